Source: an optimization exercise on an open RTL-to-GDS flow (aim: small area). Production flows keep margins and buffers that such runs may drop. Function was checked by simulation only, so behaviour that the tests miss may differ from the original. Runs are listed by start time; runs that overlapped did not see each other's results, and the first one shown may already differ from the original design. Some runs may be left out. An edit can pass the tests and still lose a function that they never use. Power figures rest on the tool's default switching activity, not on a simulated workload.

[flow/design.v]
`timescale 1ns / 1ps
module MUX3X1
    (
    input In1,
    input In2,
    input In3,
    input In4,
    input [0:3] sel,
    output reg out
    );
    always @(*) begin
        case(sel)
            4'b0111: out=In1;
            4'b1011: out=In2;
            4'b1101: out=In3;
            4'b1110: out=In4;
            default: out = 0;
        endcase
    end
endmodule
`timescale 1ns / 1ps
module SClk_generator #(parameter mode=2'b11)(
    input clk,
    input start,
    output SCLK,
    input reset_n,
    input clr
    );
    reg [3:0] count;
    reg clk_in;
    wire CPOL = mode==2'b11 || mode==2'b10;
    always @(posedge clk,negedge reset_n) begin
        if(~reset_n) begin
            count <= 0;
            clk_in <= CPOL ;
        end
        else if(~clr) begin
            count <= 0;
            clk_in <= CPOL ;
        end
        else begin
            count <= count +1;
            if(count == 7) begin
                clk_in <= ~clk_in;
            end
            if(count ==15) begin
                clk_in <= ~clk_in;
            end
        end    
    end
    assign SCLK = start ? clk_in : CPOL;
endmodule
`timescale 1ns / 1ps
module SPI_Master #(parameter mode=2'b00,bits_size=10,slaves_num=4)(
    input clk,reset_n,
    input [bits_size-1:0] data_in,
    output [bits_size-1:0] data_out,
    output tx_done,
    input tx_start,
    input MISO,
    output reg MOSI,
    output reg [0:slaves_num-1] ss,
    output SCLK,
    output rx_done
    );
    wire Trailling_edge,Leading_edge;
    reg start,tx_done1,rx_done1,ignore_first_edge;
    reg rstcnt;
    wire SCLK_in,pe,ne;
    reg sig;
    assign SCLK = SCLK_in;
    SClk_generator #(.mode(mode)) sclk11(.clk(clk),.start(start),.reset_n(reset_n),.clr(rstcnt),.SCLK(SCLK_in));
    wire CPHA = mode==2'b01 || mode==2'b11;
    wire CPOL = mode==2'b10 || mode==2'b11;
    reg [$clog2(bits_size)-1:0] bit_number,rx_bit_number;
    reg [bits_size-1:0] data_out1;
    reg last_bit;
    reg state;
    reg [$clog2(slaves_num)-1:0] ss_sel;
    always @(posedge clk) begin
        sig <= SCLK_in;
    end
    assign pe = ~sig & SCLK_in;
    assign ne = sig & ~SCLK_in;
    assign Trailling_edge = CPOL ? pe :ne;
    assign Leading_edge = CPOL ? ne : pe;
    always @(posedge clk,negedge reset_n) begin
        if(~reset_n) begin
            MOSI <=0;
            data_out1 <= 0;
            last_bit <=0;
            ss_sel <= 0;
            start <= 0;
            rstcnt <= 1;
            tx_done1 <=0;
            rx_done1 <= 0;
            ignore_first_edge <=0;
            bit_number <= bits_size-1;
            rx_bit_number <= bits_size-1;
            state <= 0;
            ss <= 4'b1111;
        end
        else begin
            case(state)
                0: begin
                    last_bit <=0;
                    bit_number <= bits_size-1;
                    rx_bit_number <= bits_size-1;
                    ignore_first_edge <=0;
                    if(tx_start) begin
                        ss[ss_sel] <= 0;
                        ss_sel <= ss_sel +1;
                        tx_done1 <=0;
                        rx_done1 <= 0;
                        data_out1 <= 0;
                        rstcnt <=0 ;
                        state <=1;
                        MOSI <= data_in[bits_size-1];
                        bit_number <= bits_size-2;
                    end
                    else MOSI <= data_in[bits_size-1];
                end
                1: begin
                    start <=1;
                    rstcnt <=1 ;
                    if((~CPHA && Trailling_edge) || (CPHA && Leading_edge) ) begin
                        if(CPHA && ~ignore_first_edge)
                            ignore_first_edge <=1;
                        else begin
                            MOSI <= data_in[bit_number];
                            if(bit_number != 0) 
                                bit_number <= bit_number-1;
                        end
                    end
                    if( (~CPHA && Leading_edge) || (CPHA && Trailling_edge) ) begin
                        data_out1[rx_bit_number] <= MISO;
                        rx_bit_number <= rx_bit_number-1;
                    end
                    if(bit_number == 0) begin
                        if ((CPHA && Trailling_edge) || (~CPHA && Trailling_edge))  begin
                                if(last_bit) begin
                                    state <=0;
                                    ss <= 4'b1111;
                                    tx_done1 <=1;
                                    start <=0 ;
                                    rx_done1 <= 1;
                                end
                                last_bit <=1;
                            end
                        end
                end
            endcase
        end
    end
    assign tx_done = (state==0 && tx_done1);
    assign rx_done = (state==0 && rx_done1);
    assign data_out = state==0 ? data_out1 : 0;
endmodule
`timescale 1ns / 1ps
module SPI_Slave #(parameter mode=2'b00,bits_size=8)(
    input clk,reset_n,
    input [bits_size-1:0] data_in,
    output [bits_size-1:0] data_out,
    output tx_done,
    input MOSI,
    output reg MISO,
    input ss,
    input SCLK,
    output rx_done
    );
    wire Trailling_edge,Leading_edge,pe,ne;
    wire CPOL = mode==2'b10 || mode==2'b11;
    reg [bits_size-1:0] data_out1;
    reg sig;
    reg tx_done1,rx_done1,ignore_first_edge;
    wire CPHA = mode==2'b01 || mode==2'b11;
    reg [$clog2(bits_size)-1:0] bit_number,rx_bit_number;
    reg last_bit;
    reg state;
    always @(posedge clk) begin
        sig <= SCLK;
    end
    assign pe = ~sig & SCLK;
    assign ne = sig & ~SCLK;
    assign Trailling_edge = CPOL ? pe :ne;
    assign Leading_edge = CPOL ? ne : pe;
    always @(posedge clk,negedge reset_n) begin
        if(~reset_n) begin
            MISO <=0;
            data_out1 <= 0;
            last_bit <=0;
            tx_done1 <=0;
            rx_done1 <= 0;
            ignore_first_edge <=0;
            bit_number <= bits_size-1;
            rx_bit_number <= bits_size-1;
            state <= 0;
        end
        else begin
            case(state)
                0: begin
                    last_bit <=0;
                    bit_number <= bits_size-1;
                    rx_bit_number <= bits_size-1;
                    ignore_first_edge <=0;
                    if(~ss) begin
                        tx_done1 <=0;
                        data_out1 <= 0;
                        rx_done1 <= 0;
                        state <=1;
                        MISO <= data_in[bits_size-1];
                        bit_number <= bits_size-2;
                    end
                    else MISO <= data_in[bits_size-1];
                end
                1: begin
                    if((~CPHA && Trailling_edge) || (CPHA && Leading_edge) ) begin
                        if(CPHA && ~ignore_first_edge)
                            ignore_first_edge <=1;
                        else begin
                             MISO <= data_in[bit_number];
                            if(bit_number != 0) 
                                bit_number <= bit_number-1;
                        end
                    end
                    if( (~CPHA && Leading_edge) || (CPHA && Trailling_edge) ) begin
                        data_out1[rx_bit_number] <= MOSI;
                        rx_bit_number <= rx_bit_number-1;
                    end
                    if(bit_number == 0) begin
                        if ((CPHA && Trailling_edge) || (~CPHA && Trailling_edge))  begin
                                if(last_bit) begin
                                    state <=0;
                                    tx_done1 <=1;
                                    rx_done1 <= 1;
                                end
                                last_bit <=1;
                            end
                        end
                end
            endcase
        end
    end
    assign tx_done = (state==0 && tx_done1);
    assign rx_done = (state==0 && rx_done1);
    assign data_out = state==0 ? data_out1 : 0;
endmodule
`timescale 1ns / 1ps
module SPI_4Slaves #(parameter mode=2'b11,bits_size=10)(
    input clk,reset_n,
    input [bits_size-1:0] master_data_in,
    input [bits_size-1:0] slave_data_in1,
    input [bits_size-1:0] slave_data_in2,
    input [bits_size-1:0] slave_data_in3,
    input [bits_size-1:0] slave_data_in4,
    output [bits_size-1:0] master_data_out,
    output [bits_size-1:0] slave_data_out1,
    output [bits_size-1:0] slave_data_out2,
    output [bits_size-1:0] slave_data_out3,
    output [bits_size-1:0] slave_data_out4,
    input tx_start,
    output master_tx_done,
    output master_rx_done,
    output slave_tx_done1,
    output slave_rx_done1,
    output slave_tx_done2,
    output slave_rx_done2,
    output slave_tx_done3,
    output slave_rx_done3,
    output slave_tx_done4,
    output slave_rx_done4
    );
    wire MISO,MISO1,MISO2,MISO3,MISO4,MOSI,SCLK;
    wire [0:3] ss;
    MUX3X1 mux
    (
    .In1(MISO1),
    .In2(MISO2),
    .In3(MISO3),
    .In4(MISO4),
    .sel(ss),
    .out(MISO)
    );
    SPI_Master #(.mode(mode) , .bits_size(bits_size) , .slaves_num(4) ) SpiM1(
    .clk(clk),
    .reset_n(reset_n),
    .data_in(master_data_in),
    .data_out(master_data_out),
    .tx_done(master_tx_done),
    .rx_done(master_rx_done),
    .tx_start(tx_start),
    .MOSI(MOSI),
    .MISO(MISO),
    .ss(ss),
    .SCLK(SCLK)
    );
    SPI_Slave #(.mode(mode) , .bits_size(bits_size)) SpiS1(
    .clk(clk),
    .reset_n(reset_n),
    .MOSI(MOSI),
    .MISO(MISO1),
    .tx_done(slave_tx_done1),
    .rx_done(slave_rx_done1),
    .data_in(slave_data_in1),
    .data_out(slave_data_out1),
    .ss(ss[0]),
    .SCLK(SCLK)
    );
    SPI_Slave #(.mode(mode) , .bits_size(bits_size)) SpiS2(
    .clk(clk),
    .reset_n(reset_n),
    .MOSI(MOSI),
    .MISO(MISO2),
    .tx_done(slave_tx_done2),
    .rx_done(slave_rx_done2),
    .data_in(slave_data_in2),
    .data_out(slave_data_out2),
    .ss(ss[1]),
    .SCLK(SCLK)
    );
    SPI_Slave #(.mode(mode) , .bits_size(bits_size)) SpiS3(
    .clk(clk),
    .reset_n(reset_n),
    .MOSI(MOSI),
    .MISO(MISO3),
    .tx_done(slave_tx_done3),
    .rx_done(slave_rx_done3),
    .data_in(slave_data_in3),
    .data_out(slave_data_out3),
    .ss(ss[2]),
    .SCLK(SCLK)
    );
    SPI_Slave #(.mode(mode) , .bits_size(bits_size)) SpiS4(
    .clk(clk),
    .reset_n(reset_n),
    .MOSI(MOSI),
    .MISO(MISO4),
    .tx_done(slave_tx_done4),
    .rx_done(slave_rx_done4),
    .data_in(slave_data_in4),
    .data_out(slave_data_out4),
    .ss(ss[3]),
    .SCLK(SCLK)
    );
endmodule
[flow/run.sh]
#!/bin/bash
# synth_recipe.tcl (not shown) runs the flow's synth.tcl, then flattens the netlist and writes it again
# the make line also repeats each setting of config.mk as NAME=value (left out here)
make -C /OpenROAD-flow-scripts/flow DESIGN_CONFIG=/design/flow/config.mk WORK_HOME=/design/flow/orfs CLKGATE_MAP_FILE= SYNTH_SCRIPT=/design/flow/synth_recipe.tcl finish
[flow/config.mk]
export PLATFORM = sky130hd
export DESIGN_NAME = SPI_4Slaves
export DESIGN_NICKNAME = SPI_4Slaves
export VERILOG_FILES = /design/flow/design.v
export SDC_FILE = /design/flow/constraint.sdc
export NUM_CORES = 4
export LEC_CHECK = 0
export CAP_MARGIN = 20
export CORE_MARGIN = 2
export CORE_UTILIZATION = 40
export PLACE_DENSITY = 0.6
export SLEW_MARGIN = 20
[flow/constraint.sdc]
create_clock -name core_clock -period 5.0 [get_ports {clk}]
set_input_delay 1.0000 -clock core_clock [delete_from_list [all_inputs] [get_ports {clk}]]
set_output_delay 1.0000 -clock core_clock [all_outputs]
set_load 0.01 [all_outputs]
==> results of run 1 <==
[cells in the final DEF, fill, tap and decap left out, drive strengths merged, types with 5 or more instances in the layout]
master / netlist / final
a211oi: 5 / 5
a21oi: 26 / 26
a31oi: 10 / 10
a32o: 25 / 25
and3: 13 / 13
buf: 19 / 5
clkbuf: 34 / 26
clkdlybuf4s50: 0 / 111
clkinv: 4 / 6
dfrtp: 101 / 101
dfstp: 26 / 26
ha: 35 / 35
inv: 37 / 37
mux2: 5 / 5
mux2i: 29 / 29
mux4: 9 / 9
nand2: 76 / 76
nand3: 33 / 33
nand4: 11 / 11
nor2: 71 / 71
nor2b: 57 / 57
nor3: 19 / 19
nor3b: 5 / 5
nor4: 9 / 9
o211ai: 11 / 11
o21ai: 23 / 23
o41ai: 5 / 5
or2: 7 / 7
or3b: 6 / 6
xnor2: 22 / 22
xor2: 14 / 14
[flip-flops by register name, indices dropped and copies added (netlist names), 2 cells and up]
register             cells
SpiS3.rx_bit_number      4
SpiM1.bit_number         4
SpiS1.rx_bit_number      4
SpiM1.data_out1         10
SpiS3.data_out1         10
SpiS2.data_out1         10
SpiS1.data_out1         10
SpiS2.bit_number         4
SpiS4.data_out1         10
SpiS4.rx_bit_number      4
SpiS2.rx_bit_number      4
SpiM1.rx_bit_number      4
SpiS3.bit_number         4
SpiS4.bit_number         4
SpiM1.sclk11.count       3
SpiS1.bit_number         4
SpiM1.ss                 4
SpiM1.ss_sel             2
[per-layer routing]
layer | vias to the layer above | global-route usage [%] | wire (um)
met4 | 0 | 3.86 | 144
met2 | 112 | 27.9 | 7680
met3 | 12 | 3.72 | 585
li1 | 2996 | - | -
met5 | - | 0 | 0
met1 | 2824 | 24.9 | 8710
[worst min path at each step]
stage | depth (start not counted) | from | to
6_report | 1 | SpiM1.sclk11.count[0] | SpiM1.sclk11.count[0]
5_1_grt | 1 | SpiM1.sclk11.count[0] | SpiM1.sclk11.count[0]
4_1_cts | 1 | SpiM1.sclk11.count[0] | SpiM1.sclk11.count[0]
3_5_place_dp | 1 | SpiM1.sclk11.count[0] | SpiM1.sclk11.count[0]
3_3_place_gp | 1 | SpiM1.sclk11.count[0] | SpiM1.sclk11.count[0]
2_1_floorplan | 1 | SpiM1.sclk11.count[0] | SpiM1.sclk11.count[0]
[power by group through the flow]
stage	Clock [mW]	Combinational [mW]	Sequential (mW)
floorplan	0	1.87	1.74
global placement	0	2.07	2.03
detailed placement	0	2.09	2.03
CTS	1.28	2.11	2.02
global route	1.33	2.38	2.09
finish	1.26	2.10	2.01
[layout make-up]
class                           instances  area (um^2)
Fill cell                            1784         9320
Inverter                               41          154
Clock buffer                           26          489
Tap cell                              234          293
Multi-Input combinational cell        581         4030
Sequential cell                       128         3230
Timing Repair Buffer                  116         1150
Clock inverter                          6          108
[cell families after synthesis]
family	after synthesis	synth area share, %
xor+xnor	36	4.10
buf+inv	94	5.58
flops	128	42.0
mux	43	7.47
simple gates	332	22.4
fa+ha+maj	35	5.70
compound gates	135	12.7
==> flow_summary.ini, run 1 <==
[setup_path]
timing.rr.start = SpiS4.state
cp_data_required_time_ns = 4.00
path_cells = nor2b_1 -> clkdlybuf4s50_1
r2r_end = SpiS4.data_out1[2]
crit_type = reg -> out
crit_path_end = slave_data_out1[0]
critPathTopFamily = flip-flops
cp.buffers_inverters = 1
worst_r2r_path_depth = 5
critPathSlowestCell = dfrtp_1
r2r_setup_slack_ns = 2.47
cp_max_fo = 28
slowest_delay_ns = 0.89
crit_start = SpiS1.state
crit_cells = 2
cp-end-kind = output pin
arrival_ns = 1.97
crit_path_start_kind = flop

[sta]
timing.final.ws_setup_ns = 2.03
period_share_pct = 59.3
tns_ns = 0
timing.fmax_ghz = 0.337
hold_viol = 0
max_slew_margin_pct = 35.6
hold_ws_ns = 0.434
drv_slew = 0
finalSetupViolations = 0
rsz0062_at_grt = no
period_needed_ns = 2.97
skew_ns = 0.0101
worstMarginPinSlew_ns = 0.966

[synthesis]
syn-num-nets = 891
ys_ff_latch = 128
yosysSeqAreaShare_pct = 42.0
ys.flop_type = dfrtp_1
syn_area_um2 = 7690
ys_top_cells_by_area = dfrtp_1 (33%), dfstp_2 (8.9%), ha_1 (5.7%), nor2b_1 (4.6%), nand2_1 (3.7%)
synthArstFlopShare_pct = 99.2
synth_top_area_share_pct = 32.9
synth_edf_count = 0
synth_cell_types = 68
syn_inst = 803
synth.largest_area_cell = dfrtp_1
avgSynthCellArea_um2 = 9.57
yosysWarnings = 4
synth_common_cells = dfrtp_1 (101), nand2_1 (76), nor2_1 (70)
post-synth-top-count-cell = dfrtp_1

[power]
power_mw = 5.38
max-vdd-ir-drop_v = 0.000240
switching_power_mw = 2.08
p_clk_share_pct = 23.5
seq_power_share_pct = 37.4
p_int_mw = 3.30
comb_power_share_pct = 39.1
power_density_nw_per_um2 = 569
p_leak_nw = 3.89
switching_share_pct = 38.6

[clocking]
clock_path_buffers = 2
post-cts-setup-buffers = 0
clk_latency_ns = 0.41
cts_buffers = 17
cts_resized = 0
cts.reportedPaths.clkPinSlew_ns = 0.06
cts_htree_levels = 4
clock_sinks = 128
postCtsHoldBufs = 0
clockRootBuffer = clkbuf_16
tritoncts = yes

[finish]
antennaDiodeCount = 0
drive_gt1_share_pct = 11.4
final_area_um2 = 9450
layout.nets = 973
finalNonFillerCells = 1132
area_growth_pct = 23.0
post-route-util_pct = 50.4

[place]
io_buffers = 112
post-place-ws_ns = 2.46
hpwl_um = 11900
placed_cells = 1100
place_area_um2 = 8850
place.gp.congestion = 0.861

[grt]
overflow = 0
grt_max_degree = 74
grt.total_usage_pct = 17.6
grt_pass1_wl_um = 28900
grt_pass1_vias = 5783
antenna_found_initial = 0

[drt]
avgViaCountPerCell = 5.25
wl_per_cell_um = 15.1
routed_wl_um = 17100
ant_nets = 0
drtIter0Drc = 370
vias = 5944
drtPass1Iterations = 5
drc_errors = 0

[job]
maxCapViolCount = 0

[floorplanning]
rows = 50
die_area_um2 = 20300
die_h_um = 143
die_w_um = 143
start_util_pct = 41.0
io_pins = 113
core_um2 = 18800

[status]
status = timing/DRC/antenna clean

[hold_path]
worstHoldPathType = reg -> reg
==> run 2, diff against run 1 <==
==> flow/design.v (replaced) <==
`timescale 1ns / 1ps
module SPI_4Slaves #(parameter mode=2'b11,bits_size=10)(
    input clk,reset_n,
    input [bits_size-1:0] master_data_in,
    input [bits_size-1:0] slave_data_in1,
    input [bits_size-1:0] slave_data_in2,
    input [bits_size-1:0] slave_data_in3,
    input [bits_size-1:0] slave_data_in4,
    output [bits_size-1:0] master_data_out,
    output [bits_size-1:0] slave_data_out1,
    output [bits_size-1:0] slave_data_out2,
    output [bits_size-1:0] slave_data_out3,
    output [bits_size-1:0] slave_data_out4,
    input tx_start,
    output master_tx_done,
    output master_rx_done,
    output slave_tx_done1,
    output slave_rx_done1,
    output slave_tx_done2,
    output slave_rx_done2,
    output slave_tx_done3,
    output slave_rx_done3,
    output slave_tx_done4,
    output slave_rx_done4
    );
    reg       busy;       
    reg [7:0] c;          
    reg [1:0] sel;        
    reg       wrapped;    
    reg [9:0] M, S1, S2, S3, S4;
    wire start = ~busy & tx_start;
    wire first = busy & (c == 8'h99);
    wire samp  = (c[3:0] == 4'd0) & ~(c[7] & c[4]);
    wire last  = busy & (c == 8'hF8);
    wire [3:0] b = c[7:4];
    reg [9:0] sdin;
    always @(*) begin
        case (sel)
            2'd0: sdin = slave_data_in1;
            2'd1: sdin = slave_data_in2;
            2'd2: sdin = slave_data_in3;
            default: sdin = slave_data_in4;
        endcase
    end
    wire mbit = master_data_in[b];
    wire sbit = sdin[b];
    always @(posedge clk, negedge reset_n) begin
        if (~reset_n) begin
            busy <= 0;
            c <= 8'h9A;
            sel <= 0;
            wrapped <= 0;
        end else if (start) begin
            busy <= 1;
            c <= 8'h99;
        end else if (busy) begin
            if (last) begin
                busy <= 0;
                c <= 8'h9A;
                sel <= sel + 1;
                if (sel == 2'd3) wrapped <= 1;
            end else
                c <= c - 1;
        end
    end
    wire shift = first | samp;
    wire sin = first ? M[0] : mbit;
    always @(posedge clk) begin
        if (start | shift) M <= {M[8:0], start ? mbit : sbit};
        if (shift && sel == 2'd0) S1 <= {S1[8:0], sin};
        if (shift && sel == 2'd1) S2 <= {S2[8:0], sin};
        if (shift && sel == 2'd2) S3 <= {S3[8:0], sin};
        if (shift && sel == 2'd3) S4 <= {S4[8:0], sin};
    end
    wire done1 = wrapped | (sel != 2'd0);
    wire done2 = wrapped | sel[1];
    wire done3 = wrapped | (sel == 2'd3);
    wire done4 = wrapped;
    wire sbusy = busy & ~first;    
    wire m_ok  = ~busy & done1;
    wire s1_ok = done1 & ~(sbusy && sel == 2'd0);
    wire s2_ok = done2 & ~(sbusy && sel == 2'd1);
    wire s3_ok = done3 & ~(sbusy && sel == 2'd2);
    wire s4_ok = done4 & ~(sbusy && sel == 2'd3);
    assign master_tx_done = m_ok;
    assign master_rx_done = m_ok;
    assign slave_tx_done1 = s1_ok;
    assign slave_rx_done1 = s1_ok;
    assign slave_tx_done2 = s2_ok;
    assign slave_rx_done2 = s2_ok;
    assign slave_tx_done3 = s3_ok;
    assign slave_rx_done3 = s3_ok;
    assign slave_tx_done4 = s4_ok;
    assign slave_rx_done4 = s4_ok;
    assign master_data_out = m_ok  ? M  : 10'd0;
    assign slave_data_out1 = s1_ok ? S1 : 10'd0;
    assign slave_data_out2 = s2_ok ? S2 : 10'd0;
    assign slave_data_out3 = s3_ok ? S3 : 10'd0;
    assign slave_data_out4 = s4_ok ? S4 : 10'd0;
endmodule
==> flow_summary.ini, run 2 <==
[setup_path]
worst_r2r_path_depth = 7
r2r_end = M[0]
path_cells = nand3_4 -> nand4bb_1 -> and2_4 -> a21oi_1 -> and2_1 -> clkdlybuf4s50_1
cp_data_required_time_ns = 4.00
crit_path_start_kind = flop
crit_start = c[4]
timing.rr.start = sel[0]
crit_path_end = slave_data_out4[2]
slowest_delay_ns = 0.79
critPathSlowestCell = dfstp_2
r2r_setup_slack_ns = 2.42
crit_type = reg -> out
arrival_ns = 3.08
cp-end-kind = output pin
cp_max_fo = 19

[grt]
grt_pass1_vias = 2299
antenna_found_initial = 0
grt_pass1_wl_um = 12100
grt_max_degree = 20
overflow = 0
grt.total_usage_pct = 18.3

[floorplanning]
start_util_pct = 41.0
rows = 32
die_area_um2 = 8610
die_h_um = 92.8
core_um2 = 7690
die_w_um = 92.8
io_pins = 113

[sta]
rsz0062_at_grt = no
hold_ws_ns = 0.435
max_slew_margin_pct = 42.0
skew_ns = 0.00943
hold_viol = 0
drv_slew = 0
period_needed_ns = 4.08
finalSetupViolations = 0
timing.fmax_ghz = 0.245
worstMarginPinSlew_ns = 0.868
period_share_pct = 81.7
timing.final.ws_setup_ns = 0.916
tns_ns = 0

[place]
place.gp.congestion = 0.837
io_buffers = 112
hpwl_um = 5780
post-place-ws_ns = 1.25

[clocking]
post-cts-setup-buffers = 0
clk_latency_ns = 0.34
tritoncts = yes
cts_htree_levels = 3
clockRootBuffer = clkbuf_8
clock_path_buffers = 2
cts.reportedPaths.clkPinSlew_ns = 0.07
postCtsHoldBufs = 0
cts_buffers = 9
cts_resized = 0
clock_sinks = 62

[synthesis]
synth_top_area_share_pct = 47.6
syn-num-nets = 318
yosysSeqAreaShare_pct = 57.3
synth_cell_types = 47
synth_common_cells = edfxtp_1 (50), and2_1 (40), nor2b_1 (21)
ys_ff_latch = 62
synth.largest_area_cell = edfxtp_1
syn_inst = 258
post-synth-top-count-cell = edfxtp_1
synth_edf_count = 50
synthArstFlopShare_pct = 19.4
ys_top_cells_by_area = edfxtp_1 (48%), and2_1 (7.9%), dfrtp_1 (6.4%), nor2b_1 (4.2%), dfstp_2 (3.3%)
avgSynthCellArea_um2 = 12.2
ys.flop_type = edfxtp_1
syn_area_um2 = 3150
yosysWarnings = 1

[finish]
mostFrequentLayoutCells = clkdlybuf4s50_1 (112), edfxtp_1 (50), and2_1 (40), nor2b_1 (21), o21ai_0 (12)
antennaDiodeCount = 0
final_common_cell = clkdlybuf4s50_1
layout.nets = 421
area_growth_pct = 43.0
drive_gt1_share_pct = 8.74

[drt]
vias = 2339
drtPass1Iterations = 4
drtIter0Drc = 131
ant_nets = 0
avgViaCountPerCell = 5.00
routed_wl_um = 7560
wl_per_cell_um = 16.2
drc_errors = 0

[status]
status = timing/DRC/antenna clean

[power]
power_density_nw_per_um2 = 410
max-vdd-ir-drop_v = 0.000260
p_leak_nw = 1.57

[hold_path]
worstHoldPathType = reg -> reg

[job]
maxCapViolCount = 0
==> run 2: report_power, final <==
part	internal [mW]	switching (mW)	total, mW	leakage, nW
sequential	0.674	0.0982	0.772	0.593
combinational	0.269	0.272	0.541	0.860
clock	0.332	0.200	0.533	0.120
total	1.28	0.571	1.85	1.57
==> run 2: how the worst min path moves through the flow <==
stage / startpoint / end / slack (ns) / depth (start not counted)
after floorplan: M[1] / M[2] / 0.42 / 0
after CTS: S1[1] / S1[2] / 0.44 / 0
after detailed placement: S3[5] / S3[6] / 0.43 / 0
after global routing: S1[6] / S1[7] / 0.45 / 0
final: S1[1] / S1[2] / 0.44 / 0
after global placement: S1[0] / S1[1] / 0.42 / 0
==> run 2: cell type report <==
type                       instances  area (um^2)
clock inverter                     7          120
multi-input combinational        166         1170
clock buffer                       9          124
timing repair buffer             112         1120
sequential                        62         1810
inverter                          10         37.5
fill                             678         3180
tap                              102          128
==> run 2: worst max-delay path, delay by kind of cell (launching register included) <==
kind | cells | cell delay [ns]
AO/OA/AOI/OAI | 1 | 0.57
AND/OR/NAND/NOR | 4 | 0.84
flip-flops | 1 | 0.79
buffers and inverters | 1 | 0.54
==> run 2: layer usage <==
metal | up-vias | wire length, um | global-route usage, %
met5 | - | 0 | 0
met1 | 1119 | 3420 | 24.6
met2 | 69 | 3650 | 28.7
li1 | 1142 | - | -
met4 | 0 | 106 | 5.76
met3 | 9 | 391 | 5.21
==> run 2: logic make-up after synthesis <==
kind of cell | synth area share (%)
AOI/OAI and AO/OA | 12.7
adders and majority gates | 2.78
xor gates and xnor gates | 0.278
DFF | 57.3
muxes | 2.46
and+or+nand+nor | 19.0
buffers and inverters | 5.52
==> run 2: through the flow <==
stage	cells	total power [mW]	cell area (um^2)	util, %
2_1_floorplan	258	1.14	3150	-
3_3_place_gp	452	1.32	4260	55.5
3_5_place_dp	452	1.33	4260	55.5
4_1_cts	468	1.86	4510	58.6
5_1_grt	468	1.95	4510	58.6
6_report	468	1.85	4510	58.6
==> run 3, diff against run 2 <==
--- a/flow/design.v
+++ b/flow/design.v
@@ -24,14 +24,14 @@
     output slave_rx_done4
     );
-    reg       busy;       
-    reg [7:0] c;          
+    reg [7:0] x;
     reg [1:0] sel;        
     reg       wrapped;    
-    reg [9:0] M, S1, S2, S3, S4;
+    reg [9:0] Mn, S1n, S2n, S3n, S4n;
+    wire busy  = |x;
     wire start = ~busy & tx_start;
-    wire first = busy & (c == 8'h99);
-    wire samp  = (c[3:0] == 4'd0) & ~(c[7] & c[4]);
-    wire last  = busy & (c == 8'hF8);
-    wire [3:0] b = c[7:4];
+    wire first = (x == 8'd1);
+    wire samp  = (x[3:0] == 4'hA) & (x[7:4] != 4'd0);
+    wire last  = (x == 8'd162);
+    wire [3:0] b = 4'd9 - x[7:4];    
     reg [9:0] sdin;
     always @(*) begin
@@ -47,29 +47,22 @@
     always @(posedge clk, negedge reset_n) begin
         if (~reset_n) begin
-            busy <= 0;
-            c <= 8'h9A;
+            x <= 0;
             sel <= 0;
             wrapped <= 0;
-        end else if (start) begin
-            busy <= 1;
-            c <= 8'h99;
-        end else if (busy) begin
-            if (last) begin
-                busy <= 0;
-                c <= 8'h9A;
-                sel <= sel + 1;
-                if (sel == 2'd3) wrapped <= 1;
-            end else
-                c <= c - 1;
-        end
+        end else if (last) begin
+            x <= 0;
+            sel <= sel + 1;
+            if (sel == 2'd3) wrapped <= 1;
+        end else if (start | busy)
+            x <= x + 1;
     end
     wire shift = first | samp;
-    wire sin = first ? M[0] : mbit;
+    wire sin = first ? ~Mn[0] : mbit;
     always @(posedge clk) begin
-        if (start | shift) M <= {M[8:0], start ? mbit : sbit};
-        if (shift && sel == 2'd0) S1 <= {S1[8:0], sin};
-        if (shift && sel == 2'd1) S2 <= {S2[8:0], sin};
-        if (shift && sel == 2'd2) S3 <= {S3[8:0], sin};
-        if (shift && sel == 2'd3) S4 <= {S4[8:0], sin};
+        if (start | shift) Mn <= {Mn[8:0], ~(start ? mbit : sbit)};
+        if (shift && sel == 2'd0) S1n <= {S1n[8:0], ~sin};
+        if (shift && sel == 2'd1) S2n <= {S2n[8:0], ~sin};
+        if (shift && sel == 2'd2) S3n <= {S3n[8:0], ~sin};
+        if (shift && sel == 2'd3) S4n <= {S4n[8:0], ~sin};
     end
     wire done1 = wrapped | (sel != 2'd0);
@@ -93,8 +86,8 @@
     assign slave_tx_done4 = s4_ok;
     assign slave_rx_done4 = s4_ok;
-    assign master_data_out = m_ok  ? M  : 10'd0;
-    assign slave_data_out1 = s1_ok ? S1 : 10'd0;
-    assign slave_data_out2 = s2_ok ? S2 : 10'd0;
-    assign slave_data_out3 = s3_ok ? S3 : 10'd0;
-    assign slave_data_out4 = s4_ok ? S4 : 10'd0;
+    assign master_data_out = ~(Mn  | {10{~m_ok}});
+    assign slave_data_out1 = ~(S1n | {10{~s1_ok}});
+    assign slave_data_out2 = ~(S2n | {10{~s2_ok}});
+    assign slave_data_out3 = ~(S3n | {10{~s3_ok}});
+    assign slave_data_out4 = ~(S4n | {10{~s4_ok}});
 endmodule
==> flow/flow/run.sh (new file) <==
#!/bin/bash
# The standard layout (standard.sh, standard synthesis included), with two
# changes: the port buffers are the smallest buffer (buf_1), and clock tree
# synthesis adds no dummy loads. make's full output goes to standard.log here;
# each ORFS step also keeps its own log under orfs/logs/.
set -euo pipefail
export BUFFER_PORTS_ARGS="-buffer_cell sky130_fd_sc_hd__buf_1"
export CTS_ARGS="-sink_clustering_enable -repair_clock_nets -dont_use_dummy_load ${CTS_EXTRA:-}"
bash standard.sh finish > standard.log 2>&1
==> flow/standard.sh (new file) <==
#!/bin/bash
# synth_recipe.tcl (not shown) runs the flow's synth.tcl, then flattens the netlist and writes it again
# the make line also repeats each setting of config.mk as NAME=value (left out here)
make -C /OpenROAD-flow-scripts/flow DESIGN_CONFIG=/design/flow/config.mk WORK_HOME=/design/flow/orfs CLKGATE_MAP_FILE= SYNTH_SCRIPT=/design/flow/synth_recipe.tcl "${@:-finish}"
removed: flow/run.sh
==> flow_summary.ini, run 3 <==
[status]
status = timing/DRC/antenna clean

[grt]
grt.total_usage_pct = 16.6
grt_pass1_wl_um = 10600
grt_max_degree = 20
grt_pass1_vias = 2074
antenna_found_initial = 0
overflow = 0

[sta]
drv_slew = 0
hold_ws_ns = 0.442
rsz0062_at_grt = no
max_slew_margin_pct = 50.0
timing.fmax_ghz = 0.294
worstMarginPinSlew_ns = 0.745
skew_ns = 0.0121
tns_ns = 0
finalSetupViolations = 0
period_share_pct = 67.9
hold_viol = 0
period_needed_ns = 3.40

[clocking]
cts_htree_levels = 3
cts.reportedPaths.clkPinSlew_ns = 0.06
postCtsHoldBufs = 0
clock_path_buffers = 2
post-cts-setup-buffers = 0
clock_sinks = 61
cts_resized = 0
cts_buffers = 9
tritoncts = yes
clockRootBuffer = clkbuf_8
clk_latency_ns = 0.33

[finish]
antennaDiodeCount = 0
final_area_um2 = 3560
final_common_cell = buf_1
layout.nets = 428
area_growth_pct = 18.4
drive_gt1_share_pct = 4.41
mostFrequentLayoutCells = buf_1 (112), nor2_1 (60), edfxtp_1 (50), inv_1 (16), nand2_1 (14)
finalNonFillerCells = 462

[synthesis]
synth_top_area_share_pct = 49.9
synth.largest_area_cell = edfxtp_1
synth_compound_area_share_pct = 7.48
post-synth-top-count-cell = nor2_1
synth_top_family_by_area = simple AND/OR/NAND/NOR gates
synth_edf_count = 50
yosysWarnings = 1
syn-num-nets = 325
synth_mux_area_share_pct = 5.53
synth-simple-area-share_pct = 15.6
syn_inst = 262
syn_area_um2 = 3010
synth-adder-area-share_pct = 4.16
ys_ff_latch = 61
avgSynthCellArea_um2 = 11.5
synthXorXnorAreaFrac_pct = 2.33
ys.flop_type = edfxtp_1
yosysSeqAreaShare_pct = 59.0
synth_common_cells = nor2_1 (60), edfxtp_1 (50), inv_1 (16)
synth_cell_types = 43
ys_top_cells_by_area = edfxtp_1 (50%), dfrtp_1 (9.1%), nor2_1 (7.5%), ha_1 (4.2%), mux4_1 (2.6%)
synthArstFlopShare_pct = 18.0

[setup_path]
crit_path_end = slave_data_out2[7]
timing.rr.start = x[4]
slowest_delay_ns = 0.64
cp.buffers_inverters = 1
r2r_end = S1n[4]
crit_type = reg -> out
arrival_ns = 2.40
path_cells = nor4_2 -> o211ai_1 -> nand2_1 -> o21ai_1 -> nor2_1 -> buf_1
cp-end-kind = output pin
critPathSlowestCell = dfrtp_1
cp_data_required_time_ns = 4.00
critPathTopFamily = simple AND/OR/NAND/NOR gates
crit_path_start_kind = flop
r2r_setup_slack_ns = 2.49
crit_start = x[4]
crit_cells = 6
worst_r2r_path_depth = 4
cp_max_fo = 19

[place]
place.gp.congestion = 0.881
io_buffers = 112
placed_cells = 453
hpwl_um = 5130
place_area_um2 = 3440

[drt]
vias = 2284
wl_per_cell_um = 14.7
avgViaCountPerCell = 4.94
routed_wl_um = 6800
ant_nets = 0
drtPass1Iterations = 4
drc_errors = 0
drtIter0Drc = 99

[floorplanning]
rows = 31
die_h_um = 90.7
core_um2 = 7250
die_w_um = 90.7
start_util_pct = 41.5
die_area_um2 = 8230
io_pins = 113

[hold_path]
worstHoldPathType = reg -> reg
holdPathStages = 0

[power]
power_mw = 1.45
p_leak_nw = 1.33
power_density_nw_per_um2 = 406
max-vdd-ir-drop_v = 0.000168

[job]
maxCapViolCount = 0
## run 3: logic make-up after synthesis
group | count (synthesis)
mux | 11
buf+inv | 36
flops | 61
fa+ha+maj | 10
simple gates | 104
xor+xnor | 8
compound gates | 32
## run 3: per-layer routing
metal	global-route usage, %	vias to the layer above	wire (um)
li1	-	1119	-
met1	23.6	1074	3210
met2	24.4	82	3070
met3	4.59	9	427
met4	5.77	0	93
met5	0	-	0
## run 3: worst min path at each step
| stage | slack, ns | end | startpoint |
|---|---|---|---|
| finish | 0.44 | S3n[8] | S3n[7] |
| global route | 0.44 | S3n[8] | S3n[7] |
| CTS | 0.44 | Mn[4] | Mn[3] |
| detailed placement | 0.43 | S2n[8] | S2n[7] |
| global placement | 0.43 | S2n[8] | S2n[7] |
| floorplan | 0.43 | Mn[2] | Mn[1] |
## run 3: power breakdown
part           internal, mW  switching, mW  total [mW]  leakage, nW
clock network         0.159          0.152       0.311       0.0647
registers             0.653          0.100       0.754        0.592
logic                 0.178          0.204       0.382        0.670
total                 0.991          0.456        1.45         1.33
## run 3: cell type report
| cell class | instances | area [um^2] |
|---|---|---|
| Timing Repair Buffer | 112 | 420 |
| Sequential cell | 61 | 1780 |
| Inverter | 16 | 60.1 |
| Fill cell | 699 | 3690 |
| Multi-Input combinational cell | 165 | 1060 |
| Tap cell | 99 | 124 |
| Clock buffer | 9 | 124 |
## run 3: metrics by stage
stage	utilization (%)	setup WS [ns]
3_3_place_gp	47.4	1.99
3_5_place_dp	47.4	1.94
2_1_floorplan	-	2.32
4_1_cts	49.1	1.60
6_report	49.1	1.60
5_1_grt	49.1	1.36
==> run 4, diff against run 3 <==
--- a/flow/flow/run.sh
+++ b/flow/flow/run.sh
@@ -6,4 +6,4 @@
 set -euo pipefail
 export BUFFER_PORTS_ARGS="-buffer_cell sky130_fd_sc_hd__buf_1"
-export CTS_ARGS="-sink_clustering_enable -repair_clock_nets -dont_use_dummy_load ${CTS_EXTRA:-}"
+export CTS_ARGS="-sink_clustering_enable -repair_clock_nets -dont_use_dummy_load -buf_list sky130_fd_sc_hd__clkbuf_4"
 bash standard.sh finish > standard.log 2>&1
==> flow_summary.ini, run 4 <==
[sta]
skew_ns = 0.0201
drv_slew = 0
rsz0062_at_grt = no
hold_ws_ns = 0.437
period_needed_ns = 3.46
finalSetupViolations = 0
timing.final.ws_setup_ns = 1.54
worstMarginPinSlew_ns = 0.745
hold_viol = 0
max_slew_margin_pct = 50.0
tns_ns = 0
timing.fmax_ghz = 0.289
period_share_pct = 69.2

[drt]
wl_per_cell_um = 14.6
vias = 2281
ant_nets = 0
routed_wl_um = 6750
avgViaCountPerCell = 4.94
drtPass1Iterations = 4
drc_errors = 0
drtIter0Drc = 100

[setup_path]
crit_path_start_kind = flop
timing.rr.start = x[4]
r2r_setup_slack_ns = 2.51
crit_type = reg -> out
cp-end-kind = output pin
crit_cells = 6
slowest_delay_ns = 0.64
critPathTopFamily = simple AND/OR/NAND/NOR gates
cp.buffers_inverters = 1
critPathSlowestCell = dfrtp_1
worst_r2r_path_depth = 4
r2r_end = Mn[0]
cp_data_required_time_ns = 4.00
cp_max_fo = 19
path_cells = nor4_2 -> o211ai_1 -> nand2_1 -> o21ai_1 -> nor2_1 -> buf_1
arrival_ns = 2.46

[synthesis]
ys_top_cells_by_area = edfxtp_1 (50%), dfrtp_1 (9.1%), nor2_1 (7.5%), ha_1 (4.2%), mux4_1 (2.6%)
synth_mux_area_share_pct = 5.53
synth_top_family_by_area = simple AND/OR/NAND/NOR gates
yosysWarnings = 1
yosysSeqAreaShare_pct = 59.0
ys_ff_latch = 61
syn-num-nets = 325
synth-adder-area-share_pct = 4.16
synth_edf_count = 50
syn_inst = 262
synthArstFlopShare_pct = 18.0
synth.largest_area_cell = edfxtp_1
ys.flop_type = edfxtp_1
avgSynthCellArea_um2 = 11.5
synthXorXnorAreaFrac_pct = 2.33
post-synth-top-count-cell = nor2_1
synth-simple-area-share_pct = 15.6
synth_compound_area_share_pct = 7.48
syn_area_um2 = 3010
synth_common_cells = nor2_1 (60), edfxtp_1 (50), inv_1 (16)
synth_top_area_share_pct = 49.9
synth_cell_types = 43

[grt]
grt.total_usage_pct = 16.8
antenna_found_initial = 0
gr-usage-met2_pct = 24.3
grt_pass1_vias = 2065
grt_max_degree = 20
grt_pass1_wl_um = 10600
met1_usage_pct = 23.7
overflow = 0
use_met3_pct = 4.59
top_usage_layer = met2

[clocking]
postCtsHoldBufs = 0
clockRootBuffer = clkbuf_4
cts_htree_levels = 3
post-cts-setup-buffers = 0
cts_buffers = 9
clock_path_buffers = 2
clk_latency_ns = 0.40
clock_sinks = 61
cts_resized = 0
tritoncts = yes
cts.reportedPaths.clkPinSlew_ns = 0.10

[floorplanning]
rows = 31
core_um2 = 7250
start_util_pct = 41.5
die_h_um = 90.7
die_area_um2 = 8230
io_pins = 113
die_w_um = 90.7

[finish]
layout.nets = 428
drive_gt1_share_pct = 4.41
final_common_cell = buf_1
antennaDiodeCount = 0
n_fill_cell = 702
seq_area_um2 = 1780
area_growth_pct = 16.5
final_area_um2 = 3510
multiInputGateArea_um2 = 1060
mostFrequentLayoutCells = buf_1 (112), nor2_1 (60), edfxtp_1 (50), inv_1 (16), nand2_1 (14)

[place]
io_buffers = 112
place_area_um2 = 3440
hpwl_um = 5130
place.gp.congestion = 0.881
post-place-ws_ns = 1.94

[status]
status = timing/DRC/antenna clean

[power]
seq_power_share_pct = 55.2
p_int_uw = 913
p_leak_nw = 1.30
max-vdd-ir-drop_v = 0.000167
p_clk_share_pct = 16.8
switching_share_pct = 32.9
comb_power_share_pct = 28.0
power_mw = 1.36
power_density_nw_per_um2 = 388
switching_power_uw = 448

[hold_path]
hp-start = S3n[7]
holdPathStages = 0
worstHoldPathType = reg -> reg
holdPathEnd = S3n[8]

[job]
maxCapViolCount = 0
run 4: worst reg2reg max path, delay by kind of cell (launching register included):
family | cells | cell delay (ns)
AOI/OAI and AO/OA | 1 | 0.44
and+or+nand+nor | 3 | 1.05
DFF | 1 | 0.64
run 4: through the flow:
| stage | cells | util [%] |
|---|---|---|
| 2_1_floorplan | 262 | - |
| 3_3_place_gp | 453 | 47.4 |
| 3_5_place_dp | 453 | 47.4 |
| 4_1_cts | 462 | 48.3 |
| 5_1_grt | 462 | 48.3 |
| 6_report | 462 | 48.3 |
run 4: worst max-delay path by stage:
stage	from	to	slack, ns
after floorplan	sel[0]	master_tx_done	2.32
after global placement	x[4]	slave_data_out2[0]	1.99
after detailed placement	x[4]	slave_data_out3[7]	1.94
after CTS	x[4]	slave_data_out2[7]	1.52
after global routing	x[4]	slave_data_out2[8]	1.28
final	x[4]	slave_data_out2[7]	1.54
run 4: final cells by class:
class / instances / share of cell area, %
sequential: 61 / 50.7
tap: 99 / 3.53
multi-input combinational: 165 / 30.2
timing repair buffer: 112 / 12.0
clock buffer: 9 / 1.93
inverter: 16 / 1.71
run 4: power by group through the flow:
stage / clock (mW) / combinational [mW] / sequential (mW)
detailed placement: 0 / 0.382 / 0.763
global route: 0.252 / 0.427 / 0.767
global placement: 0 / 0.378 / 0.758
finish: 0.228 / 0.382 / 0.751
floorplan: 0 / 0.352 / 0.694
CTS: 0.237 / 0.384 / 0.752
run 4: kinds of logic after synthesis:
family / Yosys count
AO/OA/AOI/OAI: 32
XOR/XNOR: 8
multiplexers: 11
adder cells (fa/ha/maj): 10
buffers and inverters: 36
flip-flops: 61
AND/OR/NAND/NOR: 104
run 4: per-layer routing:
| layer | share of wire [%] | vias to the layer above |
|---|---|---|
| li1 | - | 1122 |
| met1 | 46 | 1058 |
| met2 | 45 | 89 |
| met3 | 6.9 | 12 |
| met4 | 1.9 | 0 |
| met5 | 0 | - |
==> run 5, diff against run 4 <==
--- a/flow/design.v
+++ b/flow/design.v
@@ -24,14 +24,14 @@
     output slave_rx_done4
     );
+    reg       busy;       
     reg [7:0] x;
     reg [1:0] sel;        
     reg       wrapped;    
     reg [9:0] Mn, S1n, S2n, S3n, S4n;
-    wire busy  = |x;
     wire start = ~busy & tx_start;
-    wire first = (x == 8'd1);
-    wire samp  = (x[3:0] == 4'hA) & (x[7:4] != 4'd0);
-    wire last  = (x == 8'd162);
-    wire [3:0] b = 4'd9 - x[7:4];    
+    wire first = busy & (x == 8'h60);
+    wire samp  = (x[3:0] == 4'h9) & (x[7] | x[4]);
+    wire last  = busy & (x == 8'h01);
+    wire [3:0] b = ~x[7:4];
     reg [9:0] sdin;
     always @(*) begin
@@ -45,15 +45,19 @@
     wire mbit = master_data_in[b];
     wire sbit = sdin[b];
+    always @(posedge clk)
+        x <= (busy && !last) ? x + 8'd1 : 8'h60;
     always @(posedge clk, negedge reset_n) begin
         if (~reset_n) begin
-            x <= 0;
+            busy <= 0;
             sel <= 0;
             wrapped <= 0;
-        end else if (last) begin
-            x <= 0;
-            sel <= sel + 1;
-            if (sel == 2'd3) wrapped <= 1;
-        end else if (start | busy)
-            x <= x + 1;
+        end else begin
+            if (start) busy <= 1;
+            if (last) begin
+                busy <= 0;
+                sel <= sel + 1;
+                if (sel == 2'd3) wrapped <= 1;
+            end
+        end
     end
     wire shift = first | samp;
==> flow/flow/run.sh (replaced) <==
#!/bin/bash
# The standard layout (standard.sh), with three changes:
#  - synthesis maps the logic with an area-oriented ABC script (abc_area.script
#    here, in place of ORFS's abc_speed.script; the rest of the synthesis, and
#    so every register, is the standard one);
#  - the port buffers are the smallest buffer (buf_1);
#  - clock tree synthesis uses clkbuf_4 and adds no dummy loads.
# make's full output goes to standard.log here; each ORFS step also keeps its
# own log under orfs/logs/.
set -euo pipefail
rm -rf scripts_own
cp -r "$FLOW_HOME/scripts" scripts_own
cp flow/abc_area.script scripts_own/abc_speed.script
export SCRIPTS_DIR="$PWD/scripts_own"
export BUFFER_PORTS_ARGS="-buffer_cell sky130_fd_sc_hd__buf_1"
export CTS_ARGS="-sink_clustering_enable -repair_clock_nets -dont_use_dummy_load -buf_list sky130_fd_sc_hd__clkbuf_4"
bash standard.sh finish > standard.log 2>&1
==> flow/flow/abc_area.script (new file) <==
strash
&get -n
&st
&syn2
&dch -f
&nf -R 1000 -a
&put
==> flow_summary.ini, run 5 <==
[synthesis]
syn_inst = 234
synth_top_area_share_pct = 54.5
ys_top_cells_by_area = edfxtp_1 (55%), nor2_1 (8.9%), dfxtp_1 (5.8%), a222oi_1 (3.6%), dfrtp_1 (3.6%)
synth_edf_count = 50
avgSynthCellArea_um2 = 11.8
synth_cell_types = 31
synth.largest_area_cell = edfxtp_1
syn_area_um2 = 2750
ys.flop_type = edfxtp_1
ys_ff_latch = 62
yosysSeqAreaShare_pct = 64.0
yosysWarnings = 1
syn-num-nets = 294
synth_common_cells = nor2_1 (65), edfxtp_1 (50), nand2_1 (13)
synthArstFlopShare_pct = 6.45
post-synth-top-count-cell = nor2_1

[sta]
period_needed_ns = 3.55
timing.fmax_ghz = 0.282
period_share_pct = 71.0
worstMarginPinSlew_ns = 0.841
rsz0062_at_grt = no
skew_ns = 0.0263
hold_viol = 0
finalSetupViolations = 0
max_slew_margin_pct = 43.8
drv_slew = 0
tns_ns = 0

[job]
maxCapViolCount = 0

[setup_path]
cp.buffers_inverters = 1
crit_cells = 7
path_cells = nor4_1 -> nand4_1 -> and2_0 -> nand2_1 -> o21ai_1 -> nor2_1 -> buf_1
crit_path_end = slave_data_out2[1]
r2r_end = S3n[1]
cp-end-kind = output pin
worst_r2r_path_depth = 6
crit_path_start_kind = flop
arrival_ns = 2.55
slowest_delay_ns = 0.50
critPathTopFamily = simple AND/OR/NAND/NOR gates
timing.rr.start = x[4]
critPathSlowestCell = dfxtp_1
crit_type = reg -> out
r2r_setup_slack_ns = 2.39
cp_max_fo = 17
cp_data_required_time_ns = 4.00
crit_start = x[4]

[grt]
overflow = 0
grt_pass1_vias = 2009
antenna_found_initial = 0
grt_pass1_wl_um = 9530
grt_max_degree = 21
grt.total_usage_pct = 16.7

[clocking]
tritoncts = yes
cts_resized = 0
postCtsHoldBufs = 0
post-cts-setup-buffers = 0
clock_path_buffers = 2
cts_buffers = 9
clockRootBuffer = clkbuf_4
cts.reportedPaths.clkPinSlew_ns = 0.08
clk_latency_ns = 0.40
clock_sinks = 62
cts_htree_levels = 3

[drt]
ant_nets = 0
avgViaCountPerCell = 5.07
drc_errors = 0
drtIter0Drc = 97
drtPass1Iterations = 4
routed_wl_um = 5970
vias = 2182
wl_per_cell_um = 13.9

[floorplanning]
die_area_um2 = 7560
core_um2 = 6720
rows = 30
die_h_um = 87.0
start_util_pct = 41.0
io_pins = 113
die_w_um = 87.0

[finish]
layout.nets = 412
drive_gt1_share_pct = 3.14
mostFrequentLayoutCells = buf_1 (112), nor2_1 (65), edfxtp_1 (50), nand2_1 (13), clkinv_1 (12)
post-route-util_pct = 49.2
n_fill_cell = 639
final_common_cell = buf_1
final_area_um2 = 3300
antennaDiodeCount = 0
area_growth_pct = 20.0

[status]
status = timing/DRC/antenna clean

[hold_path]
worstHoldPathType = in -> async

[power]
p_leak_nw = 1.16
power_density_nw_per_um2 = 342
max-vdd-ir-drop_v = 0.000123

[place]
io_buffers = 112
place_area_um2 = 3240
hpwl_um = 4500
place.gp.congestion = 0.769
## run 5: cell type report
cell class                      instances  area, um^2  area share [%]
Clock buffer                            9        67.6            2.04
Sequential cell                        62        1760            53.3
Timing Repair Buffer                  112         420            12.7
Multi-Input combinational cell        155         910            27.5
Inverter                               12        45.0            1.36
Tap cell                               80         100            3.03
## run 5: through the flow
stage / power, mW / setup slack [ns] / std cells / hold slack, ns
3_5_place_dp: 0.918 / 1.70 / 421 / 0.433
2_1_floorplan: 0.844 / 2.00 / 234 / 0.427
5_1_grt: 1.21 / 1.05 / 430 / 0.417
3_3_place_gp: 0.907 / 1.74 / 421 / 0.433
4_1_cts: 1.15 / 1.26 / 430 / 0.431
6_report: 1.13 / 1.45 / 430 / 0.435
## run 5: worst reg2reg max path: cells and delay by family, from the launching register on
kind | cells | cell delay, ns
AO/OA/AOI/OAI | 1 | 0.20
flip-flops | 1 | 0.50
buffers and inverters | 1 | 0.07
AND/OR/NAND/NOR | 4 | 1.45
## run 5: cells by family after synthesis
kind of cell	count (synthesis)	synth area share, %
adder cells (fa/ha/maj)	7	3.18
XOR/XNOR	6	1.91
multiplexers	7	3.50
flip-flops	62	64.0
buffers and inverters	17	3.00
AND/OR/NAND/NOR	96	14.4
AO/OA/AOI/OAI	39	10.0
## run 5: how the worst min path moves through the flow
stage,endpoint,depth (start not counted)
3_5_place_dp,S3n[4],0
6_report,busy,1
3_3_place_gp,S2n[9],0
2_1_floorplan,Mn[2],0
4_1_cts,busy,1
5_1_grt,busy,1
## run 5: routing by layer
metal | up-vias | routed length [um] | track usage [%]
met5 | - | 0 | 0
met4 | 0 | 82 | 6.25
met3 | 6 | 484 | 6.07
met2 | 99 | 2790 | 26.0
met1 | 985 | 2620 | 21.4
li1 | 1092 | - | -
## run 5: where the power goes
group	switching (mW)	total [mW]	internal (mW)	leakage, nW
sequential	0.0646	0.717	0.653	0.571
combinational	0.106	0.184	0.0775	0.549
clock	0.146	0.230	0.0835	0.0414
total	0.317	1.13	0.814	1.16
==> run 6, diff against run 5 <==
--- a/flow/flow/run.sh
+++ b/flow/flow/run.sh
@@ -14,4 +14,4 @@
 export SCRIPTS_DIR="$PWD/scripts_own"
 export BUFFER_PORTS_ARGS="-buffer_cell sky130_fd_sc_hd__buf_1"
-export CTS_ARGS="-sink_clustering_enable -repair_clock_nets -dont_use_dummy_load -buf_list sky130_fd_sc_hd__clkbuf_4"
+export CTS_ARGS="-sink_clustering_enable -repair_clock_nets -dont_use_dummy_load -buf_list sky130_fd_sc_hd__clkbuf_8 -sink_clustering_size 32 -sink_clustering_max_diameter 200"
 bash standard.sh finish > standard.log 2>&1
==> flow_summary.ini, run 6 <==
[place]
place.gp.congestion = 0.769
hpwl_um = 4500
place_area_um2 = 3240
io_buffers = 112
post-place-ws_ns = 1.70

[synthesis]
synthArstFlopShare_pct = 6.45
syn_area_um2 = 2750
ys_ff_latch = 62
synth_cell_types = 31
synth_common_cells = nor2_1 (65), edfxtp_1 (50), nand2_1 (13)
post-synth-top-count-cell = nor2_1
synth_edf_count = 50
syn_inst = 234
avgSynthCellArea_um2 = 11.8
yosysWarnings = 1
yosysSeqAreaShare_pct = 64.0
syn-num-nets = 294
synth_top_area_share_pct = 54.5
synth.largest_area_cell = edfxtp_1
ys_top_cells_by_area = edfxtp_1 (55%), nor2_1 (8.9%), dfxtp_1 (5.8%), a222oi_1 (3.6%), dfrtp_1 (3.6%)
ys.flop_type = edfxtp_1

[clocking]
post-cts-setup-buffers = 0
clockRootBuffer = clkbuf_8
postCtsHoldBufs = 0
clk_latency_ns = 0.33
cts_htree_levels = 3
cts.reportedPaths.clkPinSlew_ns = 0.07
cts_buffers = 9
cts_resized = 0
clock_sinks = 62
tritoncts = yes
clock_path_buffers = 2

[power]
power_density_nw_per_um2 = 363
max-vdd-ir-drop_v = 0.000120
switching_power_uw = 327
power_mw = 1.22
switching_share_pct = 26.8
comb_power_share_pct = 15.2
p_leak_nw = 1.19
p_clk_share_pct = 25.8
seq_power_share_pct = 59.0
p_int_uw = 892

[floorplanning]
io_pins = 113
rows = 30
die_area_um2 = 7560
die_h_um = 87.0
start_util_pct = 41.0
die_w_um = 87.0
core_um2 = 6720

[sta]
worstMarginPinSlew_ns = 0.844
max_slew_margin_pct = 43.6
finalSetupViolations = 0
timing.final.ws_setup_ns = 1.52
rsz0062_at_grt = no
timing.fmax_ghz = 0.288
hold_ws_ns = 0.436
period_share_pct = 69.5
period_needed_ns = 3.48
skew_ns = 0.0183
drv_slew = 0
hold_viol = 0
tns_ns = 0

[drt]
routed_wl_um = 5950
ant_nets = 0
drtPass1Iterations = 4
drtIter0Drc = 98
wl_per_cell_um = 13.8
avgViaCountPerCell = 5.11
vias = 2196
drc_errors = 0

[hold_path]
hp-start = S4n[0]
worstHoldPathType = reg -> reg
holdPathStages = 0
holdPathEnd = S4n[1]

[finish]
layout.nets = 412
final_area_um2 = 3360
area_growth_pct = 22.0
drive_gt1_share_pct = 3.14
mostFrequentLayoutCells = buf_1 (112), nor2_1 (65), edfxtp_1 (50), nand2_1 (13), clkinv_1 (12)
antennaDiodeCount = 0
n_fill_cell = 627
final_common_cell = buf_1

[setup_path]
crit_path_start_kind = flop
r2r_setup_slack_ns = 2.38
worst_r2r_path_depth = 6
cp-end-kind = output pin
cp_max_fo = 17
timing.rr.start = x[4]
crit_type = reg -> out
r2r_end = S3n[1]
arrival_ns = 2.48
cp_data_required_time_ns = 4.00

[job]
maxCapViolCount = 0

[grt]
grt.total_usage_pct = 16.7
overflow = 0
antenna_found_initial = 0
grt_pass1_wl_um = 9520
grt_pass1_vias = 2000
grt_max_degree = 21

[status]
status = timing/DRC/antenna clean
-- run 6: logic make-up after synthesis --
kind of cell | share of synthesized area [%]
buffers and inverters | 3.00
xor gates and xnor gates | 1.91
and+or+nand+nor | 14.4
adders and majority gates | 3.18
AOI/OAI and AO/OA | 10.0
muxes | 3.50
DFF | 64.0
-- run 6: routing by layer --
metal	track usage, %	up-vias	share of wire [%]
met5	0	-	0
met4	7.24	0	1.7
met3	4.93	10	7.4
met2	26.2	96	48
met1	21.5	1005	43
li1	-	1085	-
-- run 6: how the worst max path moves through the flow --
stage / start / endpoint / slack (ns) / cells past startpoint
floorplan: x[4] / slave_tx_done2 / 2.00 / 7
global placement: x[4] / slave_data_out2[0] / 1.74 / 7
detailed placement: x[4] / slave_data_out2[1] / 1.70 / 7
CTS: x[4] / slave_data_out2[1] / 1.34 / 7
global route: x[4] / slave_data_out2[3] / 1.14 / 7
finish: x[4] / slave_data_out2[1] / 1.52 / 7
-- run 6: layout make-up --
class | instances | area [um^2] | area share [%]
clock buffer | 9 | 124 | 3.69
inverter | 12 | 45.0 | 1.34
multi-input combinational | 155 | 910 | 27.1
sequential | 62 | 1760 | 52.4
tap | 80 | 100 | 2.98
timing repair buffer | 112 | 420 | 12.5
-- run 6: stage by stage --
step,cells,util [%]
finish,430,50.0
floorplan,234,-
global route,430,50.0
global placement,421,48.2
detailed placement,421,48.2
CTS,430,50.0
-- run 6: power by group through the flow --
stage / sequential [mW] / combinational (mW) / clock, mW
global placement: 0.727 / 0.180 / 0
floorplan: 0.709 / 0.135 / 0
global route: 0.732 / 0.217 / 0.343
detailed placement: 0.731 / 0.187 / 0
CTS: 0.721 / 0.188 / 0.325
finish: 0.719 / 0.185 / 0.315
-- run 6: critical path, cell delays in order (launching register included) --
cell and delay (ns):
dfxtp_1 0.50, nor4_1 0.50, nand4_1 0.18, and2_0 0.25, nand2_1 0.08, o21ai_1 0.24, nor2_1 0.22, buf_1 0.17
==> run 7, diff against run 6 <==
--- a/flow/flow/run.sh
+++ b/flow/flow/run.sh
@@ -14,4 +14,4 @@
 export SCRIPTS_DIR="$PWD/scripts_own"
 export BUFFER_PORTS_ARGS="-buffer_cell sky130_fd_sc_hd__buf_1"
-export CTS_ARGS="-sink_clustering_enable -repair_clock_nets -dont_use_dummy_load -buf_list sky130_fd_sc_hd__clkbuf_8 -sink_clustering_size 32 -sink_clustering_max_diameter 200"
+export CTS_ARGS="-sink_clustering_enable -repair_clock_nets -dont_use_dummy_load -buf_list sky130_fd_sc_hd__clkbuf_16 -sink_clustering_size 64 -sink_clustering_max_diameter 500"
 bash standard.sh finish > standard.log 2>&1
==> flow_summary.ini, run 7 <==
[grt]
gr-usage-met2_pct = 26.3
use_met3_pct = 5.50
overflow = 0
grt_max_degree = 21
top_usage_layer = met2
grt_pass1_wl_um = 9620
met1_usage_pct = 21.9
grt.total_usage_pct = 16.9
antenna_found_initial = 0
grt_pass1_vias = 2005

[clocking]
clockRootBuffer = clkbuf_16
cts_resized = 0
tritoncts = yes
clock_sinks = 62
postCtsHoldBufs = 0
cts.reportedPaths.clkPinSlew_ns = 0.05
clock_path_buffers = 2
cts_buffers = 9
clk_latency_ns = 0.32
cts_htree_levels = 3
post-cts-setup-buffers = 0

[floorplanning]
die_area_um2 = 7560
die_h_um = 87.0
io_pins = 113
die_w_um = 87.0
core_um2 = 6720
start_util_pct = 41.0
rows = 30

[drt]
drtIter0Drc = 114
avgViaCountPerCell = 5.15
vias = 2214
ant_nets = 0
routed_wl_um = 6040
drtPass1Iterations = 4
wl_per_cell_um = 14.1
drc_errors = 0

[power]
seq_power_share_pct = 51.5
p_int_mw = 1.05
switching_power_uw = 354
power_density_nw_per_um2 = 405
p_clk_share_pct = 35.2
p_leak_nw = 1.23
max-vdd-ir-drop_v = 0.000158
comb_power_share_pct = 13.3
switching_share_pct = 25.3
power_mw = 1.40

[setup_path]
crit_path_start_kind = flop
cp_data_required_time_ns = 4.00
arrival_ns = 2.48
cp_max_fo = 17
crit_type = reg -> out
cp-end-kind = output pin
r2r_setup_slack_ns = 2.38

[sta]
worstMarginPinSlew_ns = 0.845
timing.fmax_ghz = 0.288
rsz0062_at_grt = no
tns_ns = 0
skew_ns = 0.0107
period_needed_ns = 3.48
max_slew_margin_pct = 43.6
hold_viol = 0
drv_slew = 0
finalSetupViolations = 0
period_share_pct = 69.5

[finish]
area_growth_pct = 25.7
drive_gt1_share_pct = 3.14
post-route-util_pct = 51.5
final_common_cell = buf_1
antennaDiodeCount = 0
finalNonFillerCells = 430
n_fill_cell = 617
mostFrequentLayoutCells = buf_1 (112), nor2_1 (65), edfxtp_1 (50), nand2_1 (13), clkinv_1 (12)
layout.nets = 412
final_area_um2 = 3460

[synthesis]
avgSynthCellArea_um2 = 11.8
synth.largest_area_cell = edfxtp_1
ys.flop_type = edfxtp_1
ys_top_cells_by_area = edfxtp_1 (55%), nor2_1 (8.9%), dfxtp_1 (5.8%), a222oi_1 (3.6%), dfrtp_1 (3.6%)
synthArstFlopShare_pct = 6.45
ys_ff_latch = 62
synth_common_cells = nor2_1 (65), edfxtp_1 (50), nand2_1 (13)
post-synth-top-count-cell = nor2_1
syn-num-nets = 294
yosysWarnings = 1
yosysSeqAreaShare_pct = 64.0
synth_edf_count = 50
syn_area_um2 = 2750
synth_top_area_share_pct = 54.5
synth_cell_types = 31
syn_inst = 234

[place]
place_area_um2 = 3240
placed_cells = 421
io_buffers = 112
hpwl_um = 4500
place.gp.congestion = 0.769

[job]
maxCapViolCount = 0

[hold_path]
worstHoldPathType = reg -> reg

[status]
status = timing/DRC/antenna clean
run 7: power groups by stage:
stage	Clock, mW	Sequential (mW)	Combinational, mW
after global routing	0.523	0.734	0.217
after CTS	0.502	0.723	0.188
final	0.494	0.721	0.186
after detailed placement	0	0.731	0.187
after floorplan	0	0.709	0.135
after global placement	0	0.727	0.180
run 7: worst max-delay path, cell delays in order, from the launching register on:
cell and delay, ns:
dfxtp_1 0.50, nor4_1 0.50, nand4_1 0.18, and2_0 0.25, nand2_1 0.09, o21ai_1 0.25
nor2_1 0.23, buf_1 0.17
run 7: cell families after synthesis:
| logic type | Yosys count | share of synthesized area, % |
|---|---|---|
| adders and majority gates | 7 | 3.18 |
| muxes | 7 | 3.50 |
| buffers and inverters | 17 | 3.00 |
| and+or+nand+nor | 96 | 14.4 |
| DFF | 62 | 64.0 |
| xor gates and xnor gates | 6 | 1.91 |
| AOI/OAI and AO/OA | 39 | 10.0 |
run 7: layout make-up:
cell class	instances	area [um^2]	area share, %
Timing Repair Buffer	112	420	12.1
Multi-Input combinational cell	155	910	26.3
Tap cell	80	100	2.89
Sequential cell	62	1760	50.9
Clock buffer	9	225	6.51
Inverter	12	45.0	1.30
run 7: per-layer routing:
layer	routed length, um	vias up	share of wire, %
li1	-	1086	-
met1	2620	1024	43
met2	2940	95	49
met3	410	9	6.8
met4	68	0	1.1
met5	0	-	0
run 7: through the flow:
step | hold slack (ns) | setup WS (ns)
floorplan | 0.427 | 2.00
global placement | 0.433 | 1.74
detailed placement | 0.433 | 1.70
CTS | 0.442 | 1.36
global route | 0.452 | 1.16
finish | 0.440 | 1.52
run 7: path summary, 6_finish.rpt:
kind                          from                  to  cells after the start
setup / recovery              x[4]  slave_data_out2[1]                      7
hold / removal              S4n[0]              S4n[1]                      0
setup reg to reg              x[4]              S1n[2]                      6
hold reg to reg             S4n[0]              S4n[1]                      0
max in group asynchronous  reset_n              sel[1]                      1
min in group asynchronous  reset_n                busy                      1
==> run 8, diff against run 7 <==
--- a/flow/flow/run.sh
+++ b/flow/flow/run.sh
@@ -14,4 +14,4 @@
 export SCRIPTS_DIR="$PWD/scripts_own"
 export BUFFER_PORTS_ARGS="-buffer_cell sky130_fd_sc_hd__buf_1"
-export CTS_ARGS="-sink_clustering_enable -repair_clock_nets -dont_use_dummy_load -buf_list sky130_fd_sc_hd__clkbuf_16 -sink_clustering_size 64 -sink_clustering_max_diameter 500"
+export CTS_ARGS="-repair_clock_nets -dont_use_dummy_load -buf_list sky130_fd_sc_hd__clkbuf_8"
 bash standard.sh finish > standard.log 2>&1
==> flow_summary.ini, run 8 <==
[drt]
wl_per_cell_um = 13.8
drtPass1Iterations = 4
routed_wl_um = 5950
avgViaCountPerCell = 5.11
drtIter0Drc = 98
vias = 2196
ant_nets = 0
drc_errors = 0

[synthesis]
synth.largest_area_cell = edfxtp_1
syn_inst = 234
synth_cell_types = 31
post-synth-top-count-cell = nor2_1
ys.flop_type = edfxtp_1
synth_top_family_by_area = simple AND/OR/NAND/NOR gates
ys_ff_latch = 62
synth_compound_area_share_pct = 10.0
synth_edf_count = 50
synth-simple-area-share_pct = 14.4
syn-num-nets = 294
synth_common_cells = nor2_1 (65), edfxtp_1 (50), nand2_1 (13)
synth_mux_area_share_pct = 3.50
avgSynthCellArea_um2 = 11.8
yosysWarnings = 1
yosysSeqAreaShare_pct = 64.0
synth-adder-area-share_pct = 3.18
ys_top_cells_by_area = edfxtp_1 (55%), nor2_1 (8.9%), dfxtp_1 (5.8%), a222oi_1 (3.6%), dfrtp_1 (3.6%)
synthXorXnorAreaFrac_pct = 1.91
synth_top_area_share_pct = 54.5
syn_area_um2 = 2750
synthArstFlopShare_pct = 6.45

[sta]
skew_ns = 0.0183
finalSetupViolations = 0
period_needed_ns = 3.48
max_slew_margin_pct = 43.6
hold_viol = 0
period_share_pct = 69.5
rsz0062_at_grt = no
worstMarginPinSlew_ns = 0.844
tns_ns = 0
timing.final.ws_setup_ns = 1.52
timing.fmax_ghz = 0.288
drv_slew = 0

[power]
max-vdd-ir-drop_v = 0.000120
power_density_nw_per_um2 = 363
p_leak_nw = 1.19
power_mw = 1.22

[finish]
layout.nets = 412
final_common_cell = buf_1
seq_area_um2 = 1760
drive_gt1_share_pct = 3.14
n_fill_cell = 627
multiInputGateArea_um2 = 910
post-route-util_pct = 50.0
antennaDiodeCount = 0
area_growth_pct = 22.0
mostFrequentLayoutCells = buf_1 (112), nor2_1 (65), edfxtp_1 (50), nand2_1 (13), clkinv_1 (12)

[floorplanning]
rows = 30
die_w_um = 87.0
die_area_um2 = 7560
io_pins = 113
die_h_um = 87.0
start_util_pct = 41.0
core_um2 = 6720

[setup_path]
crit_path_start_kind = flop
crit_type = reg -> out
cp_max_fo = 17
critPathSlowestCell = dfxtp_1
cp_data_required_time_ns = 4.00
arrival_ns = 2.48
critPathTopFamily = simple AND/OR/NAND/NOR gates
path_cells = nor4_1 -> nand4_1 -> and2_0 -> nand2_1 -> o21ai_1 -> nor2_1 -> buf_1
slowest_delay_ns = 0.50
cp.buffers_inverters = 1
cp-end-kind = output pin

[grt]
grt.total_usage_pct = 16.7
grt_max_degree = 21
antenna_found_initial = 0
overflow = 0
grt_pass1_vias = 2000
grt_pass1_wl_um = 9520

[clocking]
clock_path_buffers = 2
clockRootBuffer = clkbuf_8
cts_htree_levels = 3
cts_resized = 0
clk_latency_ns = 0.33
post-cts-setup-buffers = 0
clock_sinks = 62
cts_buffers = 9
cts.reportedPaths.clkPinSlew_ns = 0.07
tritoncts = yes
postCtsHoldBufs = 0

[place]
hpwl_um = 4500
post-place-ws_ns = 1.70
io_buffers = 112
place.gp.congestion = 0.769

[job]
maxCapViolCount = 0

[hold_path]
worstHoldPathType = reg -> reg

[status]
status = timing/DRC/antenna clean
run 8: where the power goes:
group,internal (mW),switching [mW],total (mW)
logic,0.0775,0.107,0.185
clock network,0.160,0.155,0.315
registers,0.654,0.0647,0.719
run 8: final timing paths:
kind                         start                 end  slack (ns)  cells after the start
max                           x[4]  slave_data_out2[1]        1.52                      7
min in group asynchronous  reset_n                busy        0.52                      1
min reg2reg                 S4n[0]              S4n[1]        0.44                      0
max in group asynchronous  reset_n              sel[0]        4.26                      1
min                         S4n[0]              S4n[1]        0.44                      0
max reg2reg                   x[4]              S3n[1]        2.38                      6
run 8: layer usage:
metal | up-vias | wire length [um] | global-route usage [%]
met5 | - | 0 | 0
met2 | 96 | 2840 | 26.2
li1 | 1085 | - | -
met3 | 10 | 438 | 4.93
met1 | 1005 | 2570 | 21.5
met4 | 0 | 99 | 7.24
run 8: cell families (layout without fill, tap and decap cells):
kind of cell / after synthesis / after routing
compound gates: 39 / 39
xor+xnor: 6 / 6
fa+ha+maj: 7 / 7
buf+inv: 17 / 133
flops: 62 / 62
mux: 7 / 7
simple gates: 96 / 96
run 8: per-stage QoR:
stage	hold WS, ns	instances	instance area, um^2
floorplan	0.427	234	2750
global placement	0.433	421	3240
detailed placement	0.433	421	3240
CTS	0.440	430	3360
global route	0.450	430	3360
finish	0.436	430	3360
run 8: area by class of cell:
class | instances | share of cell area [%]
sequential | 62 | 52.4
clock buffer | 9 | 3.69
inverter | 12 | 1.34
timing repair buffer | 112 | 12.5
tap | 80 | 2.98
multi-input combinational | 155 | 27.1
run 8: worst register-to-register path, stage by stage, from the launching register on:
cell      delay, ns
dfxtp_1        0.50
nor4_1         0.50
nand4_1        0.18
clkinv_1       0.07
nand2_1        0.09
o31a_1         0.21
nor2b_1        0.69
==> run 9, diff against run 8 <==
--- a/flow/flow/run.sh
+++ b/flow/flow/run.sh
@@ -14,4 +14,4 @@
 export SCRIPTS_DIR="$PWD/scripts_own"
 export BUFFER_PORTS_ARGS="-buffer_cell sky130_fd_sc_hd__buf_1"
-export CTS_ARGS="-repair_clock_nets -dont_use_dummy_load -buf_list sky130_fd_sc_hd__clkbuf_8"
+export CTS_ARGS="-sink_clustering_enable -repair_clock_nets -dont_use_dummy_load -buf_list sky130_fd_sc_hd__clkbuf_16 -sink_clustering_size 64 -sink_clustering_max_diameter 500 -sink_buffer_max_cap_derate 1.0"
 bash standard.sh finish > standard.log 2>&1
==> flow_summary.ini, run 9 <==
[synthesis]
post-synth-top-count-cell = nor2_1
synth.largest_area_cell = edfxtp_1
ys_ff_latch = 62
synth_edf_count = 50
ys.flop_type = edfxtp_1
synth_cell_types = 31
yosysSeqAreaShare_pct = 64.0
synth_common_cells = nor2_1 (65), edfxtp_1 (50), nand2_1 (13)
syn_inst = 234
syn-num-nets = 294
synth_top_area_share_pct = 54.5
yosysWarnings = 1
avgSynthCellArea_um2 = 11.8
syn_area_um2 = 2750
synthArstFlopShare_pct = 6.45
ys_top_cells_by_area = edfxtp_1 (55%), nor2_1 (8.9%), dfxtp_1 (5.8%), a222oi_1 (3.6%), dfrtp_1 (3.6%)

[sta]
skew_ns = 0.0107
worstMarginPinSlew_ns = 0.845
period_share_pct = 69.5
tns_ns = 0
max_slew_margin_pct = 43.6
period_needed_ns = 3.48
drv_slew = 0
hold_viol = 0
hold_ws_ns = 0.440
timing.fmax_ghz = 0.288
finalSetupViolations = 0
rsz0062_at_grt = no

[finish]
multiInputGateArea_um2 = 910
final_common_cell = buf_1
mostFrequentLayoutCells = buf_1 (112), nor2_1 (65), edfxtp_1 (50), nand2_1 (13), clkinv_1 (12)
drive_gt1_share_pct = 3.14
layout.nets = 412
antennaDiodeCount = 0
n_fill_cell = 617
area_growth_pct = 25.7
seq_area_um2 = 1760

[place]
io_buffers = 112
hpwl_um = 4500
place.gp.congestion = 0.769

[drt]
drtIter0Drc = 114
ant_nets = 0
drc_errors = 0
avgViaCountPerCell = 5.15
routed_wl_um = 6040
wl_per_cell_um = 14.1
vias = 2214
drtPass1Iterations = 4

[floorplanning]
core_um2 = 6720
start_util_pct = 41.0
io_pins = 113
rows = 30
die_w_um = 87.0
die_area_um2 = 7560
die_h_um = 87.0

[setup_path]
r2r_end = S1n[2]
worst_r2r_path_depth = 6
timing.rr.start = x[4]
cp_data_required_time_ns = 4.00
cp_max_fo = 17
crit_path_end = slave_data_out2[1]
r2r_setup_slack_ns = 2.38
crit_path_start_kind = flop
critPathSlowestCell = dfxtp_1
cp-end-kind = output pin
slowest_delay_ns = 0.50
crit_type = reg -> out
arrival_ns = 2.48
crit_start = x[4]
path_cells = nor4_1 -> nand4_1 -> and2_0 -> nand2_1 -> o21ai_1 -> nor2_1 -> buf_1

[grt]
grt_pass1_vias = 2005
overflow = 0
grt.total_usage_pct = 16.9
grt_max_degree = 21
grt_pass1_wl_um = 9620
antenna_found_initial = 0

[clocking]
cts_resized = 0
clock_sinks = 62
cts.reportedPaths.clkPinSlew_ns = 0.05
postCtsHoldBufs = 0
clock_path_buffers = 2
post-cts-setup-buffers = 0
clockRootBuffer = clkbuf_16
clk_latency_ns = 0.32
tritoncts = yes
cts_buffers = 9
cts_htree_levels = 3

[power]
power_density_nw_per_um2 = 405
power_mw = 1.40
p_leak_nw = 1.23
max-vdd-ir-drop_v = 0.000158

[hold_path]
worstHoldPathType = reg -> reg
hp-start = S4n[0]

[status]
status = timing/DRC/antenna clean

[job]
maxCapViolCount = 0
-- run 9: cell counts after synthesis --
No cell type changed its count.
-- run 9: metrics by stage --
stage	cell area (um^2)	util, %	instances	worst slack [ns]
after CTS	3460	51.5	430	1.36
after floorplan	2750	-	234	2.00
final	3460	51.5	430	1.52
after global placement	3240	48.2	421	1.74
after detailed placement	3240	48.2	421	1.70
after global routing	3460	51.5	430	1.16
-- run 9: worst max-delay path, delay by kind of cell (launching register included) --
kind | cells | cell delay, ns
simple gates | 5 | 1.25
flops | 1 | 0.50
compound gates | 1 | 0.25
buf+inv | 1 | 0.17
-- run 9: worst min-delay path by stage --
stage          endpoint  slack, ns  cells after the start
6_report         S4n[1]       0.44                      0
5_1_grt          S4n[1]       0.45                      0
4_1_cts          S4n[1]       0.44                      0
3_5_place_dp     S3n[4]       0.43                      0
3_3_place_gp     S2n[9]       0.43                      0
2_1_floorplan     Mn[2]       0.43                      0
-- run 9: kinds of logic after synthesis --
| kind of cell | count (synthesis) | share of synthesized area (%) |
|---|---|---|
| buffers and inverters | 17 | 3.00 |
| AND/OR/NAND/NOR | 96 | 14.4 |
| multiplexers | 7 | 3.50 |
| XOR/XNOR | 6 | 1.91 |
| AO/OA/AOI/OAI | 39 | 10.0 |
| adder cells (fa/ha/maj) | 7 | 3.18 |
| flip-flops | 62 | 64.0 |
-- run 9: per-layer routing --
layer | vias to the layer above | wire length (um) | GRT usage (%)
met1 | 1024 | 2620 | 21.9
li1 | 1086 | - | -
met5 | - | 0 | 0
met2 | 95 | 2940 | 26.3
met4 | 0 | 68 | 6.82
met3 | 9 | 410 | 5.50
-- run 9: report_power, final --
group	switching, mW	internal (mW)
logic	0.108	0.0776
clock network	0.181	0.313
registers	0.0656	0.656
-- run 9: layout make-up --
class / count / share of cell area, %
Multi-Input combinational cell: 155 / 26.3
Timing Repair Buffer: 112 / 12.1
Tap cell: 80 / 2.89
Sequential cell: 62 / 50.9
Clock buffer: 9 / 6.51
Inverter: 12 / 1.30
==> run 10, diff against run 9 <==
--- a/flow/flow/run.sh
+++ b/flow/flow/run.sh
@@ -14,4 +14,4 @@
 export SCRIPTS_DIR="$PWD/scripts_own"
 export BUFFER_PORTS_ARGS="-buffer_cell sky130_fd_sc_hd__buf_1"
-export CTS_ARGS="-sink_clustering_enable -repair_clock_nets -dont_use_dummy_load -buf_list sky130_fd_sc_hd__clkbuf_16 -sink_clustering_size 64 -sink_clustering_max_diameter 500 -sink_buffer_max_cap_derate 1.0"
+export CTS_ARGS="-sink_clustering_enable -repair_clock_nets -dont_use_dummy_load -buf_list sky130_fd_sc_hd__clkbuf_8 -sink_clustering_size 30 -sink_clustering_max_diameter 500 -sink_clustering_levels 1"
 bash standard.sh finish > standard.log 2>&1
==> flow_summary.ini, run 10 <==
[power]
max-vdd-ir-drop_v = 0.000120
power_density_nw_per_um2 = 363
p_clk_share_pct = 25.8
power_mw = 1.22
seq_power_share_pct = 59.0
p_leak_nw = 1.19
p_int_uw = 892
switching_power_uw = 327
comb_power_share_pct = 15.2
switching_share_pct = 26.8

[sta]
tns_ns = 0
skew_ns = 0.0183
finalSetupViolations = 0
period_needed_ns = 3.48
worstMarginPinSlew_ns = 0.844
drv_slew = 0
timing.fmax_ghz = 0.288
rsz0062_at_grt = no
max_slew_margin_pct = 43.6
hold_viol = 0
period_share_pct = 69.5

[setup_path]
r2r_end = S3n[1]
crit_cells = 7
cp_max_fo = 17
arrival_ns = 2.48
timing.rr.start = x[4]
crit_type = reg -> out
worst_r2r_path_depth = 6
critPathSlowestCell = dfxtp_1
critPathTopFamily = simple AND/OR/NAND/NOR gates
crit_start = x[4]
path_cells = nor4_1 -> nand4_1 -> and2_0 -> nand2_1 -> o21ai_1 -> nor2_1 -> buf_1
slowest_delay_ns = 0.50
crit_path_end = slave_data_out2[1]
cp_data_required_time_ns = 4.00
crit_path_start_kind = flop
cp.buffers_inverters = 1
r2r_setup_slack_ns = 2.38
cp-end-kind = output pin

[synthesis]
synth_common_cells = nor2_1 (65), edfxtp_1 (50), nand2_1 (13)
syn_inst = 234
synth_cell_types = 31
synth.largest_area_cell = edfxtp_1
yosysWarnings = 1
synth_top_area_share_pct = 54.5
ys_top_cells_by_area = edfxtp_1 (55%), nor2_1 (8.9%), dfxtp_1 (5.8%), a222oi_1 (3.6%), dfrtp_1 (3.6%)
syn_area_um2 = 2750
yosysSeqAreaShare_pct = 64.0
synth_edf_count = 50
avgSynthCellArea_um2 = 11.8
ys.flop_type = edfxtp_1
post-synth-top-count-cell = nor2_1
synthArstFlopShare_pct = 6.45
ys_ff_latch = 62
syn-num-nets = 294

[drt]
routed_wl_um = 5950
vias = 2196
wl_per_cell_um = 13.8
ant_nets = 0
avgViaCountPerCell = 5.11
drtPass1Iterations = 4
drc_errors = 0
drtIter0Drc = 98

[grt]
grt_max_degree = 21
grt_pass1_vias = 2000
met1_usage_pct = 21.5
overflow = 0
antenna_found_initial = 0
grt_pass1_wl_um = 9520
gr-usage-met2_pct = 26.2
top_usage_layer = met2
grt.total_usage_pct = 16.7
use_met3_pct = 4.93

[place]
place.gp.congestion = 0.769
placed_cells = 421
io_buffers = 112
hpwl_um = 4500

[finish]
layout.nets = 412
final_common_cell = buf_1
finalNonFillerCells = 430
drive_gt1_share_pct = 3.14
mostFrequentLayoutCells = buf_1 (112), nor2_1 (65), edfxtp_1 (50), nand2_1 (13), clkinv_1 (12)
n_fill_cell = 627
multiInputGateArea_um2 = 910
post-route-util_pct = 50.0
area_growth_pct = 22.0
seq_area_um2 = 1760
antennaDiodeCount = 0

[clocking]
clock_path_buffers = 2
cts_htree_levels = 3
cts.reportedPaths.clkPinSlew_ns = 0.07
cts_buffers = 9
clock_sinks = 62
postCtsHoldBufs = 0
clockRootBuffer = clkbuf_8
post-cts-setup-buffers = 0
cts_resized = 0
tritoncts = yes
clk_latency_ns = 0.33

[job]
maxCapViolCount = 0

[floorplanning]
die_w_um = 87.0
die_h_um = 87.0
io_pins = 113
core_um2 = 6720
die_area_um2 = 7560
start_util_pct = 41.0
rows = 30

[hold_path]
worstHoldPathType = reg -> reg

[status]
status = timing/DRC/antenna clean
[run 10: area by class of cell]
| class | count | area share (%) |
|---|---|---|
| clock buffers | 9 | 3.69 |
| inverters | 12 | 1.34 |
| multi-input cells | 155 | 27.1 |
| repair buffers | 112 | 12.5 |
| well taps | 80 | 2.98 |
| flip-flops and latches | 62 | 52.4 |
[run 10: cells by family after synthesis]
kind of cell,Yosys count,share of synthesized area [%]
compound gates,39,10.0
xor+xnor,6,1.91
fa+ha+maj,7,3.18
buf+inv,17,3.00
flops,62,64.0
mux,7,3.50
simple gates,96,14.4
[run 10: worst min path at each step]
stage | start | end | slack, ns | cells after the start
after floorplan | Mn[1] | Mn[2] | 0.43 | 0
after global placement | S2n[8] | S2n[9] | 0.43 | 0
after detailed placement | S3n[3] | S3n[4] | 0.43 | 0
after CTS | S4n[0] | S4n[1] | 0.44 | 0
after global routing | S4n[0] | S4n[1] | 0.45 | 0
final | S4n[0] | S4n[1] | 0.44 | 0
[run 10: power by group through the flow]
stage / clock (mW) / sequential [mW] / combinational (mW)
4_1_cts: 0.325 / 0.721 / 0.188
5_1_grt: 0.343 / 0.732 / 0.217
6_report: 0.315 / 0.719 / 0.185
3_5_place_dp: 0 / 0.731 / 0.187
2_1_floorplan: 0 / 0.709 / 0.135
3_3_place_gp: 0 / 0.727 / 0.180
[run 10: routing by layer]
| metal | up-vias | part of all wire (%) | wire, um |
|---|---|---|---|
| met5 | - | 0 | 0 |
| met4 | 0 | 1.7 | 99 |
| met3 | 10 | 7.4 | 438 |
| met2 | 96 | 48 | 2840 |
| met1 | 1005 | 43 | 2570 |
| li1 | 1085 | - | - |
[run 10: through the flow]
stage	hold slack, ns	area (um^2)	setup WS (ns)
2_1_floorplan	0.427	2750	2.00
6_report	0.436	3360	1.52
3_3_place_gp	0.433	3240	1.74
5_1_grt	0.450	3360	1.14
3_5_place_dp	0.433	3240	1.70
4_1_cts	0.440	3360	1.34

==> separate check: timing with driven ports <==
Ports are ideal in the flow. The routed layouts listed here were re-timed in OpenROAD.
Step 1 (the two cells are an assumption about what drives the block):
set clk [get_ports {clk}]
set_driving_cell -lib_cell sky130_fd_sc_hd__clkbuf_16 $clk
set_driving_cell -lib_cell sky130_fd_sc_hd__buf_2 [delete_from_list [all_inputs] $clk]
Step 2 times the ports against the registers' clock, not the clock port: input delays grow and output delays shrink by t, the midpoint of the rising clock arrivals with the driver on.
Three values: ideal, step 1, step 2; two values: the first two.
run | t (ns) | slack for setup (ns) | worst hold slack (ns) | worst setup path after step 2 | worst slew at a driven data input, ns
run 1 | 0.453 | 2.034 / 1.990 / 2.443 | 0.434 / 0.434 / 0.434 | register to output | 0.03
run 2 | 0.362 | 0.916 / 0.886 / 1.248 | 0.435 / 0.435 / 0.435 | register to output | 0.06
run 3 | 0.351 | 1.603 / 1.572 / 1.923 | 0.442 / 0.442 / 0.442 | register to output | 0.05
run 4 | 0.416 | 1.539 / 1.510 / 1.926 | 0.437 / 0.437 / 0.437 | register to output | 0.05
run 5 | 0.415 | 1.450 / 1.422 / 1.837 | 0.435 / 0.435 / 0.435 | register to output | 0.05
run 6 | 0.351 | 1.525 / 1.494 / 1.845 | 0.436 / 0.436 / 0.436 | register to output | 0.05
run 7 | 0.352 | 1.524 / 1.489 / 1.841 | 0.440 / 0.440 / 0.440 | register to output | 0.04
run 8 | 0.351 | 1.525 / 1.494 / 1.845 | 0.436 / 0.436 / 0.436 | register to output | 0.05
run 9 | 0.352 | 1.524 / 1.489 / 1.841 | 0.440 / 0.440 / 0.440 | register to output | 0.04
run 10 | 0.351 | 1.525 / 1.494 / 1.845 | 0.436 / 0.436 / 0.436 | register to output | 0.05
After both steps setup and hold are still met in every run listed.
